Background: an optimization exercise with open tools, aiming at small area. Do not read the settings as production practice. In this exercise RTL edits were held to simulation tests only and were not proved equivalent to the original. Runs are listed by start time; runs that overlapped did not see each other's results, and the first one shown may already differ from the original design. Not every run is shown, and edits may drop behaviour that the tests do not exercise. The clock port is modelled as an ideal driver, which makes a skipped or thinned clock tree look cheaper than it is; a real chip needs a root buffer or a tree.

### flow/config.mk
export PLATFORM = sky130hd
export DESIGN_NAME = Counter
export DESIGN_NICKNAME = Counter
export VERILOG_FILES = /design/flow/design.v
export SDC_FILE = /design/flow/constraint.sdc
export NUM_CORES = 4
export LEC_CHECK = 0
export CAP_MARGIN = 20
export CORE_MARGIN = 2
export CORE_UTILIZATION = 40
export SLEW_MARGIN = 20
### flow/constraint.sdc
create_clock -name core_clock -period 15.0 [get_ports {clk}]
set_input_delay 3.0000 -clock core_clock [delete_from_list [all_inputs] [get_ports {clk}]]
set_output_delay 3.0000 -clock core_clock [all_outputs]
set_load 0.01 [all_outputs]
### flow/design.v
`timescale 1ns / 1ps
module ClockDivider #(parameter DIV = 1, parameter CLOCK_FREQ = 1_000_000) (
    input wire clk,
    input wire rst,
    output reg reclk
);
    parameter LIMIT = CLOCK_FREQ / DIV;
    parameter WIDTH = $clog2(LIMIT);
    parameter ZERO = {{WIDTH} {1'b0}};
    parameter MAX = LIMIT - 1'b1;
    reg [WIDTH-1:0] counter;
    always @(posedge clk) begin
        if (rst) begin
            reclk <= 1'b0;
            counter <= ZERO;
        end
        else if (counter == MAX) begin
            reclk <= 1'b1;
            counter <= ZERO;
        end
        else begin
            reclk <= 1'b0;
            counter <= counter + 1;
        end
    end
endmodule
`timescale 1ns / 1ps
module Debouncer #(MS = 5, parameter CLOCK_FREQ = 1_000_000) (
    input wire clk,
    input wire rst,
    input wire unstable,
    output reg stable
);
    parameter DIV = CLOCK_FREQ / ((CLOCK_FREQ / 1_000) * MS);
    wire reclk;
    ClockDivider #(.DIV(DIV)) DebouncerDivider (.clk(clk), .rst(rst), .reclk(reclk));
    reg [2:0] meta_state;
    always @(posedge clk) begin
        if (rst) begin
            stable <= 1'b0;
            meta_state <= 3'b000;
        end else begin
            if (reclk) begin
                stable <= meta_state[2];
            end
            meta_state <= {meta_state[1:0], unstable};
        end
    end
endmodule
`timescale 1ns / 1ps
module SevenSegmentDecoder(
    input wire [3:0] value,
    input wire decimal,
    output reg [7:0] segments
);    
    always @(*)
        if (decimal == 1)
            case (value)            
                   4'd0: segments = ~8'b1111_1100;
                   4'd1: segments = ~8'b0110_0000;
                   4'd2: segments = ~8'b1101_1010;
                   4'd3: segments = ~8'b1111_0010;
                   4'd4: segments = ~8'b0110_0110;
                   4'd5: segments = ~8'b1011_0110;
                   4'd6: segments = ~8'b1011_1110;
                   4'd7: segments = ~8'b1110_0000;
                   4'd8: segments = ~8'b1111_1110;
                   4'd9: segments = ~8'b1111_0110;
                default: segments = ~8'b0000_0010;
            endcase
        else
            case (value)         
                4'h0: segments = ~8'b1111_1100;
                4'h1: segments = ~8'b0110_0000;
                4'h2: segments = ~8'b1101_1010;
                4'h3: segments = ~8'b1111_0010;
                4'h4: segments = ~8'b0110_0110;
                4'h5: segments = ~8'b1011_0110;
                4'h6: segments = ~8'b1011_1110;
                4'h7: segments = ~8'b1110_0000;
                4'h8: segments = ~8'b1111_1110;
                4'h9: segments = ~8'b1111_0110;
                4'ha: segments = ~8'b1110_1110;
                4'hb: segments = ~8'b0011_1110;
                4'hc: segments = ~8'b0001_1010;
                4'hd: segments = ~8'b0111_1010;
                4'he: segments = ~8'b1001_1110;
                4'hf: segments = ~8'b1000_1110;
            endcase
endmodule
`timescale 1ns / 1ps
module FourDigitSevenSegmentDecoder(
    input wire clk,
    input wire rst,
    input wire [3:0] v3, v2, v1, v0,
    input wire [3:0] digits,
    input wire decimal,
    output reg [3:0] anodes,
    output reg [7:0] cathodes
);
    reg reclk;
    reg [11:0] counter;
    always @(posedge clk) begin
        if (rst) begin
            reclk <= 0;
            counter <= 12'd0;
        end else begin
        reclk <= 0;
        if (counter == 12'd4_000) begin
            reclk <= 1;
            counter <= 1;
        end 
        else
            counter <= counter + 1;
        end
    end
    parameter s3 = 4'b1000;
    parameter s2 = 4'b0100;
    parameter s1 = 4'b0010;
    parameter s0 = 4'b0001;
    reg [3:0] state;   
    reg [1:0] idx;   
    reg [3:0] value;   
    wire [7:0] segments;   
    SevenSegmentDecoder SingleDigitDecoder (
    .value(value), 
    .decimal(decimal), 
    .segments(segments)
    );
    always @(*) begin
        case (state)
            s0: begin
                value = v0;
                idx = 2'd0;
            end
            s1: begin
                value = v1;
                idx = 2'd1;
            end
            s2: begin
                value = v2;
                idx = 2'd2;
            end
            s3: begin
                value = v3;
                idx = 2'd3;
            end
            default: begin
                value = 4'b0;
                idx = 2'd0;
            end
        endcase
        anodes = digits[idx] ? ~state : ~4'b0;
        cathodes = digits[idx] ? segments : ~8'b0;
    end
    always @(posedge clk) begin
        if (rst)
            state <= s0;
        else
        if (reclk) begin
            case (state)
                s0: state <= s1;
                s1: state <= s2;
                s2: state <= s3;
                s3: state <= s0;
                default: state <= s0;
            endcase
        end
    end
endmodule
`timescale 1ns / 1ps
module FullSevenSegmentDisplay(
    input wire clk,
    input wire rst,
    input wire [7:0] value,
    output reg [3:0] anodes,
    output reg [7:0] cathodes
);   
    parameter MSB = 7;
    wire sign = value[MSB];
    wire [MSB:0] abs = sign ? (~value + 1) : value;
    reg [3:0] sel;   
    reg [3:0] v3, v2, v1, v0;   
    wire [3:0] digits;
    wire [7:0] segments;
    FourDigitSevenSegmentDecoder FourDigitDecoder (
    .clk(clk),
    .rst(rst),
    .v3(v3), 
    .v2(v2), 
    .v1(v1), 
    .v0(v0), 
    .digits(sel),
    .decimal(1'b1),   
    .anodes(digits),
    .cathodes(segments)
    );
    always @(*) begin
        v3 = 4'd10; v2 = 4'd10; v1 = 4'd10; v0 = 4'd10;
        if (abs < 8'd10) begin
            sel = sign ? 4'b0011 : 4'b0001;
            v0 = abs[3:0];   
        end
        else if (abs < 8'd100) begin
            sel = sign ? 4'b0111 : 4'b0011;
            v1 = abs / 8'd10;   
            v0 = abs - v1 * 8'd10;   
        end
        else begin
            sel = sign ? 4'b1111 : 4'b0111;
            v2 = abs / 8'd100;   
            v1 = (abs - v2 * 8'd100) / 8'd10;   
            v0 = abs - v2 * 8'd100 - v1 * 8'd10;   
        end
        anodes = digits;
        cathodes = segments;
    end
endmodule
`timescale 1ns / 1ps
module Counter(
    input wire clk,
    input wire rst,
    input wire up,
    input wire down,
    input wire reset,
    input wire [3:0] amount,
    output reg [3:0] anodes,
    output reg [7:0] cathodes
);
    reg signed [7:0] value;
    wire [3:0] digits;
    wire [7:0] segments;
    FullSevenSegmentDisplay Display (.clk(clk), .rst(rst), .value(value), .anodes(digits), .cathodes(segments));
    wire up_stable, down_stable, reset_stable;
    reg up_pressed, down_pressed, reset_pressed;
    Debouncer IncrementDebouncer (.clk(clk), .rst(rst), .unstable(up), .stable(up_stable));
    Debouncer DecrementDebouncer (.clk(clk), .rst(rst), .unstable(down), .stable(down_stable));
    Debouncer ResetDebouncer (.clk(clk), .rst(rst), .unstable(reset), .stable(reset_stable));
    wire reclk;
    parameter MS = 10;
    parameter CLOCK_FREQ = 1_000_000;
    parameter DIV = CLOCK_FREQ / ((CLOCK_FREQ / 1_000) * MS);
    ClockDivider #(.DIV(DIV)) ButtonDivider (.clk(clk), .rst(rst), .reclk(reclk));
    always @(posedge clk) begin
        if (rst) begin
            value <= 8'b0;
            up_pressed <= 1'b0;
            down_pressed <= 1'b0;
            reset_pressed <= 1'b0;
            anodes <= 4'b1111;
            cathodes <= 8'b1111_1111;
        end else begin
        if (reclk) begin
            if (up_stable) begin
                if (~up_pressed)
                    value <= value + {4'b0, amount};
                    up_pressed <= 1'b1;
            end else
                up_pressed <= 1'b0;
            if (down_stable) begin
                if (~down_pressed)
                    value <= value - {4'b0, amount};
                    down_pressed <= 1'b1;
            end else
                down_pressed <= 1'b0;
            if (reset_stable) begin
                if (~reset_pressed)
                    value <= 8'b0;
                    reset_pressed <= 1'b1;
            end else
                reset_pressed <= 1'b0;
        end
        anodes <= digits;
        cathodes <= segments;
        end
    end
endmodule
### flow/run.sh
#!/bin/bash
# synth_recipe.tcl (not shown) runs the flow's synth.tcl, then flattens the netlist and writes it again
# the make line also repeats each setting of config.mk as NAME=value (left out here)
make -C /OpenROAD-flow-scripts/flow DESIGN_CONFIG=/design/flow/config.mk WORK_HOME=/design/flow/orfs CLKGATE_MAP_FILE= SYNTH_SCRIPT=/design/flow/synth_recipe.tcl finish
==> run_results.csv, run 1 <==
group,metric,value,unit
logic_synthesis,synthArstFlopShare,0,
cells_and_area,mostFrequentLayoutCells,"nor2_1, dfxtp_1, nand2_1",
clock_network,numCtsBuffers,9,
logic_synthesis,synth_edf_count,0,
clock_network,clk_pin_slew_worst_paths,70,ps
worst_setup_path,cp_common_cell,"ha_1",
clock_network,ctsResizeCount,0,
clock_network,post_cts_buffers,0,
floorplanning,core,16640,sq um
grt,grt_usage,0.1555,
cells_and_area,final_common_cell,"nor2_1",
worst_setup_path,worst_setup_path_end_kind,"register",
cells_and_area,syn2layout_area_growth,9.057,%
worst_setup_path,crit_arrival,9590,ps
clock_network,cts_hold_buf,0,
cells_and_area,n_fill_cell,1660,
clock_network,cts_root_buffer,"clkbuf_16",
logic_synthesis,yosys_warnings,7,
placed_design,numPortBuffers,19,
sta,finalHoldViolCount,0,
floorplanning,pin_count,21,
sta,finClkSkew,9.699,ps
grt,grt_pass1_vias,5137,
sta,fmax,107.5,MHz
routing,drtIter0Drc,221,
floorplanning,start_util,0.4092,
worst_setup_path,crit_path_top_delay_cell,"dfxtp_1",
sta,drv_slew,0,
sta,rsz0062_at_grt,"false",
routing,antenna_left,0,
clock_network,clk_latency,340,ps
cells_and_area,multi_input_area,4353,sq um
cells_and_area,fin_nets,867,
floorplanning,rows,47,
logic_synthesis,ys_ff_latch,108,
clock_network,cts_sinks,108,
grt,gr-usage-met3,0.01914,
grt,top_usage_layer,"met2",
placed_design,placedCellCount,1029,
placed_design,place_hpwl,9.860,mm
clock_network,cts_tree,"yes",
logic_synthesis,synth_ff_type,"dfxtp_1",
logic_synthesis,yosys.cell_types.count,89,
routing,drc_errors,0,
grt,grt-ovfl-total,0,
worst_setup_path,critical_path.max_stage_delay,660,ps
sta,worst_pin_slew,805.2,ps
cells_and_area,diodes,0,
logic_synthesis,netlist_area,6810,sq um
routing,routed_via_density,5.234,
grt,met2_usage,0.2489,
cells_and_area,instances_no_fill,1044,
clock_network,h-tree-depth,3,
routing,wirelength,13.51,mm
floorplanning,die_w,134.5,um
floorplanning,die-area,18080,sq um
logic_synthesis,synth_fp_nets,869,
cells_and_area,drive_above_1_share,0.05704,
placed_design,globalplace.congestion,0.8424,
grt,grt_use_met1,0.2139,
sta,tns,0,ps
hold_path,hold_path.class,"register to register",
logic_synthesis,syn-instance-count,822,
status,status,"timing/DRC/antenna clean",
sta,period_minus_slack,9301,ps
worst_setup_path,worstPathMaxFanout,19,
grt,grt_first_pass_wirelength,23.81,mm
routing,firstDrtPassIters,5,
grt,grt_max_degree,45,
clock_network,cts_buffer_depth,2,
worst_setup_path,required,15290,ps
routing,wl_per_cell,12.94,um
sta,setup_viol,0,
flow_run,maxCapViolations,0,
routing,vias,5464,
grt,antenna_found_initial,0,
cells_and_area,seq_area,2162,sq um
floorplanning,die_h,134.5,um
worst_setup_path,worstSetupPathType,"register to register",
sta,min_period_over_period,0.6201,
logic_synthesis,syn_area_per_cell,8.285,sq um
worst_setup_path,start_kind,"register",
sta,slew_headroom,0.4576,
logic_synthesis,yosysSeqAreaShare,0.3175,
-- per-stage QoR --
step                utilization  hold slack (ps)  worst slack [ps]  cell area, sq um
CTS                      0.4463            443.3              5694              7427
floorplan                     -            413.2              6888              6810
global route             0.4463            462.0              4839              7427
finish                   0.4463            441.9              5699              7427
global placement         0.4282            419.3              5967              7127
detailed placement       0.4282            426.7              5709              7127
-- cell families (layout without fill, tap and decap cells) --
logic type	count (synthesis)	count (layout)	synth area share
flops	108	108	0.3175
other cells	1	1	0.0005506
compound gates	144	144	0.1567
simple gates	361	361	0.2625
mux	26	26	0.04170
fa+ha+maj	40	40	0.07827
xor+xnor	74	74	0.09940
buf+inv	68	70	0.04336
-- synthesized netlist by cell type, types with 12 or more instances --
cell type | number | area share
xnor2_1 | 34 | 0.044
nand2b_1 | 16 | 0.015
clkbuf_1 | 23 | 0.013
inv_1 | 32 | 0.018
nand4_1 | 12 | 0.011
and3_1 | 17 | 0.016
xor2_1 | 37 | 0.048
nor2_1 | 145 | 0.080
nor3_1 | 20 | 0.015
a21oi_1 | 26 | 0.019
o21ai_0 | 29 | 0.021
ha_1 | 33 | 0.061
nand3_1 | 36 | 0.026
dfxtp_1 | 108 | 0.32
nand2_1 | 58 | 0.032
nor2b_1 | 16 | 0.015
mux2i_1 | 19 | 0.028
-- path summary, 6_finish.rpt --
kind,cells past startpoint,from,slack [ps],to
max,30,value[1],5700,cathodes[3]
max reg2reg,30,value[1],5700,cathodes[3]
min reg2reg,1,DecrementDebouncer.meta_state[1],440,DecrementDebouncer.meta_state[2]
min,1,DecrementDebouncer.meta_state[1],440,DecrementDebouncer.meta_state[2]
-- flip-flops by register name, indices dropped and copies added, names as in the netlist, 3 cells and up --
register	flops
ButtonDivider.counter	14
DecrementDebouncer.DebouncerDivider.counter	13
IncrementDebouncer.DebouncerDivider.counter	13
ResetDebouncer.DebouncerDivider.counter	13
Display.FourDigitDecoder.counter	12
value	8
cathodes	7
Display.FourDigitDecoder.state	4
anodes	4
DecrementDebouncer.meta_state	3
IncrementDebouncer.meta_state	3
ResetDebouncer.meta_state	3
-- layer usage --
| metal | vias up | part of all wire | wire length, um |
|---|---|---|---|
| li1 | 2861 | - | - |
| met5 | - | 0 | 0 |
| met1 | 2504 | 0.50 | 6753 |
| met3 | 20 | 0.022 | 303 |
| met4 | 0 | 0.019 | 261 |
| met2 | 79 | 0.46 | 6188 |
-- worst max-delay path, delay by kind of cell, from the launching register on --
| kind | cells | cell delay (ps) |
|---|---|---|
| compound gates | 10 | 3400 |
| xor+xnor | 1 | 540 |
| fa+ha+maj | 6 | 1880 |
| buf+inv | 4 | 640 |
| flops | 1 | 660 |
| mux | 3 | 490 |
| simple gates | 6 | 1620 |
-- layout make-up --
class / count / area share
timing repair buffer: 22 / 0.02796
multi-input combinational: 646 / 0.5861
tap: 220 / 0.03706
clock buffer: 10 / 0.03218
clock inverter: 5 / 0.008255
inverter: 33 / 0.01735
sequential: 108 / 0.2911
Power of run 1 is not shown: the default activity estimate is doubtful for this run.
==> inputs of run 2 (changes only) <==
==> flow/design.v (replaced) <==
`timescale 1ns / 1ps
module Counter(
    input wire clk,
    input wire rst,
    input wire up,
    input wire down,
    input wire reset,
    input wire [3:0] amount,
    output reg [3:0] anodes,
    output wire [7:0] cathodes
);
    reg [10:0] p;
    reg [2:0] q8;
    reg [2:0] q5;
    wire wrap = (p == 11'd1999);
    always @(posedge clk) begin
        if (rst) begin
            p <= 11'd2046;
            q8 <= 3'd0;
            q5 <= 3'd0;
        end else begin
            p <= wrap ? 11'd0 : p + 11'd1;
            if (wrap) begin
                q8 <= q8 + 3'd1;
                q5 <= (q5 == 3'd4) ? 3'd0 : q5 + 3'd1;
            end
        end
    end
    wire [1:0] idx = q8[2:1];
    wire sample = (p == 11'd995) && (q5 == 3'd2);    
    wire exam = (p == 11'd1998) && (q5 == 3'd4);     
    reg [2:0] prev;
    reg [1:0] act;    
    always @(posedge clk) begin
        if (rst)
            prev <= 3'b000;
        else if (sample) begin
            prev <= {reset, down, up};
            if (reset & ~prev[2]) act <= 2'b11;
            else if (down & ~prev[1]) act <= 2'b10;
            else if (up & ~prev[0]) act <= 2'b01;
            else act <= 2'b00;
        end
    end
    reg [7:0] value;
    always @(posedge clk) begin
        if (rst)
            value <= 8'd0;
        else if (exam) begin
            case (act)
                2'b01: value <= value + {4'b0, amount};
                2'b10: value <= value - {4'b0, amount};
                2'b11: value <= 8'd0;
                default: ;
            endcase
        end
    end
    wire sign = value[7];
    wire [7:0] abs = sign ? -value : value;
    wire ge10 = abs >= 8'd10;
    wire ge100 = abs >= 8'd100;
    wire [6:0] rem = ge100 ? abs - 8'd100 : abs;
    wire [3:0] tens = rem / 7'd10;
    wire [3:0] units = rem % 7'd10;
    reg [3:0] dig;
    reg show;
    always @(*) begin
        case (idx)
            2'd0: begin dig = units; show = 1'b1; end
            2'd1: begin dig = ge10 ? tens : 4'd10; show = ge10 | sign; end
            2'd2: begin dig = ge100 ? 4'd1 : 4'd10; show = ge100 | (ge10 & sign); end
            default: begin dig = 4'd10; show = ge100 & sign; end
        endcase
    end
    reg [6:0] seg;
    always @(*) begin
        case (dig)           
            4'd0: seg = 7'b0000001;
            4'd1: seg = 7'b1001111;
            4'd2: seg = 7'b0010010;
            4'd3: seg = 7'b0000110;
            4'd4: seg = 7'b1001100;
            4'd5: seg = 7'b0100100;
            4'd6: seg = 7'b0100000;
            4'd7: seg = 7'b0001111;
            4'd8: seg = 7'b0000000;
            4'd9: seg = 7'b0000100;
            default: seg = 7'b1111110;
        endcase
    end
    reg [6:0] cat;
    always @(posedge clk) begin
        if (rst) begin
            anodes <= 4'b1111;
            cat <= 7'b1111111;
        end else begin
            anodes <= show ? ~(4'b0001 << idx) : 4'b1111;
            cat <= show ? seg : 7'b1111111;
        end
    end
    assign cathodes = {cat, 1'b1};
endmodule
--- a/flow/config.mk
+++ b/flow/config.mk
@@ -6,6 +6,7 @@
 export NUM_CORES = 4
 export LEC_CHECK = 0
+export ABC_AREA = 1
 export CAP_MARGIN = 20
 export CORE_MARGIN = 2
-export CORE_UTILIZATION = 40
+export CORE_UTILIZATION = 70
 export SLEW_MARGIN = 20
==> run 2 against run 1 <==
Flip-flop and latch count decreased by 67; core utilization rose by 35 points; count of clock-buffer cells in the layout fell by 5; clock skew hardly changed; worst hold slack better by 26 ps; critical path depth is 10 lower; register-to-register slack improved by 4500 ps; cell area is 53% lower; via count fell by 46%.
==> run_results.csv, run 2 <==
group,metric,value,unit
status,status,"timing/DRC/antenna clean",
cells_and_area,diodes,0,
clock_network,h-tree-depth,2,
routing,routed_via_density,5.581,
grt,antenna_found_initial,0,
worst_setup_path,required,15210,ps
routing,antenna_left,0,
clock_network,numCtsBuffers,5,
grt,grt_pass1_vias,2850,
worst_setup_path,start_kind,"input pin",
cells_and_area,final_common_cell,"nand2_1",
logic_synthesis,synth_fp_nets,493,
sta,worst_pin_slew,706.4,ps
worst_setup_path,r2r_end,"cat[3]",
logic_synthesis,yosysSeqAreaShare,0.2665,
floorplanning,die-area,5061,sq um
sta,finClkSkew,10.18,ps
logic_synthesis,synth_top_area_share,0.2474,
floorplanning,rows,24,
sta,drv_slew,0,
logic_synthesis,ys_ff_latch,41,
cells_and_area,largest-register,"p",
hold_path,min_from,"prev[1]",
routing,firstDrtPassIters,4,
hold_path,whs_path_depth,2,
worst_setup_path,reg2reg_depth,38,
sta,period_minus_slack,5587,ps
flow_run,maxCapViolations,0,
logic_synthesis,synth_ff_type,"dfxtp_1",
clock_network,cts_tree,"yes",
clock_network,cts_buffer_depth,2,
routing,wirelength,6.618,mm
worst_setup_path,critical_path.max_stage_delay,500,ps
clock_network,post_cts_buffers,0,
worst_setup_path,crit_path_top_delay_cell,"clkdlybuf4s50_1",
cells_and_area,fin_nets,513,
clock_network,cts_hold_buf,0,
clock_network,clk_pin_slew_worst_paths,80,ps
worst_setup_path,critPathTopFamily,"simple AND/OR/NAND/NOR gates",
logic_synthesis,netlist_area,3156,sq um
logic_synthesis,yosys.cell_types.count,42,
floorplanning,core,4354,sq um
worst_setup_path,worst_setup_path_end_kind,"register",
placed_design,globalplace.congestion,0.8582,
floorplanning,start_util,0.7247,
floorplanning,pin_count,21,
cells_and_area,drive_above_1_share,0.1345,
placed_design,place_hpwl,5.157,mm
grt,grt-ovfl-total,0,
cells_and_area,syn2layout_area_growth,10.51,%
routing,wl_per_cell,12.53,um
routing,drc_errors,0,
logic_synthesis,synthArstFlopShare,0,
cells_and_area,top_regs,"p (11), value (8), cat (7)",
worst_setup_path,r2r_slack,10230,ps
clock_network,clk_latency,300,ps
floorplanning,die_w,71.14,um
worst_setup_path,crit_arrival,5800,ps
clock_network,cts_root_buffer,"clkbuf_8",
sta,slew_headroom,0.5276,
logic_synthesis,yosysMostFrequentCell,"nand2_1",
sta,fmax,179.0,MHz
logic_synthesis,yosys_warnings,1,
clock_network,ctsResizeCount,0,
grt,grt_max_degree,19,
grt,grt_first_pass_wirelength,11.70,mm
grt,grt_usage,0.2809,
cells_and_area,mostFrequentLayoutCells,"nand2_1, inv_1, nand3_1, dfxtp_1, nor2_1",
logic_synthesis,yosys.area.top_type,"dfxtp_1",
clock_network,cts_sinks,41,
cells_and_area,largest_reg_flops,11,
logic_synthesis,synth_commonest_cells,"nand2_1, inv_1, dfxtp_1, nand3_1, nor2_1",
routing,drtIter0Drc,104,
sta,finalHoldViolCount,0,
hold_path,hold_path.class,"register to register",
worst_setup_path,worstSetupPathType,"input pin to register",
logic_synthesis,syn-instance-count,455,
sta,tns,0,ps
logic_synthesis,syn_area_per_cell,6.935,sq um
hold_path,holdPathEnd,"prev[1]",
routing,vias,2947,
sta,rsz0062_at_grt,"false",
worst_setup_path,timing.rr.start,"value[1]",
floorplanning,die_h,71.14,um
worst_setup_path,cp_common_cell,"nor2_1",
logic_synthesis,synth_edf_count,2,
sta,setup_viol,0,
placed_design,numPortBuffers,19,
worst_setup_path,path_cells,"clkdlybuf4s50_1, inv_1, ha_1, nand2_1, o21ai_0, inv_1, ha_1, nand2_1, nor2_1, a211oi_1, nor2_1, nor2_1, o21ai_0, and2_1, nor2_1, nor2_1, nor2_1, xor2_1, nand2_1, a21oi_1",
sta,min_period_over_period,0.3725,
worst_setup_path,worstPathMaxFanout,3,
worst_setup_path,critPathBufInv,3,
logic_synthesis,synth_area_leaders,"dfxtp_1, nand2_1, ha_1, inv_1, nand3_1",
[run 2: layer usage]
metal  global-route usage  up-vias  routed length, um
li1                     -     1508                  -
met1               0.3280     1344               2851
met2               0.4959       79               3338
met3              0.04701       16                268
met4               0.1342        0                159
met5                    0        -                  0
[run 2: cell families after synthesis]
kind of cell               after synthesis  share of synthesized area
adders and majority gates               29                     0.1174
xor gates and xnor gates                12                    0.03331
buffers and inverters                   82                     0.1035
AOI/OAI and AO/OA                       59                     0.1114
DFF                                     41                     0.2665
and+or+nand+nor                        231                     0.3668
other                                    1                   0.001188
[run 2: how the worst max path moves through the flow]
| stage | cells past startpoint | startpoint | end |
|---|---|---|---|
| after global routing | 20 | amount[0] | value[7] |
| final | 20 | amount[0] | value[7] |
| after detailed placement | 20 | amount[0] | value[7] |
| after floorplan | 19 | amount[1] | value[7] |
| after CTS | 20 | amount[0] | value[7] |
| after global placement | 20 | amount[0] | value[7] |
[run 2: layout make-up]
cell class,instances,area (sq um)
fillers,324,867.1
flip-flops and latches,41,840.8
clock buffers,5,68.82
clock inverters,3,45.04
repair buffers,20,197.7
inverters,75,281.5
multi-input cells,332,1988
well taps,52,65.06
[run 2: tightest hold or removal path: cells and delay by family, from the launching register on]
kind,cells,cell delay [ps]
AO/OA/AOI/OAI,1,60
buffers and inverters,1,60
flip-flops,1,300
[run 2: through the flow]
step	utilization	area, sq um	worst slack, ps	hold WS (ps)	cells
floorplan	-	3156	9956	433.3	455
global placement	0.7747	3373	9311	450.6	520
detailed placement	0.7747	3373	9129	455.6	520
CTS	0.8009	3487	9431	472.3	528
global route	0.8009	3487	9223	495.6	528
finish	0.8009	3487	9413	467.8	528
Power of run 2 is not shown: the default activity estimate is doubtful for this run.
==> inputs of run 3 (changes only) <==
--- a/flow/design.v
+++ b/flow/design.v
@@ -7,27 +7,29 @@
     input wire reset,
     input wire [3:0] amount,
-    output reg [3:0] anodes,
+    output wire [3:0] anodes,
     output wire [7:0] cathodes
 );
-    reg [10:0] p;
+    reg [10:0] lf;
     reg [2:0] q8;
     reg [2:0] q5;
-    wire wrap = (p == 11'd1999);
+    wire wrap = &lf;                             
     always @(posedge clk) begin
         if (rst) begin
-            p <= 11'd2046;
+            lf <= 11'b00111111110;
             q8 <= 3'd0;
-            q5 <= 3'd0;
+            q5 <= 3'b000;
         end else begin
-            p <= wrap ? 11'd0 : p + 11'd1;
+            lf <= {lf[9:3], lf[2] ^ wrap, lf[1:0], lf[10] ^ lf[8]};
             if (wrap) begin
                 q8 <= q8 + 3'd1;
-                q5 <= (q5 == 3'd4) ? 3'd0 : q5 + 3'd1;
+                q5 <= {q5[1:0], ~(q5[1] | q5[2])};
             end
         end
     end
     wire [1:0] idx = q8[2:1];
-    wire sample = (p == 11'd995) && (q5 == 3'd2);    
-    wire exam = (p == 11'd1998) && (q5 == 3'd4);     
+    wire q5_2 = q5[1] & q5[0];                   
+    wire q5_4 = q5[2] & ~q5[1];                  
+    wire sample = (lf == 11'b00000010100) && q5_2;    
+    wire exam = (lf == 11'b01111111111) && q5_4;      
     reg [2:0] prev;
     reg [1:0] act;    
@@ -43,4 +45,10 @@
         end
     end
+    reg [3:0] amt;
+    reg rst_q;
+    always @(posedge clk) begin
+        amt <= amount;
+        rst_q <= rst;
+    end
     reg [7:0] value;
     always @(posedge clk) begin
@@ -49,6 +57,6 @@
         else if (exam) begin
             case (act)
-                2'b01: value <= value + {4'b0, amount};
-                2'b10: value <= value - {4'b0, amount};
+                2'b01: value <= value + {4'b0, amt};
+                2'b10: value <= value - {4'b0, amt};
                 2'b11: value <= 8'd0;
                 default: ;
@@ -57,10 +65,10 @@
     end
     wire sign = value[7];
-    wire [7:0] abs = sign ? -value : value;
-    wire ge10 = abs >= 8'd10;
-    wire ge100 = abs >= 8'd100;
-    wire [6:0] rem = ge100 ? abs - 8'd100 : abs;
-    wire [3:0] tens = rem / 7'd10;
-    wire [3:0] units = rem % 7'd10;
+    wire [7:0] n = sign ? -value : value;
+    wire [3:0] q = n / 8'd10;           
+    wire ge10 = q != 4'd0;
+    wire ge100 = q >= 4'd10;
+    wire [3:0] tens = ge100 ? q - 4'd10 : q;
+    wire [3:0] units = n - {q, 3'b000} - {q, 1'b0};
     reg [3:0] dig;
     reg show;
@@ -89,14 +97,6 @@
         endcase
     end
-    reg [6:0] cat;
-    always @(posedge clk) begin
-        if (rst) begin
-            anodes <= 4'b1111;
-            cat <= 7'b1111111;
-        end else begin
-            anodes <= show ? ~(4'b0001 << idx) : 4'b1111;
-            cat <= show ? seg : 7'b1111111;
-        end
-    end
-    assign cathodes = {cat, 1'b1};
+    wire blank = rst_q | ~show;
+    assign anodes = blank ? 4'b1111 : ~(4'b0001 << idx);
+    assign cathodes = {blank ? 7'b1111111 : seg, 1'b1};
 endmodule
==> flow/flow/run.sh (new file) <==
#!/bin/bash
# Own layout flow: the standard flow with an area-oriented logic synthesis
# (no full-adder extraction, a deeper ABC area script) and minimum-size port
# buffers. Registers and their names are those of the standard synthesis.
set -euo pipefail
WORK=$(pwd)
FLOWDIR=$WORK/flow

# Synthesis: ORFS synth.tcl with the ABC script swapped for flow/area.abc
sed 's|^\( *\)log_cmd abc {\*}$abc_args|\1log_cmd abc -script '"$FLOWDIR"'/area.abc {*}[lrange $abc_args 2 end]|' \
    "$FLOW_HOME/scripts/synth.tcl" > "$WORK/area_synth_body.tcl"
grep -q "area.abc" "$WORK/area_synth_body.tcl"
sed 's|source \$::env(SCRIPTS_DIR)/synth.tcl|source '"$WORK"'/area_synth_body.tcl|' \
    "$WORK/synth_recipe.tcl" > "$WORK/area_synth.tcl"
grep -q "area_synth_body.tcl" "$WORK/area_synth.tcl"

# The standard flow's make command, with the synthesis script above and extra settings
sed -e 's|SYNTH_SCRIPT=[^ ]*synth_recipe.tcl|SYNTH_SCRIPT='"$WORK"'/area_synth.tcl|' \
    -e 's|"\${@:-finish}"|ADDER_MAP_FILE= "BUFFER_PORTS_ARGS=-buffer_cell sky130_fd_sc_hd__buf_1" "CTS_ARGS=-sink_clustering_enable -repair_clock_nets -dont_use_dummy_load" "${@:-finish}"|' \
    "$WORK/standard.sh" > "$WORK/area_standard.sh"
grep -q "area_synth.tcl" "$WORK/area_standard.sh"

bash "$WORK/area_standard.sh" > "$WORK/flow_make.log" 2>&1
==> flow/flow/area.abc (new file) <==
strash
&get -n
&deepsyn -T 60
&put
dch -f
map -a
topo
stime -c
==> flow/standard.sh (new file) <==
#!/bin/bash
# synth_recipe.tcl (not shown) runs the flow's synth.tcl, then flattens the netlist and writes it again
# the make line also repeats each setting of config.mk as NAME=value (left out here)
make -C /OpenROAD-flow-scripts/flow DESIGN_CONFIG=/design/flow/config.mk WORK_HOME=/design/flow/orfs CLKGATE_MAP_FILE= SYNTH_SCRIPT=/design/flow/synth_recipe.tcl "${@:-finish}"
--- a/flow/config.mk
+++ b/flow/config.mk
@@ -6,7 +6,6 @@
 export NUM_CORES = 4
 export LEC_CHECK = 0
-export ABC_AREA = 1
 export CAP_MARGIN = 20
-export CORE_MARGIN = 2
-export CORE_UTILIZATION = 70
+export CORE_AREA = 2.3 2.72 60.72 60.56
+export DIE_AREA = 0 0 63 63
 export SLEW_MARGIN = 20
removed: flow/run.sh
==> run 3 against run 2 <==
Die area decreased by 22%; synthesized cell count decreased by 39%; flip-flop and latch count decreased by 6; first-iteration DRC count decreased by 40%; register-to-register slack improved by 2300 ps; critical path type is now register to output port; still clean; critical endpoint is now cathodes[4]; final cell count decreased by 34%.
==> run_results.csv, run 3 <==
group,metric,value,unit
status,status,"timing/DRC/antenna clean",
cells_and_area,largest_reg_flops,11,
routing,routed-wl-met2,1.549,mm
worst_setup_path,timing.rr.start,"act[0]",
grt,grt_max_degree,13,
logic_synthesis,synth_top_family_by_area,"simple AND/OR/NAND/NOR gates",
worst_setup_path,r2r_end,"value[7]",
cells_and_area,n_fill_cell,353,
cells_and_area,mostFrequentLayoutCells,"clkinv_1, nand2_1, nor2_1",
logic_synthesis,syn-instance-count,278,
clock_network,numCtsBuffers,5,
cells_and_area,top_regs,"lf (11), value (8), amt (4)",
flow_run,maxCapViolations,0,
cells_and_area,fin_nets,312,
clock_network,cts_tree,"yes",
logic_synthesis,yosys.area_share.simple,0.2653,
worst_setup_path,crit_arrival,4650,ps
floorplanning,die-area,3969,sq um
cells_and_area,diodes,0,
routing,routed_via_density,4.960,
sta,period_minus_slack,7649,ps
routing,drc_errors,0,
routing,drtIter0Drc,62,
routing,highest_layer,"met4",
worst_setup_path,worst_setup_path_end_kind,"output port",
clock_network,post_cts_buffers,0,
worst_setup_path,reg2reg_depth,13,
grt,grt_first_pass_wirelength,6.492,mm
worst_setup_path,critical_path.max_stage_delay,390,ps
placed_design,place_hpwl,2.809,mm
worst_setup_path,required,12000,ps
logic_synthesis,ys_ff_latch,35,
routing,wirelength,3.452,mm
grt,grt-ovfl-total,0,
hold_path,holdPathEnd,"lf[10]",
cells_and_area,largest-register,"lf",
sta,min_period_over_period,0.5099,
worst_setup_path,crit_path_top_delay_cell,"dfxtp_1",
logic_synthesis,synth_commonest_cells,"clkinv_1, nand2_1, nor2_1",
cells_and_area,syn2layout_area_growth,8.467,%
clock_network,cts_hold_buf,0,
clock_network,cts_sinks,35,
cells_and_area,final_common_cell,"clkinv_1",
logic_synthesis,yosys-mux-area-fraction,0,
logic_synthesis,yosys.area_share.adder,0.005333,
logic_synthesis,netlist_area,1877,sq um
worst_setup_path,start_kind,"register",
routing,vias,1721,
logic_synthesis,synth_compound_area_frac,0.1767,
logic_synthesis,yosys.cell_types.count,27,
placed_design,globalplace.congestion,0.8523,
routing,wl_per_cell,9.948,um
logic_synthesis,synth_fp_nets,287,
clock_network,h-tree-depth,2,
placed_design,numPortBuffers,19,
logic_synthesis,synth-xor-area-share,0.06067,
logic_synthesis,syn_area_per_cell,6.751,sq um
sta,slew_headroom,0.5776,
placed_design,placedCellCount,342,
logic_synthesis,synthArstFlopShare,0,
floorplanning,pin_count,21,
sta,rsz0062_at_grt,"false",
sta,drv_slew,0,
logic_synthesis,synth_ff_type,"dfxtp_1",
clock_network,clk_pin_slew_worst_paths,90,ps
sta,worst_pin_slew,627.8,ps
sta,setup_viol,0,
sta,fmax,130.7,MHz
floorplanning,die_h,63,um
hold_path,whs_path_depth,2,
clock_network,cts_root_buffer,"clkbuf_4",
grt,antenna_found_initial,0,
grt,grt_pass1_vias,1620,
logic_synthesis,synth_area_leaders,"dfxtp_1, clkinv_1, nand2_1, nor2_1, o21ai_0",
clock_network,clk_latency,330,ps
floorplanning,start_util,0.5624,
routing,antenna_left,0,
floorplanning,rows,21,
logic_synthesis,yosys.area.top_type,"dfxtp_1",
routing,met3_length,104,um
routing,firstDrtPassIters,4,
sta,tns,0,ps
clock_network,cts_buffer_depth,2,
worst_setup_path,r2r_slack,12570,ps
floorplanning,die_w,63,um
sta,finalHoldViolCount,0,
clock_network,ctsResizeCount,0,
logic_synthesis,yosysSeqAreaShare,0.3840,
grt,grt_usage,0.2047,
cells_and_area,drive_above_1_share,0.04983,
hold_path,hold_path.class,"register to register",
hold_path,min_from,"lf[9]",
logic_synthesis,yosysMostFrequentCell,"clkinv_1",
sta,finClkSkew,23.12,ps
logic_synthesis,yosys_warnings,1,
worst_setup_path,cp_common_cell,"clkinv_1",
worst_setup_path,worstSetupPathType,"register to output port",
logic_synthesis,synth_edf_count,2,
worst_setup_path,worstPathMaxFanout,5,
cells_and_area,instances_no_fill,347,
logic_synthesis,synth_top_area_share,0.3520,
floorplanning,core,3337,sq um
routing,wirelength_met1,1.738,mm
run 3: changes by cell type after synthesis, sizes merged, moves of 6 or more:
cell    delta
clkinv    +50
dfxtp      -6
ha        -28
inv       -74
nand2     -70
nand3     -50
nor2       +6
o22ai      +6
or2        +9
run 3: how the worst max path moves through the flow:
| stage | end | slack, ps | cells after the start | startpoint |
|---|---|---|---|---|
| 6_report | cathodes[4] | 7350 | 30 | value[6] |
| 5_1_grt | cathodes[4] | 6580 | 28 | value[5] |
| 4_1_cts | cathodes[4] | 7320 | 30 | value[6] |
| 3_5_place_dp | cathodes[4] | 7690 | 30 | value[6] |
| 3_3_place_gp | cathodes[4] | 7760 | 30 | value[6] |
| 2_1_floorplan | cathodes[4] | 8160 | 29 | value[6] |
run 3: per-layer routing:
metal  GRT usage  up-vias
met3     0.05405        8
li1            -      953
met2      0.3497       26
met1      0.2423      734
met4     0.08333        0
met5           0        -
run 3: cell families (layout without fill, tap and decap cells):
group,count (synthesis),count (layout)
AND/OR/NAND/NOR,118,118
AO/OA/AOI/OAI,58,58
buffers and inverters,52,75
flip-flops,35,35
XOR/XNOR,13,13
adder cells (fa/ha/maj),1,1
other,1,1
run 3: area by class of cell:
class                      count  area (sq um)  area share
clock buffer                   5         37.54     0.01844
inverter                      51         191.4     0.09404
multi-input combinational    191         957.2      0.4702
sequential                    35         720.7      0.3540
tap                           46         57.56     0.02827
timing repair buffer          19         71.32     0.03503
run 3: stage by stage:
stage               area [sq um]  utilization  setup slack, ps  hold WS [ps]
floorplan                   1877            -             8156         407.3
global placement            1998       0.5988             7762         426.7
detailed placement          1998       0.5988             7687         429.3
CTS                         2036       0.6100             7322         445.1
global route                2036       0.6100             6581         473.2
finish                      2036       0.6100             7351         443.7
run 3: critical path: cells and delay by family, from the launching register on:
family | cells | cell delay, ps
AOI/OAI and AO/OA | 6 | 1140
xor gates and xnor gates | 1 | 330
buffers and inverters | 9 | 910
DFF | 1 | 390
and+or+nand+nor | 14 | 1530
Power of run 3 is not shown: the default activity estimate is doubtful for this run.
==> inputs of run 4 (changes only) <==
--- a/flow/flow/run.sh
+++ b/flow/flow/run.sh
@@ -17,5 +17,5 @@
 # The standard flow's make command, with the synthesis script above and extra settings
 sed -e 's|SYNTH_SCRIPT=[^ ]*synth_recipe.tcl|SYNTH_SCRIPT='"$WORK"'/area_synth.tcl|' \
-    -e 's|"\${@:-finish}"|ADDER_MAP_FILE= "BUFFER_PORTS_ARGS=-buffer_cell sky130_fd_sc_hd__buf_1" "CTS_ARGS=-sink_clustering_enable -repair_clock_nets -dont_use_dummy_load" "${@:-finish}"|' \
+    -e 's|"\${@:-finish}"|ADDER_MAP_FILE= "BUFFER_PORTS_ARGS=-buffer_cell sky130_fd_sc_hd__buf_1" "CTS_ARGS=-sink_clustering_enable -repair_clock_nets -dont_use_dummy_load -sink_clustering_size 40 -sink_clustering_max_diameter 80 -buf_list sky130_fd_sc_hd__clkbuf_8" "${@:-finish}"|' \
     "$WORK/standard.sh" > "$WORK/area_standard.sh"
 grep -q "area_synth.tcl" "$WORK/area_standard.sh"
==> run 4 against run 3 <==
Synthesized cell count did not move; sequential share of layout area down 0.54 points; via count down 0.29%; final cell count unchanged; still clean; critical path depth unchanged; maximum frequency is 0.52% higher; worst setup slack better by 39 ps; non-clock buffer count unchanged; register-to-register slack barely moved; synthesized area stayed put; core utilization up 0.94 points; worst hold slack lost 0.77 ps.
==> run_results.csv, run 4 <==
group,metric,value,unit
logic_synthesis,netlist_area,1877,sq um
logic_synthesis,synth_ff_type,"dfxtp_1",
worst_setup_path,cp_common_cell,"clkinv_1",
hold_path,hold_path.class,"register to register",
logic_synthesis,yosys_warnings,1,
floorplanning,die_h,63,um
floorplanning,die_w,63,um
routing,vias,1716,
sta,slew_headroom,0.5797,
logic_synthesis,synth_area_leaders,"dfxtp_1, clkinv_1, nand2_1, nor2_1, o21ai_0",
worst_setup_path,critical_path.max_stage_delay,390,ps
sta,fmax,131.4,MHz
cells_and_area,fin_nets,312,
floorplanning,pin_count,21,
sta,rsz0062_at_grt,"false",
clock_network,ctsResizeCount,0,
cells_and_area,syn2layout_area_growth,10.13,%
routing,wirelength,3.472,mm
clock_network,clk_latency,280,ps
placed_design,numPortBuffers,19,
sta,finClkSkew,13.77,ps
clock_network,post_cts_buffers,0,
clock_network,h-tree-depth,2,
placed_design,globalplace.congestion,0.8523,
floorplanning,start_util,0.5624,
clock_network,cts_sinks,35,
clock_network,cts_tree,"yes",
sta,min_period_over_period,0.5073,
hold_path,min_from,"lf[9]",
worst_setup_path,worstSetupPathType,"register to output port",
cells_and_area,drive_above_1_share,0.04983,
worst_setup_path,required,12000,ps
routing,antenna_left,0,
placed_design,place_hpwl,2.809,mm
sta,tns,0,ps
worst_setup_path,worst_setup_path_end_kind,"output port",
sta,worst_pin_slew,624.7,ps
cells_and_area,largest-register,"lf",
logic_synthesis,synth_edf_count,2,
logic_synthesis,yosys.area.top_type,"dfxtp_1",
hold_path,whs_path_depth,2,
clock_network,cts_hold_buf,0,
grt,grt_max_degree,13,
logic_synthesis,synth_fp_nets,287,
worst_setup_path,r2r_slack,12570,ps
logic_synthesis,synth_commonest_cells,"clkinv_1, nand2_1, nor2_1",
worst_setup_path,crit_arrival,4610,ps
flow_run,maxCapViolations,0,
logic_synthesis,synthArstFlopShare,0,
cells_and_area,largest_reg_flops,11,
cells_and_area,top_regs,"lf (11), value (8), amt (4)",
cells_and_area,mostFrequentLayoutCells,"clkinv_1, nand2_1, nor2_1",
grt,grt_usage,0.2005,
cells_and_area,seq_area,720.7,sq um
clock_network,numCtsBuffers,5,
floorplanning,die-area,3969,sq um
routing,wl_per_cell,10.01,um
sta,period_minus_slack,7609,ps
grt,antenna_found_initial,0,
worst_setup_path,reg2reg_depth,13,
floorplanning,core,3337,sq um
grt,grt_first_pass_wirelength,6.479,mm
cells_and_area,multi_input_area,957.2,sq um
sta,setup_viol,0,
cells_and_area,final_common_cell,"clkinv_1",
cells_and_area,n_fill_cell,345,
worst_setup_path,start_kind,"register",
grt,grt-ovfl-total,0,
worst_setup_path,worstPathMaxFanout,5,
logic_synthesis,syn-instance-count,278,
grt,grt_pass1_vias,1623,
logic_synthesis,syn_area_per_cell,6.751,sq um
logic_synthesis,synth_top_area_share,0.3520,
sta,drv_slew,0,
status,status,"timing/DRC/antenna clean",
worst_setup_path,crit_path_start,"value[6]",
hold_path,holdPathEnd,"lf[10]",
worst_setup_path,r2r_end,"value[7]",
cells_and_area,diodes,0,
clock_network,cts_buffer_depth,2,
routing,routed_via_density,4.945,
logic_synthesis,ys_ff_latch,35,
clock_network,cts_root_buffer,"clkbuf_8",
floorplanning,rows,21,
worst_setup_path,timing.rr.start,"act[0]",
worst_setup_path,crit_path_top_delay_cell,"dfxtp_1",
logic_synthesis,yosysMostFrequentCell,"clkinv_1",
logic_synthesis,yosysSeqAreaShare,0.3840,
logic_synthesis,yosys.cell_types.count,27,
routing,drtIter0Drc,62,
sta,finalHoldViolCount,0,
clock_network,clk_pin_slew_worst_paths,60,ps
routing,firstDrtPassIters,4,
sta,hold_ws,443.0,ps
routing,drc_errors,0,
## run 4: cell counts after synthesis
No cell type changed its count.
## run 4: worst max path at each step
stage	to	depth (start not counted)	slack (ps)
floorplan	cathodes[4]	29	8160
global placement	cathodes[4]	30	7760
detailed placement	cathodes[4]	30	7690
CTS	cathodes[4]	30	7380
global route	cathodes[4]	28	6650
finish	cathodes[4]	30	7390
## run 4: area by class of cell
cell class,instances,share of cell area
sequential,35,0.3487
inverter,51,0.09262
tap,46,0.02785
multi-input combinational,191,0.4631
clock buffer,5,0.03329
timing repair buffer,19,0.03450
## run 4: logic make-up (layout without fill, tap and decap cells)
| kind of cell | count (synthesis) | count (layout) | synth area share |
|---|---|---|---|
| compound gates | 58 | 58 | 0.1767 |
| xor+xnor | 13 | 13 | 0.06067 |
| fa+ha+maj | 1 | 1 | 0.005334 |
| buf+inv | 52 | 75 | 0.1060 |
| flops | 35 | 35 | 0.3840 |
| other cells | 1 | 1 | 0.001998 |
| simple gates | 118 | 118 | 0.2653 |
## run 4: worst max-delay path: cells and delay by family (launching register included)
| family | cells | cell delay (ps) |
|---|---|---|
| AOI/OAI and AO/OA | 6 | 1140 |
| xor gates and xnor gates | 1 | 330 |
| buffers and inverters | 9 | 920 |
| DFF | 1 | 390 |
| and+or+nand+nor | 14 | 1530 |
## run 4: through the flow
stage | worst slack, ps | cell area [sq um] | cells | util
final | 7391 | 2067 | 347 | 0.6194
after global routing | 6651 | 2067 | 347 | 0.6194
after floorplan | 8156 | 1877 | 278 | -
after global placement | 7762 | 1998 | 342 | 0.5988
after detailed placement | 7687 | 1998 | 342 | 0.5988
after CTS | 7380 | 2067 | 347 | 0.6194
## run 4: routing by layer
metal | GRT usage | share of wire | up-vias
met5 | 0 | 0 | -
met4 | 0.05833 | 0.0060 | 0
met3 | 0.04324 | 0.028 | 2
met2 | 0.3564 | 0.47 | 24
met1 | 0.2412 | 0.50 | 741
li1 | - | - | 949
Power of run 4 is not shown: the default activity estimate is doubtful for this run.
==> inputs of run 5 (changes only) <==
--- a/flow/design.v
+++ b/flow/design.v
@@ -52,16 +52,10 @@
     end
     reg [7:0] value;
-    always @(posedge clk) begin
-        if (rst)
-            value <= 8'd0;
-        else if (exam) begin
-            case (act)
-                2'b01: value <= value + {4'b0, amt};
-                2'b10: value <= value - {4'b0, amt};
-                2'b11: value <= 8'd0;
-                default: ;
-            endcase
-        end
-    end
+    wire en_add = exam & (act == 2'b01);
+    wire en_sub = exam & (act == 2'b10);
+    wire clr = rst | (exam & (act == 2'b11));
+    wire [7:0] step = {{4{en_sub}}, ({4{en_add}} & amt) | ({4{en_sub}} & ~amt)};
+    always @(posedge clk)
+        value <= clr ? 8'd0 : value + step + {7'd0, en_sub};
     wire sign = value[7];
     wire [7:0] n = sign ? -value : value;
@@ -70,5 +64,5 @@
     wire ge100 = q >= 4'd10;
     wire [3:0] tens = ge100 ? q - 4'd10 : q;
-    wire [3:0] units = n - {q, 3'b000} - {q, 1'b0};
+    wire [3:0] units = n % 8'd10;
     reg [3:0] dig;
     reg show;
==> flow/flow/run.sh (replaced) <==
#!/bin/bash
# Own layout flow: the standard flow (standard.sh, same make targets and
# settings) with an area-oriented logic synthesis and minimum-size port buffers.
#  - synthesis is the standard flow's synthesis script with full-adder extraction off and
#    the ABC mapping script replaced by flow/area.abc (deepsyn + amap); it is run
#    with several ABC seeds in parallel and the smallest netlist is kept.
#    Registers and their names are those of the standard synthesis.
#  - port buffers are buf_1; CTS uses no dummy loads.
# Each tool's output goes to a log file in the work folder (synth_s*.log,
# flow_make.log) and ORFS's own logs under orfs*/logs.
set -euo pipefail
WORK=$(pwd)
FLOWDIR=$WORK/flow

sed 's|^\( *\)log_cmd abc {\*}$abc_args|\1log_cmd abc -script $::env(AREA_ABC_SCRIPT) {*}[lrange $abc_args 2 end]|' \
    "$FLOW_HOME/scripts/synth.tcl" > "$WORK/area_synth_body.tcl"
grep -q "AREA_ABC_SCRIPT" "$WORK/area_synth_body.tcl"
sed 's|source \$::env(SCRIPTS_DIR)/synth.tcl|source '"$WORK"'/area_synth_body.tcl|' \
    "$WORK/synth_recipe.tcl" > "$WORK/area_synth.tcl"
grep -q "area_synth_body.tcl" "$WORK/area_synth.tcl"

sed -e 's|SYNTH_SCRIPT=[^ ]*synth_recipe.tcl|SYNTH_SCRIPT='"$WORK"'/area_synth.tcl|' \
    -e 's|"\${@:-finish}"|ADDER_MAP_FILE= "BUFFER_PORTS_ARGS=-buffer_cell sky130_fd_sc_hd__buf_1" "CTS_ARGS=-sink_clustering_enable -repair_clock_nets -dont_use_dummy_load" "${@:-finish}"|' \
    "$WORK/standard.sh" > "$WORK/area_standard.sh"
grep -q "area_synth.tcl" "$WORK/area_standard.sh"

# Synthesis with several ABC seeds, in parallel
SEEDS="1 2 3 4"
for s in $SEEDS; do
  sed "s/SEED/$s/g" "$FLOWDIR/area.abc" > "$WORK/area_s$s.abc"
  ( AREA_ABC_SCRIPT="$WORK/area_s$s.abc" bash "$WORK/area_standard.sh" WORK_HOME="$WORK/orfs_s$s" synth \
      > "$WORK/synth_s$s.log" 2>&1 || echo "seed $s failed" ) &
done
wait
best=""; best_area=""
for s in $SEEDS; do
  rpt="$WORK/orfs_s$s/reports/sky130hd/Counter/base/synth_stat.txt"
  [[ -f "$rpt" && -f "$WORK/orfs_s$s/results/sky130hd/Counter/base/1_synth.odb" ]] || continue
  a=$(grep "Chip area for module" "$rpt" | tail -1 | awk '{print $NF}')
  echo "seed $s area $a" | tee -a "$WORK/synth_choice.log"
  if [[ -z "$best" ]] || awk -v a="$a" -v b="$best_area" 'BEGIN{exit !(a<b)}'; then best=$s; best_area=$a; fi
done
[[ -n "$best" ]]
echo "chosen seed $best area $best_area" | tee -a "$WORK/synth_choice.log"
rm -rf "$WORK/orfs"
mv "$WORK/orfs_s$best" "$WORK/orfs"

# Rest of the standard flow on the chosen netlist
AREA_ABC_SCRIPT="$WORK/area_s$best.abc" bash "$WORK/area_standard.sh" > "$WORK/flow_make.log" 2>&1
==> flow/flow/area.abc (replaced) <==
strash
&get -n
&deepsyn -T 60 -S SEED
&put
dch -f
amap -F 4 -A 20
topo
stime -c
==> run 5 against run 4 <==
Still clean; final cell count down 10%; die area unchanged; routed wire length about the same; critical path depth down 6; flip-flop and latch count unchanged; clock skew fell by 0.92 ps; worst hold slack improved by 6.0 ps; global-route usage is 0.65 points lower; count of clock-buffer cells in the layout unchanged.
==> run_results.csv, run 5 <==
group,metric,value,unit
status,status,"timing/DRC/antenna clean",
clock_network,post_cts_buffers,0,
worst_setup_path,crit_path_top_delay_cell,"o41ai_1",
logic_synthesis,synth_commonest_cells,"nor2_1, clkinv_1, dfxtp_1",
sta,period_minus_slack,8979,ps
sta,setup_viol,0,
cells_and_area,top_regs,"lf (11), value (8), amt (4)",
logic_synthesis,synth_ff_type,"dfxtp_1",
sta,rsz0062_at_grt,"false",
logic_synthesis,yosysSeqAreaShare,0.4051,
floorplanning,die_h,63,um
placed_design,place_hpwl,2.742,mm
placed_design,numPortBuffers,19,
worst_setup_path,critPathBufInv,5,
worst_setup_path,worst_setup_path_end_kind,"output port",
clock_network,cts_root_buffer,"clkbuf_4",
logic_synthesis,synth_top_family_by_area,"compound AO/OA/AOI/OAI gates",
cells_and_area,syn2layout_area_growth,8.931,%
cells_and_area,final_common_cell,"nor2_1",
worst_setup_path,cp_common_cell,"nor2_1",
worst_setup_path,path_depth,24,
worst_setup_path,required,12000,ps
sta,worst_pin_slew,824.9,ps
logic_synthesis,yosys.cell_types.count,35,
logic_synthesis,syn_area_per_cell,7.352,sq um
clock_network,numCtsBuffers,5,
grt,met2_usage,0.3231,
sta,tns,0,ps
clock_network,cts_hold_buf,0,
grt,antenna_found_initial,0,
clock_network,clk_pin_slew_worst_paths,90,ps
routing,wirelength,3.471,mm
floorplanning,start_util,0.5332,
cells_and_area,largest-register,"lf",
cells_and_area,finalCoreUtilization,0.5808,
logic_synthesis,ys_ff_latch,35,
floorplanning,die-area,3969,sq um
clock_network,ctsResizeCount,0,
sta,drv_slew,0,
logic_synthesis,synth_fp_nets,251,
logic_synthesis,synth_area_leaders,"dfxtp_1, nor2_1, clkinv_1, o21ai_0, a21oi_1",
clock_network,clk_latency,330,ps
routing,antenna_left,0,
sta,slew_headroom,0.4429,
worst_setup_path,worstPathMaxFanout,9,
clock_network,cts_buffer_depth,2,
floorplanning,die_w,63,um
logic_synthesis,yosys.area_share.simple,0.2215,
routing,drtIter0Drc,139,
cells_and_area,n_fill_cell,342,
logic_synthesis,yosys.area.top_type,"dfxtp_1",
logic_synthesis,synth_edf_count,2,
routing,routed_via_density,5.524,
logic_synthesis,synthArstFlopShare,0,
grt,grt_first_pass_wirelength,6.299,mm
worst_setup_path,worstSetupPathType,"register to output port",
sta,finClkSkew,12.84,ps
logic_synthesis,yosys_warnings,1,
floorplanning,rows,21,
cells_and_area,seq_area,720.7,sq um
placed_design,globalplace.congestion,0.9704,
worst_setup_path,critical_path.max_stage_delay,680,ps
logic_synthesis,synth_top_area_share,0.3713,
logic_synthesis,synth_compound_area_frac,0.2911,
clock_network,cts_sinks,35,
grt,grt_pass1_vias,1526,
hold_path,hold_path.class,"register to register",
routing,vias,1718,
cells_and_area,largest_reg_flops,11,
sta,hold_ws,449.0,ps
hold_path,whs_path_depth,2,
worst_setup_path,crit_arrival,5980,ps
logic_synthesis,yosysMostFrequentCell,"nor2_1",
worst_setup_path,critPathTopFamily,"compound AO/OA/AOI/OAI gates",
routing,drc_errors,0,
worst_setup_path,start_kind,"register",
worst_setup_path,reg2reg_depth,21,
sta,min_period_over_period,0.5986,
logic_synthesis,netlist_area,1779,sq um
sta,finalHoldViolCount,0,
cells_and_area,mostFrequentLayoutCells,"nor2_1, clkinv_1, dfxtp_1",
floorplanning,core,3337,sq um
flow_run,maxCapViolations,0,
cells_and_area,fin_nets,276,
routing,wl_per_cell,11.16,um
clock_network,cts_tree,"yes",
placed_design,placedCellCount,306,
clock_network,h-tree-depth,2,
routing,firstDrtPassIters,4,
logic_synthesis,synth-xor-area-share,0,
cells_and_area,instances_no_fill,311,
logic_synthesis,yosys.area_share.adder,0,
cells_and_area,drive_above_1_share,0.01887,
grt,grt_max_degree,15,
cells_and_area,multi_input_area,915.9,sq um
worst_setup_path,path_cells,"clkinv_1, o21ai_0, a22oi_1, or3_1, a222oi_1, a21o_1, nor2_1, o31ai_1, clkinv_1, nor2_1, clkinv_1, o211a_1, nor2_1, clkinv_1, a22oi_1, nor2_1, o41ai_1, a31oi_1, nand2_1, nor2_1, o21ai_0, o21bai_1, o21a_1, buf_1",
grt,grt_use_met1,0.2457,
grt,gr-usage-met3,0.04505,
grt,grt_usage,0.1940,
cells_and_area,diodes,0,
sta,fmax,111.4,MHz
logic_synthesis,syn-instance-count,242,
grt,top_usage_layer,"met2",
floorplanning,pin_count,21,
logic_synthesis,yosys-mux-area-fraction,0,
grt,grt-ovfl-total,0,
==> run 5: cell types whose count changed in the layout (fill, tap and decap cells not counted), sizes merged, moves of 4 or more <==
| cell | previous run | this run |
|---|---|---|
| clkinv | 51 | 36 |
| nand2 | 47 | 21 |
| nor2 | 46 | 40 |
| nor2b | 0 | 5 |
| o211a | 0 | 4 |
| or2 | 10 | 6 |
| xnor2 | 5 | 0 |
| xor2 | 8 | 0 |
==> run 5: logic make-up (layout without fill, tap and decap cells) <==
logic type	Yosys count	in the layout
flops	35	35
buf+inv	37	60
other cells	1	1
compound gates	82	82
simple gates	87	87
==> run 5: worst paths after layout <==
| check | slack, ps | startpoint | to |
|---|---|---|---|
| setup reg to reg | 10760 | lf[6] | value[7] |
| hold reg to reg | 450 | lf[1] | lf[2] |
| hold / removal | 450 | lf[1] | lf[2] |
| setup / recovery | 6020 | value[7] | cathodes[5] |
==> run 5: cell type report <==
cell class	instances	share of cell area
Sequential cell	35	0.3719
Timing Repair Buffer	19	0.03680
Clock buffer	5	0.01937
Multi-Input combinational cell	170	0.4726
Tap cell	46	0.02970
Inverter	36	0.06972
==> run 5: through the flow <==
step,area [sq um],setup WS [ps]
final,1938,6021
after global routing,1938,5324
after CTS,1938,6101
after detailed placement,1901,6464
after global placement,1901,6736
after floorplan,1779,7294
==> run 5: tightest hold or removal path, stage by stage, from the launching register on <==
cell and delay [ps]:
dfxtp_1 320, clkinv_1 50, nand2_1 40
==> run 5: metal layers <==
layer	wire [um]	vias to the layer above
met1	1650	768
li1	-	909
met4	31	0
met5	0	-
met2	1637	36
met3	152	5
Power of run 5 is not shown: the default activity estimate is doubtful for this run.
==> inputs of run 6 (changes only) <==
--- a/flow/design.v
+++ b/flow/design.v
@@ -10,5 +10,7 @@
     output wire [7:0] cathodes
 );
-    reg [10:0] lf;
+    localparam [10:0] LF_POL = 11'b10101010101;
+    reg [10:0] lf_r;
+    wire [10:0] lf = lf_r ^ LF_POL;
     reg [2:0] q8;
     reg [2:0] q5;
@@ -16,9 +18,9 @@
     always @(posedge clk) begin
         if (rst) begin
-            lf <= 11'b00111111110;
+            lf_r <= 11'b00111111110 ^ LF_POL;
             q8 <= 3'd0;
             q5 <= 3'b000;
         end else begin
-            lf <= {lf[9:3], lf[2] ^ wrap, lf[1:0], lf[10] ^ lf[8]};
+            lf_r <= {lf[9:3], lf[2] ^ wrap, lf[1:0], lf[10] ^ lf[8]} ^ LF_POL;
             if (wrap) begin
                 q8 <= q8 + 3'd1;
@@ -64,5 +66,5 @@
     wire ge100 = q >= 4'd10;
     wire [3:0] tens = ge100 ? q - 4'd10 : q;
-    wire [3:0] units = n % 8'd10;
+    wire [3:0] units = n - {q, 3'b000} - {q, 1'b0};    
     reg [3:0] dig;
     reg show;
--- a/flow/flow/run.sh
+++ b/flow/flow/run.sh
@@ -4,5 +4,5 @@
 #  - synthesis is the standard flow's synthesis script with full-adder extraction off and
 #    the ABC mapping script replaced by flow/area.abc (deepsyn + amap); it is run
-#    with several ABC seeds in parallel and the smallest netlist is kept.
+#    with several ABC seeds, in parallel, and the smallest netlist is kept.
 #    Registers and their names are those of the standard synthesis.
 #  - port buffers are buf_1; CTS uses no dummy loads.
@@ -26,9 +26,13 @@
 
 # Synthesis with several ABC seeds, in parallel
-SEEDS="1 2 3 4"
+SEEDS="1 2 3 4 5 6 7 8"
+PAR=${NUM_CORES:-4}
+n=0
 for s in $SEEDS; do
   sed "s/SEED/$s/g" "$FLOWDIR/area.abc" > "$WORK/area_s$s.abc"
   ( AREA_ABC_SCRIPT="$WORK/area_s$s.abc" bash "$WORK/area_standard.sh" WORK_HOME="$WORK/orfs_s$s" synth \
       > "$WORK/synth_s$s.log" 2>&1 || echo "seed $s failed" ) &
+  n=$((n+1))
+  if (( n % PAR == 0 )); then wait; fi
 done
 wait
==> flow/flow/area.abc (replaced) <==
strash
&get -n
&deepsyn -T 40 -S SEED
&put
dch -f
amap -F 4 -A 20
topo
stime -c
==> run 6 against run 5 <==
Count of clock-buffer cells in the layout stayed put; critical endpoint is now cathodes[6]; critical path type unchanged; still clean; synthesized area shrank 0.42%; clock skew decreased by 2.9 ps; critical path depth is 3 lower; largest cell class unchanged.
==> run_results.csv, run 6 <==
group,metric,value,unit
placed_design,numPortBuffers,19,
sta,rsz0062_at_grt,"false",
routing,vias,1669,
logic_synthesis,yosysMostFrequentCell,"nor2_1",
worst_setup_path,worstSetupPathType,"register to output port",
clock_network,clk_pin_slew_worst_paths,100,ps
logic_synthesis,ys_ff_latch,35,
clock_network,cts_buffer_depth,2,
worst_setup_path,crit_path_start,"value[7]",
floorplanning,rows,21,
clock_network,cts_sinks,35,
placed_design,place_hpwl,2.698,mm
routing,antenna_left,0,
sta,fmax,133.5,MHz
grt,met2_usage,0.3231,
worst_setup_path,crit_path_top_delay_cell,"dfxtp_1",
sta,finClkSkew,9.895,ps
cells_and_area,n_fill_cell,333,
status,status,"timing/DRC/antenna clean",
logic_synthesis,yosys_warnings,1,
cells_and_area,diodes,0,
floorplanning,die-area,3969,sq um
logic_synthesis,syn-instance-count,233,
worst_setup_path,path_cells,"clkinv_1, nand2_1, a22oi_1, o32ai_1, o22ai_1, a21oi_1, clkinv_1, nor2b_1, nor4_1, o22ai_1, o21ai_0, nor2_1, nor2_1, nor2_1, nor3_1, a311oi_1, o311ai_0, or2_0, nor2_1, o22a_1, buf_1",
logic_synthesis,synth_fp_nets,242,
clock_network,clk_latency,330,ps
sta,drv_slew,0,
sta,period_minus_slack,7488,ps
floorplanning,die_h,63,um
clock_network,cts_tree,"yes",
grt,antenna_found_initial,0,
routing,drc_errors,0,
logic_synthesis,yosys.cell_types.count,42,
sta,min_period_over_period,0.4992,
routing,wirelength,3.526,mm
sta,finalHoldViolCount,0,
placed_design,globalplace.congestion,0.8218,
worst_setup_path,r2r_end,"value[7]",
worst_setup_path,reg2reg_depth,20,
routing,routed_via_density,5.526,
cells_and_area,largest-register,"lf_r",
logic_synthesis,yosys.area.top_type,"dfxtp_1",
clock_network,cts_hold_buf,0,
clock_network,cts_root_buffer,"clkbuf_4",
logic_synthesis,syn_area_per_cell,7.604,sq um
worst_setup_path,worstPathMaxFanout,7,
worst_setup_path,crit_arrival,4490,ps
clock_network,numCtsBuffers,5,
floorplanning,start_util,0.5309,
logic_synthesis,netlist_area,1772,sq um
sta,slew_headroom,0.3265,
worst_setup_path,required,12000,ps
flow_run,maxCapViolations,0,
cells_and_area,largest_reg_flops,11,
logic_synthesis,synth_commonest_cells,"nor2_1, dfxtp_1, clkinv_1",
grt,top_usage_layer,"met2",
worst_setup_path,critical_path.max_stage_delay,450,ps
worst_setup_path,worst_setup_path_end_kind,"output port",
worst_setup_path,cp-endpoint,"cathodes[6]",
floorplanning,pin_count,21,
hold_path,hold_path.class,"register to register",
clock_network,post_cts_buffers,0,
cells_and_area,syn2layout_area_growth,8.969,%
grt,gr-usage-met3,0.05586,
routing,wl_per_cell,11.68,um
cells_and_area,top_regs,"lf_r (11), value (8), amt (4)",
routing,drtIter0Drc,113,
grt,grt_pass1_vias,1493,
logic_synthesis,synth_edf_count,2,
worst_setup_path,timing.rr.start,"lf_r[4]",
floorplanning,die_w,63,um
worst_setup_path,cp_common_cell,"nor2_1",
logic_synthesis,synth_area_leaders,"dfxtp_1, nor2_1, clkinv_1, a21oi_1, o21ai_0",
cells_and_area,fin_nets,267,
sta,worst_pin_slew,999.7,ps
routing,firstDrtPassIters,4,
clock_network,ctsResizeCount,0,
grt,grt_usage,0.1974,
logic_synthesis,synth_ff_type,"dfxtp_1",
grt,grt_use_met1,0.2441,
worst_setup_path,r2r_slack,11200,ps
floorplanning,core,3337,sq um
cells_and_area,final_common_cell,"nor2_1",
sta,setup_viol,0,
cells_and_area,drive_above_1_share,0.01953,
grt,grt-ovfl-total,0,
grt,grt_first_pass_wirelength,6.210,mm
logic_synthesis,synth_top_area_share,0.3729,
clock_network,h-tree-depth,2,
logic_synthesis,synthArstFlopShare,0,
grt,grt_max_degree,15,
cells_and_area,mostFrequentLayoutCells,"nor2_1, dfxtp_1, clkinv_1",
worst_setup_path,start_kind,"register",
logic_synthesis,yosysSeqAreaShare,0.4068,
sta,tns,0,ps
[run 6: changes by cell type after synthesis, moves of 3 or more]
cell      previous run  this run
o211a_1              4         1
o22ai_1              4         9
o21ai_0             25        19
nand2_1             21        13
nand4b_1             0         4
clkinv_1            36        26
nor2_1              40        45
a31oi_1              4         1
nor3_1               1         6
[run 6: how the worst min path moves through the flow]
stage	from	to	cells past startpoint
after CTS	lf_r[4]	lf_r[5]	1
after global routing	lf_r[6]	lf_r[7]	1
final	lf_r[4]	lf_r[5]	1
after detailed placement	lf_r[4]	lf_r[5]	1
after floorplan	lf_r[4]	lf_r[5]	1
after global placement	lf_r[6]	lf_r[7]	1
[run 6: cells by family (layout without fill, tap and decap cells)]
logic type                count (synthesis)  after routing  share of synthesized area
and+or+nand+nor                          93             93                     0.2507
buffers and inverters                    27             50                    0.05932
AOI/OAI and AO/OA                        76             76                     0.2761
DFF                                      35             35                     0.4068
xor gates and xnor gates                  1              1                   0.004944
other                                     1              1                   0.002117
[run 6: cell type report]
type,instances,area [sq um],area share
sequential,35,720.7,0.3733
tap,46,57.56,0.02981
timing repair buffer,19,71.32,0.03694
inverter,26,97.59,0.05055
multi-input combinational,171,945.9,0.4900
clock buffer,5,37.54,0.01944
[run 6: worst max-delay path: cells and delay by family, from the launching register on]
kind | cells | cell delay, ps
buffers and inverters | 3 | 500
AND/OR/NAND/NOR | 9 | 1280
AO/OA/AOI/OAI | 9 | 1940
flip-flops | 1 | 450
[run 6: metrics by stage]
stage	setup WS (ps)	instances	area, sq um	utilization	hold slack [ps]
5_1_grt	6864	302	1931	0.5786	410.1
3_3_place_gp	8032	297	1893	0.5673	375.9
2_1_floorplan	8473	233	1772	-	360.7
3_5_place_dp	7945	297	1893	0.5673	378.2
4_1_cts	7536	302	1931	0.5786	387.7
6_report	7512	302	1931	0.5786	397.5
[run 6: metal layers]
metal / vias to the layer above / share of wire
met5: - / 0
met4: 0 / 0.0094
met3: 4 / 0.023
met2: 21 / 0.48
li1: 899 / -
met1: 745 / 0.48
Power of run 6 is not shown: the default activity estimate is doubtful for this run.
==> inputs of run 7 (changes only) <==
--- a/flow/flow/run.sh
+++ b/flow/flow/run.sh
@@ -3,5 +3,5 @@
 # settings) with an area-oriented logic synthesis and minimum-size port buffers.
 #  - synthesis is the standard flow's synthesis script with full-adder extraction off and
-#    the ABC mapping script replaced by flow/area.abc (deepsyn + amap); it is run
+#    the ABC mapping script replaced by flow/area.abc (deepsyn, amap and mfs3); it is run
 #    with several ABC seeds, in parallel, and the smallest netlist is kept.
 #    Registers and their names are those of the standard synthesis.
@@ -26,5 +26,5 @@
 
 # Synthesis with several ABC seeds, in parallel
-SEEDS="1 2 3 4 5 6 7 8"
+SEEDS="1 2 3 4 5 6 7 8 9 10 11 12"
 PAR=${NUM_CORES:-4}
 n=0
==> flow/flow/area.abc (replaced) <==
strash
&get -n
&deepsyn -T 40 -S SEED
&put
dch -f
amap -F 4 -A 20
mfs3 -ae
topo
stime -c
==> run 7 against run 6 <==
Still clean on timing, DRC and antenna; first-iteration DRC count down 12%; non-clock buffer count unchanged; register-to-register slack better by 640 ps; global-route usage up 0.21 points; final cell count up 0.33%; maximum frequency down 14%; flip-flop and latch count unchanged; sequential share of layout area up 0.59 points; worst hold slack better by 6.4 ps; critical path depth up 7; core utilization down 0.90 points; routed wire length up 2.5%.
==> run_results.csv, run 7 <==
group,metric,value,unit
status,status,"timing/DRC/antenna clean",
worst_setup_path,cp_common_cell,"nor2_1",
hold_path,hold_path.class,"register to register",
sta,fmax,114.9,MHz
grt,grt_pass1_vias,1536,
clock_network,cts_tree,"yes",
clock_network,cts_sinks,35,
routing,wl_per_cell,11.93,um
sta,rsz0062_at_grt,"false",
grt,grt_first_pass_wirelength,6.389,mm
worst_setup_path,worstSetupPathType,"register to output port",
floorplanning,die_h,63,um
logic_synthesis,synth_area_leaders,"dfxtp_1, nor2_1, clkinv_1, o21ai_0, a21oi_1",
cells_and_area,syn2layout_area_growth,9.123,%
cells_and_area,fin_nets,268,
cells_and_area,n_fill_cell,351,
cells_and_area,stdcell_area,1901,sq um
placed_design,placed_area,1863,sq um
clock_network,numCtsBuffers,5,
clock_network,cts_root_buffer,"clkbuf_4",
logic_synthesis,synthArstFlopShare,0,
cells_and_area,final_common_cell,"nor2_1",
logic_synthesis,synth_fp_nets,243,
logic_synthesis,yosysSeqAreaShare,0.4138,
hold_path,min_from,"lf_r[6]",
worst_setup_path,crit_path_top_delay_cell,"dfxtp_1",
worst_setup_path,start_kind,"register",
grt,grt_usage,0.1995,
logic_synthesis,yosys.area_share.adder,0,
routing,routed_via_density,5.531,
sta,finalHoldViolCount,0,
placed_design,dp_slack,6680,ps
logic_synthesis,yosysMostFrequentCell,"nor2_1",
logic_synthesis,syn_area_per_cell,7.443,sq um
clock_network,ctsResizeCount,0,
cells_and_area,largest_reg_flops,11,
logic_synthesis,netlist_area,1742,sq um
floorplanning,pin_count,21,
sta,slew_headroom,0.5901,
worst_setup_path,critical_path.max_stage_delay,420,ps
cells_and_area,diodes,0,
logic_synthesis,synth_top_area_share,0.3793,
logic_synthesis,synth_compound_area_frac,0.2909,
routing,drtIter0Drc,100,
floorplanning,core,3337,sq um
sta,tns,0,ps
routing,antenna_left,0,
floorplanning,die_w,63,um
floorplanning,rows,21,
sta,setup_ws,6296,ps
sta,setup_viol,0,
cells_and_area,top_regs,"lf_r (11), value (8), amt (4)",
sta,worst_pin_slew,610.2,ps
worst_setup_path,timing.rr.start,"act[0]",
worst_setup_path,worstPathMaxFanout,8,
placed_design,place_hpwl,2.788,mm
worst_setup_path,crit_arrival,5700,ps
logic_synthesis,synth_top_family_by_area,"compound AO/OA/AOI/OAI gates",
routing,wirelength,3.615,mm
cells_and_area,largest-register,"lf_r",
placed_design,globalplace.congestion,0.9008,
clock_network,cts_hold_buf,0,
clock_network,cts_buffer_depth,2,
routing,drc_errors,0,
worst_setup_path,worst_setup_path_end_kind,"output port",
clock_network,clk_pin_slew_worst_paths,110,ps
logic_synthesis,ys_ff_latch,35,
logic_synthesis,syn-instance-count,234,
sta,hold_ws,403.9,ps
cells_and_area,seq_area,720.7,sq um
flow_run,maxCapViolations,0,
cells_and_area,mostFrequentLayoutCells,"nor2_1, clkinv_1, dfxtp_1",
cells_and_area,multi_input_area,885.9,sq um
clock_network,post_cts_buffers,0,
grt,grt-ovfl-total,0,
logic_synthesis,yosys.area_share.simple,0.2155,
clock_network,clk_latency,330,ps
clock_network,h-tree-depth,2,
logic_synthesis,synth-xor-area-share,0,
grt,antenna_found_initial,0,
floorplanning,start_util,0.5219,
logic_synthesis,yosys-mux-area-fraction,0,
worst_setup_path,required,12000,ps
sta,drv_slew,0,
grt,grt_max_degree,14,
logic_synthesis,synth_commonest_cells,"nor2_1, clkinv_1, dfxtp_1",
sta,finClkSkew,29.39,ps
logic_synthesis,yosys_warnings,1,
cells_and_area,drive_above_1_share,0.01946,
placed_design,numPortBuffers,19,
logic_synthesis,synth_ff_type,"dfxtp_1",
worst_setup_path,crit_path_start,"value[7]",
sta,min_period_over_period,0.5803,
routing,firstDrtPassIters,4,
logic_synthesis,synth_edf_count,2,
sta,period_minus_slack,8704,ps
logic_synthesis,yosys.cell_types.count,37,
routing,vias,1676,
floorplanning,die-area,3969,sq um
logic_synthesis,yosys.area.top_type,"dfxtp_1",
## run 7: cell families (layout without fill, tap and decap cells)
group                  count (synthesis)  count (layout)
AND/OR/NAND/NOR                       84              84
AO/OA/AOI/OAI                         79              79
flip-flops                            35              35
buffers and inverters                 35              58
other                                  1               1
## run 7: critical path, delay by kind of cell (launching register included)
| kind | cells | cell delay, ps |
|---|---|---|
| compound gates | 13 | 2670 |
| simple gates | 11 | 1630 |
| buf+inv | 4 | 680 |
| flops | 1 | 420 |
## run 7: layer usage
layer	routed length [um]	GRT usage	part of all wire	up-vias
met5	0	0	0	-
met4	19	0.05833	0.0053	0
met3	186	0.04865	0.051	2
met2	1698	0.3431	0.47	57
met1	1711	0.2455	0.47	720
li1	-	-	-	897
## run 7: final timing paths
check	to	slack, ps	cells past startpoint
hold reg to reg	lf_r[7]	400	1
setup / recovery	cathodes[6]	6300	28
setup reg to reg	value[7]	11840	12
hold / removal	lf_r[7]	400	1
## run 7: per-stage QoR
stage                       util  instances
after floorplan                -        234
after global placement    0.5583        298
after detailed placement  0.5583        298
after CTS                 0.5696        303
after global routing      0.5696        303
final                     0.5696        303
## run 7: final cells by class
cell class              instances  share of cell area
clock buffers                   5             0.01975
flip-flops and latches         35              0.3792
multi-input cells             164              0.4661
well taps                      46             0.03028
inverters                      34             0.06715
repair buffers                 19             0.03752
Power of run 7 is not shown: the default activity estimate is doubtful for this run.
==> inputs of run 8 (changes only) <==
--- a/flow/design.v
+++ b/flow/design.v
@@ -53,5 +53,6 @@
         rst_q <= rst;
     end
-    reg [7:0] value;
+    reg [7:0] value_n;
+    wire [7:0] value = ~value_n;
     wire en_add = exam & (act == 2'b01);
     wire en_sub = exam & (act == 2'b10);
@@ -59,5 +60,5 @@
     wire [7:0] step = {{4{en_sub}}, ({4{en_add}} & amt) | ({4{en_sub}} & ~amt)};
     always @(posedge clk)
-        value <= clr ? 8'd0 : value + step + {7'd0, en_sub};
+        value_n <= clr ? 8'hff : ~(value + step + {7'd0, en_sub});
     wire sign = value[7];
     wire [7:0] n = sign ? -value : value;
==> run 8 against run 7 <==
Still clean; flip-flop and latch count unchanged; maximum frequency fell by 8.6%; count of clock-buffer cells in the layout unchanged; first-iteration DRC count down 38%; final cell count shrank 2.3%; synthesized area fell by 0.79%; worst setup slack lost 820 ps; global-route usage decreased by 1.1 points; core utilization is 0.41 points lower; via count is 1.4% lower; non-clock buffer count did not move; die area unchanged; largest cell class unchanged.
==> run_results.csv, run 8 <==
group,metric,value,unit
worst_setup_path,timing.rr.start,"lf_r[3]",
logic_synthesis,synth_top_family_by_area,"compound AO/OA/AOI/OAI gates",
placed_design,globalplace.congestion,0.9840,
placed_design,dp_slack,5897,ps
grt,grt-ovfl-total,0,
sta,min_period_over_period,0.6351,
floorplanning,core,3337,sq um
logic_synthesis,yosys.area.top_type,"dfxtp_1",
clock_network,h-tree-depth,2,
logic_synthesis,yosys.cell_types.count,37,
cells_and_area,diodes,0,
flow_run,maxCapViolations,0,
worst_setup_path,crit_path_top_delay_cell,"dfxtp_1",
cells_and_area,top_regs,"lf_r (11), value_n (8), amt (4)",
clock_network,cts_buffer_depth,2,
floorplanning,die_h,63,um
sta,setup_ws,5474,ps
clock_network,cts_hold_buf,0,
logic_synthesis,synth_ff_type,"dfxtp_1",
cells_and_area,drive_above_1_share,0.02000,
logic_synthesis,yosysSeqAreaShare,0.4171,
worst_setup_path,start_kind,"register",
routing,routed_via_density,5.584,
worst_setup_path,worstPathMaxFanout,6,
logic_synthesis,yosys-mux-area-fraction,0.005793,
sta,drv_slew,0,
clock_network,post_cts_buffers,0,
logic_synthesis,syn_area_per_cell,7.612,sq um
clock_network,ctsResizeCount,0,
grt,antenna_found_initial,0,
placed_design,place_hpwl,2.653,mm
logic_synthesis,yosysMostFrequentCell,"nor2_1",
grt,grt_first_pass_wirelength,6.147,mm
hold_path,min_from,"lf_r[6]",
sta,rsz0062_at_grt,"false",
logic_synthesis,netlist_area,1728,sq um
sta,period_minus_slack,9526,ps
logic_synthesis,yosys.area_share.simple,0.2143,
cells_and_area,fin_nets,261,
cells_and_area,largest_reg_flops,11,
logic_synthesis,synth_fp_nets,236,
logic_synthesis,yosys.area_share.adder,0,
cells_and_area,n_fill_cell,341,
clock_network,numCtsBuffers,5,
worst_setup_path,worstSetupPathType,"register to output port",
floorplanning,start_util,0.5178,
cells_and_area,syn2layout_area_growth,9.196,%
worst_setup_path,required,12000,ps
sta,fmax,105.0,MHz
worst_setup_path,critical_path.max_stage_delay,430,ps
floorplanning,die-area,3969,sq um
floorplanning,pin_count,21,
routing,firstDrtPassIters,4,
grt,grt_usage,0.1888,
sta,worst_pin_slew,645.6,ps
logic_synthesis,synth-xor-area-share,0.01014,
worst_setup_path,cp_common_cell,"nor2_1",
status,status,"timing/DRC/antenna clean",
routing,wirelength,3.386,mm
worst_setup_path,crit_path_start,"value_n[1]",
routing,vias,1653,
sta,finalHoldViolCount,0,
routing,antenna_left,0,
routing,drc_errors,0,
clock_network,cts_sinks,35,
logic_synthesis,synth_top_area_share,0.3823,
logic_synthesis,synth_edf_count,2,
worst_setup_path,worst_setup_path_end_kind,"output port",
cells_and_area,largest-register,"lf_r",
floorplanning,rows,21,
logic_synthesis,synth_compound_area_frac,0.2831,
routing,drtIter0Drc,62,
sta,finClkSkew,16.31,ps
logic_synthesis,ys_ff_latch,35,
cells_and_area,final_common_cell,"nor2_1",
logic_synthesis,synthArstFlopShare,0,
logic_synthesis,synth_commonest_cells,"nor2_1, dfxtp_1, clkinv_1",
logic_synthesis,yosys_warnings,1,
clock_network,cts_root_buffer,"clkbuf_4",
grt,grt_pass1_vias,1546,
clock_network,clk_pin_slew_worst_paths,100,ps
clock_network,clk_latency,330,ps
floorplanning,die_w,63,um
clock_network,cts_tree,"yes",
logic_synthesis,synth_area_leaders,"dfxtp_1, nor2_1, clkinv_1, o21ai_0, nand2_1",
logic_synthesis,syn-instance-count,227,
sta,tns,0,ps
worst_setup_path,crit_arrival,6530,ps
sta,setup_viol,0,
cells_and_area,mostFrequentLayoutCells,"nor2_1, dfxtp_1, clkinv_1",
routing,wl_per_cell,11.44,um
placed_design,numPortBuffers,19,
grt,grt_max_degree,14,
sta,slew_headroom,0.5642,
hold_path,hold_path.class,"register to register",
-- run 8: cell types whose count changed after synthesis, moves of 3 or more --
cell      previous run  this run
a211oi_1             5         2
nand2_1             14        22
clkinv_1            34        29
nand2b_1             1         4
nor3_1               8         4
o211ai_1             2         9
nor2_1              41        34
o22ai_1              8         4
nor2b_1              1         4
-- run 8: final timing paths --
path                               endpoint  slack (ps)  cells past startpoint
worst max-delay path            cathodes[6]        5470                     34
worst min-delay path                lf_r[7]         390                      1
worst max register to register   value_n[7]       11340                     22
worst min register to register      lf_r[7]         390                      1
-- run 8: final cells by class --
class / count / area, sq um / share of cell area
flip-flops and latches: 35 / 720.7 / 0.3820
inverters: 29 / 108.9 / 0.05769
multi-input cells: 162 / 890.9 / 0.4721
well taps: 46 / 57.56 / 0.03050
clock buffers: 5 / 37.54 / 0.01989
repair buffers: 19 / 71.32 / 0.03780
-- run 8: worst max-delay path, delay by kind of cell, from the launching register on --
family	cells	cell delay, ps
AO/OA/AOI/OAI	15	3190
buffers and inverters	4	580
flip-flops	1	430
AND/OR/NAND/NOR	15	2010
-- run 8: cell families (layout without fill, tap and decap cells) --
group | count (synthesis) | in the layout
buffers and inverters | 30 | 53
xor gates and xnor gates | 2 | 2
other | 1 | 1
DFF | 35 | 35
muxes | 1 | 1
and+or+nand+nor | 83 | 83
AOI/OAI and AO/OA | 75 | 75
-- run 8: per-layer routing --
metal	part of all wire	routed length, um	vias to the layer above	global-route usage
met5	0	0	-	0
met3	0.033	111	4	0.05405
li1	-	-	866	-
met1	0.45	1531	759	0.2061
met4	0.010	34	0	0.05000
met2	0.51	1710	24	0.3524
-- run 8: through the flow --
stage,hold WS (ps),instance area [sq um],cells,util
finish,394.3,1887,296,0.5654
global route,423.0,1887,296,0.5654
CTS,401.0,1887,296,0.5654
detailed placement,382.5,1849,291,0.5542
global placement,372.3,1849,291,0.5542
floorplan,362.0,1728,227,-
Power of run 8 is not shown: the default activity estimate is doubtful for this run.
==> inputs of run 9 (changes only) <==
--- a/flow/flow/run.sh
+++ b/flow/flow/run.sh
@@ -26,5 +26,5 @@
 
 # Synthesis with several ABC seeds, in parallel
-SEEDS="1 2 3 4 5 6 7 8 9 10 11 12"
+SEEDS=$(seq 1 24)
 PAR=${NUM_CORES:-4}
 n=0
==> flow/flow/area.abc (replaced) <==
strash
&get -n
&deepsyn -T 20 -S SEED
&put
dch -f
amap -F 4 -A 20
mfs3 -ae
topo
stime -c
==> run 9 against run 8 <==
Clock skew is the same; flip-flop and latch count is the same; count of clock-buffer cells in the layout is the same; highest routed layer unchanged; worst setup slack is the same; largest cell class unchanged; core utilization is the same; final cell count is the same; global-route usage is the same; critical path depth is the same.
==> run_results.csv, run 9 <==
group,metric,value,unit
clock_network,ctsResizeCount,0,
floorplanning,start_util,0.5178,
worst_setup_path,cp_common_cell,"nor2_1",
grt,grt_pass1_vias,1546,
cells_and_area,largest-register,"lf_r",
floorplanning,die-area,3969,sq um
logic_synthesis,synth_ff_type,"dfxtp_1",
routing,drtIter0Drc,62,
logic_synthesis,netlist_area,1728,sq um
clock_network,cts_root_buffer,"clkbuf_4",
floorplanning,die_w,63,um
flow_run,maxCapViolations,0,
routing,firstDrtPassIters,4,
worst_setup_path,worstSetupPathType,"register to output port",
grt,grt_first_pass_wirelength,6.147,mm
routing,drc_errors,0,
sta,setup_viol,0,
cells_and_area,finalCoreUtilization,0.5654,
clock_network,clk_pin_slew_worst_paths,100,ps
cells_and_area,mostFrequentLayoutCells,"nor2_1, dfxtp_1, clkinv_1",
grt,grt_max_degree,14,
sta,setup_ws,5474,ps
cells_and_area,syn2layout_area_growth,9.196,%
floorplanning,core,3337,sq um
clock_network,cts_hold_buf,0,
sta,fmax,105.0,MHz
routing,wl_per_cell,11.44,um
floorplanning,die_h,63,um
grt,grt-ovfl-total,0,
logic_synthesis,yosysSeqAreaShare,0.4171,
routing,wirelength,3.386,mm
logic_synthesis,synth_commonest_cells,"nor2_1, dfxtp_1, clkinv_1",
logic_synthesis,yosys.area.top_type,"dfxtp_1",
sta,finalHoldViolCount,0,
logic_synthesis,synth_edf_count,2,
cells_and_area,final_common_cell,"nor2_1",
worst_setup_path,start_kind,"register",
placed_design,globalplace.congestion,0.9840,
clock_network,cts_buffer_depth,2,
sta,finClkSkew,16.31,ps
placed_design,numPortBuffers,19,
hold_path,hold_path.class,"register to register",
sta,rsz0062_at_grt,"false",
cells_and_area,top_regs,"lf_r (11), value_n (8), amt (4)",
cells_and_area,n_fill_cell,341,
placed_design,dp_slack,5897,ps
logic_synthesis,syn_area_per_cell,7.612,sq um
cells_and_area,diodes,0,
clock_network,cts_tree,"yes",
clock_network,clk_latency,330,ps
logic_synthesis,synth_area_leaders,"dfxtp_1, nor2_1, clkinv_1, o21ai_0, nand2_1",
grt,antenna_found_initial,0,
worst_setup_path,worst_setup_path_end_kind,"output port",
worst_setup_path,crit_arrival,6530,ps
cells_and_area,fin_nets,261,
logic_synthesis,synthArstFlopShare,0,
cells_and_area,largest_reg_flops,11,
clock_network,post_cts_buffers,0,
clock_network,numCtsBuffers,5,
grt,grt_usage,0.1888,
logic_synthesis,yosys.cell_types.count,37,
clock_network,cts_sinks,35,
sta,slew_headroom,0.5642,
floorplanning,rows,21,
cells_and_area,drive_above_1_share,0.02000,
routing,vias,1653,
routing,antenna_left,0,
worst_setup_path,crit_path_top_delay_cell,"dfxtp_1",
worst_setup_path,critical_path.max_stage_delay,430,ps
worst_setup_path,critPathTopFamily,"compound AO/OA/AOI/OAI gates",
worst_setup_path,required,12000,ps
status,status,"timing/DRC/antenna clean",
worst_setup_path,worstPathMaxFanout,6,
logic_synthesis,synth_top_area_share,0.3823,
logic_synthesis,syn-instance-count,227,
placed_design,place_hpwl,2.653,mm
sta,worst_pin_slew,645.6,ps
floorplanning,pin_count,21,
logic_synthesis,synth_fp_nets,236,
logic_synthesis,yosysMostFrequentCell,"nor2_1",
routing,routed_via_density,5.584,
logic_synthesis,yosys_warnings,1,
sta,min_period_over_period,0.6351,
worst_setup_path,critPathBufInv,4,
sta,tns,0,ps
logic_synthesis,ys_ff_latch,35,
sta,period_minus_slack,9526,ps
clock_network,h-tree-depth,2,
sta,drv_slew,0,
## run 9: final timing paths
path	from	end	slack (ps)	cells after the start
worst max register to register	lf_r[3]	value_n[7]	11340	22
worst min-delay path	lf_r[6]	lf_r[7]	390	1
worst max-delay path	value_n[1]	cathodes[6]	5470	34
worst min register to register	lf_r[6]	lf_r[7]	390	1
## run 9: layout make-up
class                      count  area (sq um)  area share
clock buffer                   5         37.54     0.01989
tap                           46         57.56     0.03050
multi-input combinational    162         890.9      0.4721
sequential                    35         720.7      0.3820
timing repair buffer          19         71.32     0.03780
inverter                      29         108.9     0.05769
## run 9: routing by layer
layer	up-vias	wire length, um	track usage
met4	0	34	0.05000
met5	-	0	0
met3	4	111	0.05405
met2	24	1710	0.3524
li1	866	-	-
met1	759	1531	0.2061
## run 9: kinds of logic after synthesis
group,synth area share
AO/OA/AOI/OAI,0.2831
buffers and inverters,0.06734
XOR/XNOR,0.01014
other,0.002170
flip-flops,0.4171
multiplexers,0.005793
AND/OR/NAND/NOR,0.2143
## run 9: through the flow
step	instances	hold slack (ps)	cell area, sq um
after floorplan	227	362.0	1728
after global placement	291	372.3	1849
after detailed placement	291	382.5	1849
after CTS	296	401.0	1887
after global routing	296	423.0	1887
final	296	394.3	1887
Power of run 9 is not shown: the default activity estimate is doubtful for this run.
==> inputs of run 10 (changes only) <==
--- a/flow/flow/run.sh
+++ b/flow/flow/run.sh
@@ -6,5 +6,6 @@
 #    with several ABC seeds, in parallel, and the smallest netlist is kept.
 #    Registers and their names are those of the standard synthesis.
-#  - port buffers are buf_1; CTS uses no dummy loads.
+#  - port buffers are buf_1; CTS uses no dummy loads, and its root buffer is
+#    dropped (the clock port drives the four leaf clock buffers).
 # Each tool's output goes to a log file in the work folder (synth_s*.log,
 # flow_make.log) and ORFS's own logs under orfs*/logs.
@@ -26,5 +27,5 @@
 
 # Synthesis with several ABC seeds, in parallel
-SEEDS=$(seq 1 24)
+SEEDS="1 2 3 4 5 6 7 8 9 10 11 12"
 PAR=${NUM_CORES:-4}
 n=0
@@ -51,3 +52,6 @@
 
 # Rest of the standard flow on the chosen netlist
-AREA_ABC_SCRIPT="$WORK/area_s$best.abc" bash "$WORK/area_standard.sh" > "$WORK/flow_make.log" 2>&1
+# (after CTS, flow/noroot.tcl removes the clock tree's root buffer so that
+# the clock port feeds the four leaf buffers directly)
+AREA_ABC_SCRIPT="$WORK/area_s$best.abc" POST_CTS_TCL="$FLOWDIR/noroot.tcl" \
+    bash "$WORK/area_standard.sh" > "$WORK/flow_make.log" 2>&1
==> flow/flow/area.abc (replaced) <==
strash
&get -n
&deepsyn -T 40 -S SEED
&put
dch -f
amap -F 4 -A 20
mfs3 -ae
topo
stime -c
==> flow/flow/noroot.tcl (new file) <==
set block [ord::get_db_block]
set root [$block findInst clkbuf_0_clk]
if { $root != "NULL" } {
  set in_net [[$root findITerm A] getNet]
  set out_net [[$root findITerm X] getNet]
  set loads {}
  foreach it [$out_net getITerms] {
    if { [$it getInst] != $root } { lappend loads $it }
  }
  if { [llength $loads] <= 4 && [$out_net getBTerms] == "" } {
    foreach it $loads {
      $it disconnect
      $it connect $in_net
    }
    [$root findITerm A] disconnect
    [$root findITerm X] disconnect
    odb::dbInst_destroy $root
    odb::dbNet_destroy $out_net
    estimate_parasitics -placement
    puts "noroot: removed clkbuf_0_clk, [llength $loads] leaf buffers on the clock port"
  } else {
    puts "noroot: kept clkbuf_0_clk ([llength $loads] loads)"
  }
}
==> run 10 against run 9 <==
Still clean; flip-flop and latch count is the same; routed wire length shrank 1.7%; maximum frequency increased by 1.8%; first-iteration DRC count rose by 21%; cell area shrank 0.40%; die area stayed put; count of clock-buffer cells in the layout is 1 lower; critical endpoint unchanged.
==> run_results.csv, run 10 <==
group,metric,value,unit
cells_and_area,mostFrequentLayoutCells,"nor2_1, dfxtp_1, clkinv_1",
floorplanning,die_w,63,um
worst_setup_path,worstSetupPathType,"register to output port",
routing,routed_via_density,5.573,
worst_setup_path,worstPathMaxFanout,6,
sta,period_minus_slack,9353,ps
routing,vias,1644,
logic_synthesis,syn-instance-count,227,
logic_synthesis,synth_edf_count,2,
cells_and_area,top_regs,"lf_r (11), value_n (8), amt (4)",
routing,firstDrtPassIters,4,
grt,grt_max_degree,14,
grt,grt_first_pass_wirelength,6.099,mm
logic_synthesis,synth_commonest_cells,"nor2_1, dfxtp_1, clkinv_1",
sta,finClkSkew,14.10,ps
sta,min_period_over_period,0.6235,
routing,drtIter0Drc,75,
logic_synthesis,yosysMostFrequentCell,"nor2_1",
cells_and_area,largest-register,"lf_r",
logic_synthesis,synth_fp_nets,236,
routing,antenna_left,0,
placed_design,globalplace.congestion,0.9840,
worst_setup_path,critical_path.max_stage_delay,430,ps
clock_network,clk_latency,160,ps
clock_network,clk_pin_slew_worst_paths,100,ps
status,status,"timing/DRC/antenna clean",
floorplanning,start_util,0.5178,
worst_setup_path,worst_setup_path_end_kind,"output port",
floorplanning,pin_count,21,
logic_synthesis,yosysSeqAreaShare,0.4171,
cells_and_area,drive_above_1_share,0.01606,
logic_synthesis,yosys.cell_types.count,37,
cells_and_area,final_common_cell,"nor2_1",
logic_synthesis,yosys_warnings,1,
grt,grt-ovfl-total,0,
grt,antenna_found_initial,0,
sta,slew_headroom,0.5642,
logic_synthesis,synth_ff_type,"dfxtp_1",
sta,setup_viol,0,
cells_and_area,syn2layout_area_growth,8.762,%
routing,wl_per_cell,11.29,um
floorplanning,rows,21,
routing,wirelength,3.330,mm
routing,drc_errors,0,
worst_setup_path,cp_common_cell,"nor2_1",
worst_setup_path,crit_path_top_delay_cell,"dfxtp_1",
sta,drv_slew,0,
sta,tns,0,ps
placed_design,place_hpwl,2.653,mm
grt,grt_usage,0.1842,
logic_synthesis,ys_ff_latch,35,
sta,fmax,106.9,MHz
logic_synthesis,synth_area_leaders,"dfxtp_1, nor2_1, clkinv_1, o21ai_0, nand2_1",
sta,rsz0062_at_grt,"false",
floorplanning,die_h,63,um
hold_path,hold_path.class,"register to register",
cells_and_area,fin_nets,260,
worst_setup_path,start_kind,"register",
placed_design,numPortBuffers,19,
cells_and_area,largest_reg_flops,11,
floorplanning,core,3337,sq um
worst_setup_path,crit_arrival,6350,ps
grt,grt_pass1_vias,1538,
logic_synthesis,synthArstFlopShare,0,
logic_synthesis,yosys.area.top_type,"dfxtp_1",
logic_synthesis,syn_area_per_cell,7.612,sq um
flow_run,maxCapViolations,0,
sta,worst_pin_slew,645.5,ps
worst_setup_path,required,12000,ps
cells_and_area,diodes,0,
logic_synthesis,synth_top_area_share,0.3823,
floorplanning,die-area,3969,sq um
clock_network,cts_sinks,35,
logic_synthesis,netlist_area,1728,sq um
sta,finalHoldViolCount,0,
worst_setup_path,r2r_slack,11360,ps
==> run 10: cells by family (layout without fill, tap and decap cells) <==
| logic type | count (synthesis) | after routing | synth area share |
|---|---|---|---|
| compound gates | 75 | 75 | 0.2831 |
| buf+inv | 30 | 52 | 0.06734 |
| mux | 1 | 1 | 0.005793 |
| xor+xnor | 2 | 2 | 0.01014 |
| flops | 35 | 35 | 0.4171 |
| simple gates | 83 | 83 | 0.2143 |
| other cells | 1 | 1 | 0.002170 |
==> run 10: path summary, 6_finish.rpt <==
path,end,from,cells after the start
max reg2reg,value_n[7],lf_r[3],22
min reg2reg,lf_r[7],lf_r[6],1
min,lf_r[7],lf_r[6],1
max,cathodes[6],value_n[1],34
==> run 10: layer usage <==
metal | vias up | GRT usage | wire [um]
li1 | 862 | - | -
met1 | 755 | 0.2061 | 1516
met2 | 24 | 0.3524 | 1690
met3 | 3 | 0.03784 | 90
met4 | 0 | 0.04167 | 32
met5 | - | 0 | 0
==> run 10: critical path, delay by kind of cell (launching register included) <==
kind,cells,cell delay [ps]
compound gates,15,3180
buf+inv,4,580
flops,1,430
simple gates,15,2020
==> run 10: through the flow <==
stage | utilization | instance area (sq um) | std cells | hold slack [ps] | worst slack, ps
floorplan | - | 1728 | 227 | 362.0 | 6606
global placement | 0.5542 | 1849 | 291 | 372.3 | 6309
detailed placement | 0.5542 | 1849 | 291 | 382.5 | 5897
global route | 0.5632 | 1879 | 295 | 423.0 | 4678
finish | 0.5632 | 1879 | 295 | 394.3 | 5647
==> run 10: area by class of cell <==
| cell class | instances | area (sq um) |
|---|---|---|
| Clock buffer | 4 | 30.03 |
| Sequential cell | 35 | 720.7 |
| Timing Repair Buffer | 19 | 71.32 |
| Fill cell | 342 | 1458 |
| Tap cell | 46 | 57.56 |
| Multi-Input combinational cell | 162 | 890.9 |
| Inverter | 29 | 108.9 |
Power of run 10 is not shown: the default activity estimate is doubtful for this run.

-- re-timing with driven ports --
Ports are ideal in the flow. The routed layouts listed here were re-timed in OpenROAD. Step 1 (the two cells are an assumption about what drives the block):
set clk [get_ports {clk}]
set_driving_cell -lib_cell sky130_fd_sc_hd__clkbuf_16 $clk
set_driving_cell -lib_cell sky130_fd_sc_hd__buf_2 [delete_from_list [all_inputs] $clk]
Step 2, shift: input delay + t, output delay - t, t = (earliest + latest rising clock arrival at the registers) / 2. This alone moves slack from input paths to output paths. Slacks: ideal ports / drivers / drivers and shift; pairs: ideal ports / drivers.
run	t, ns	slack for setup (ns)	worst setup path at the end	latest minus earliest clock arrival (ns)
run 1	0.375	5.699 / 5.699 / 5.699	register to register	0.010 / 0.010
run 2	0.323	9.413 / 9.420 / 9.097	input to register	0.010 / 0.010
run 3	0.345	7.351 / 7.329 / 7.674	register to output	0.023 / 0.023
run 4	0.295	7.391 / 7.369 / 7.664	register to output	0.014 / 0.014
run 5	0.347	6.021 / 5.999 / 6.346	register to output	0.013 / 0.013
run 6	0.343	7.512 / 7.489 / 7.832	register to output	0.010 / 0.010
run 7	0.340	6.296 / 6.274 / 6.614	register to output	0.029 / 0.029
run 8	0.341	5.474 / 5.452 / 5.793	register to output	0.016 / 0.016
run 9	0.341	5.474 / 5.452 / 5.793	register to output	0.016 / 0.016
run 10	0.194	5.647 / 5.608 / 5.802	register to output	0.014 / 0.014
After both steps setup and hold are still met in every run listed. For run 2, which loses most, drivers alone change the setup slack by +0.007 ns; drivers and shift together by -0.316 ns.
